Source: an optimization exercise on an open RTL-to-GDS flow (aim: small area). Production flows keep margins and buffers that such runs may drop.
At most, simulation tests tie the RTL to the original design; equivalence was not proved.
Runs are listed by start time; runs that overlapped did not see each other's results, and the first one shown may already differ from the original design.
Some runs may be left out. An edit can pass the tests and still lose a function that they never use.
For runs 3, 10 and 11, only the layout was checked, not whether the RTL still works.
The clock cells of runs 6, 7, 9 and 10 come from the design's own scripts or RTL, not from TritonCTS.
The flow treats the clock pin as an ideal source. Dropping or thinning the clock tree relies on that and would not hold on a real chip.
Power is estimated from default activity; no workload was simulated.

**flow/run.sh**
```bash
#!/bin/bash
# synth_recipe.tcl (not shown) runs the flow's synth.tcl, then flattens the netlist and writes it again
# the make line also repeats each setting of config.mk as NAME=value (left out here)
make -C /OpenROAD-flow-scripts/flow DESIGN_CONFIG=/design/flow/config.mk WORK_HOME=/design/flow/orfs CLKGATE_MAP_FILE= SYNTH_SCRIPT=/design/flow/synth_recipe.tcl finish
```
**flow/config.mk**
```make
export PLATFORM = sky130hd
export DESIGN_NAME = BP
export DESIGN_NICKNAME = BP
export VERILOG_FILES = /design/flow/design.v
export SDC_FILE = /design/flow/constraint.sdc
export NUM_CORES = 4
export LEC_CHECK = 0
export CAP_MARGIN = 20
export CORE_MARGIN = 2
export CORE_UTILIZATION = 40
export SLEW_MARGIN = 20
```
**flow/constraint.sdc**
```tcl
create_clock -name core_clock -period 8.0 [get_ports {clk}]
set_input_delay 1.6000 -clock core_clock [delete_from_list [all_inputs] [get_ports {clk}]]
set_output_delay 1.6000 -clock core_clock [all_outputs]
set_load 0.01 [all_outputs]
```
**flow/design.v**
```verilog
module BP(
  clk,
  rst_n,
  in_valid,
  guy,
  in0,
  in1,
  in2,
  in3,
  in4,
  in5,
  in6,
  in7,
  out_valid,
  out
);
parameter IDLE=2'd0,LOAD=2'd1,OUT=2'd2;
reg [1:0]ns ,cs ;
input             clk, rst_n;
input             in_valid;
input       [2:0] guy;
input       [1:0] in0, in1, in2, in3, in4, in5, in6, in7;
output reg        out_valid;
output reg  [1:0] out;
reg [3:0]prev_pos;
reg [5:0]counter;
reg [5:0]cnta,cnt,cntc;
reg [5:0]cycle_gap[0:31];
reg [3:0]idx_gap[0:31];
reg [1:0]type_wall[0:31];
integer i;
reg [5:0]cnt2,cnt1;
reg [3:0]abs;
always@(*)
begin
  if(idx_gap[cnt1][3]) 
  begin
    abs=~(idx_gap[cnt1])+4'd1;
  end
  else begin
    abs=idx_gap[cnt1];
  end
end
always@(posedge clk or negedge rst_n)
begin
  if(!rst_n)
  begin
    cs <= IDLE ;
  end
  else begin
    cs <= ns ;
  end
end
always@(*)
begin
  case(cs)
  IDLE:begin
    if(in_valid)
    begin
      ns = LOAD ;
    end
    else begin
      ns = IDLE ;
    end
  end
  LOAD:begin
    if(in_valid)
    begin
      ns = LOAD;
    end
    else begin
      ns = OUT ; 
    end
  end
  OUT:begin
    if(counter < 6'd63)
    begin
      ns = OUT ;
    end
    else begin
      ns = IDLE ;
    end
  end
  default:ns = IDLE ;
  endcase
end
always@(posedge clk or negedge rst_n)begin 
  if(!rst_n)
  begin
    cnt<=6'd0;
  end
  else if(ns == IDLE)
  begin
      cnt<= 6'd0 ;
  end
  else if(ns == LOAD)
  begin
    if(in7!=2'b0)
    begin
      cnt<=cnt+6'd1;
    end
  end
end
always@(posedge clk or negedge rst_n)
begin
  if(!rst_n)
  begin
    for(i=0;i<32;i=i+1)
    begin
      idx_gap[i]<=0;
    end
  end
  else if( ns == IDLE)
  begin
    for(i=0;i<32;i=i+1)
    begin
      idx_gap[i]<=0;
    end
  end
  else if(ns == LOAD)
  begin
    if(in7 != 2'b00) begin
      if( in0 != 2'b11)begin
        idx_gap[cnt]<= $signed($signed(4'd7)-prev_pos);
      end
      else if(in1 != 2'b11) begin
        idx_gap[cnt]<= $signed($signed(4'd6)-prev_pos);
      end
      else if(in2 != 2'b11) begin
        idx_gap[cnt]<= $signed($signed(4'd5)-prev_pos);
      end
      else if(in3 != 2'b11) begin
        idx_gap[cnt]<= $signed($signed(4'd4)-prev_pos);
      end
      else if(in4 != 2'b11) begin
        idx_gap[cnt]<= $signed($signed(4'd3)-prev_pos);
      end
      else if(in5 != 2'b11) begin
        idx_gap[cnt]<= $signed($signed(4'd2)-prev_pos);
      end
      else if(in6 != 2'b11) begin
        idx_gap[cnt]<= $signed($signed(4'd1)-prev_pos);
      end
      else if(in7 != 2'b11) begin
       idx_gap[cnt]<= $signed($signed(4'd0)-prev_pos);
      end
    end
  end
end
always@(posedge clk or negedge rst_n)
begin
  if(!rst_n)
  begin
    prev_pos<=0;
  end
  else if(cs == IDLE  && in_valid)
  begin
    prev_pos<=7-guy;
  end
  else if(ns == LOAD)
  begin
    if(in7 != 2'b00) begin
      if( in0 != 2'b11)begin
        prev_pos<= $signed(4'd7);
      end
      else if(in1 != 2'b11) begin
        prev_pos<=$signed(4'd6);
      end
      else if(in2 != 2'b11) begin
        prev_pos<=$signed(4'd5);
      end
      else if(in3 != 2'b11) begin
        prev_pos<=$signed(4'd4);
      end
      else if(in4 != 2'b11) begin
        prev_pos<=$signed(4'd3);
      end
      else if(in5 != 2'b11) begin
        prev_pos<=$signed(4'd2);
      end
      else if(in6 != 2'b11) begin
        prev_pos<=$signed(4'd1);
      end
      else if(in7 != 2'b11) begin
        prev_pos<=$signed(4'd0);
      end
    end
  end
end
always@(posedge clk or negedge rst_n)begin
  if(!rst_n)
  begin
    for(i=0;i<32;i=i+1)
    begin
      type_wall[i]<=2'b00;
    end
  end
  else if (ns == IDLE )
  begin
    for(i=0;i<32;i=i+1)
    begin
      type_wall[i]<=2'b00;
    end
  end
  else if(ns == LOAD)
  begin
   if(in0 == 2'b01 || in1 == 2'b01 || in2 == 2'b01 ||in3 == 2'b01 || in4 == 2'b01 || in5 == 2'b01 ||in6 == 2'b01 || in7 == 2'b01 ) 
    begin
        type_wall[cnt]<=2'b01;
    end
    else if(in0 == 2'b10 || in1 == 2'b10 || in2 == 2'b10 ||in3 == 2'b10 || in4 == 2'b10 || in5 == 2'b10 ||in6 == 2'b10 || in7 == 2'b10) 
    begin
        type_wall[cnt]<=2'b10;
    end
  end
end
always@(posedge clk or negedge rst_n)
begin
  if(!rst_n) begin
    counter <= 6'd0;
  end
  else if( ns == IDLE )
  begin
    counter <=  6'd0;
  end
  else if( cs == OUT )
  begin
    counter <= counter + 6'd1;
  end
end
always@(posedge clk or negedge rst_n)
begin
  if(!rst_n) begin
    out_valid <= 1'b0;
  end
  else if( ns == IDLE) begin
    out_valid <= 1'b0;
  end
  else if( cs == OUT )
  begin
    out_valid<=1'b1;
  end
end
always@(posedge clk or negedge rst_n)
begin
  if(!rst_n)
  begin
    for(i=0;i<32;i=i+1)
    begin
      cycle_gap[i]<=0;
    end
  end
  else if(ns == IDLE)
  begin
    for(i=0;i<32;i=i+1)
    begin
      cycle_gap[i]<=0;
    end
  end
  else if( ns == LOAD)
  begin
    if(in7!=2'b00)
    begin
      cycle_gap[cnt]<=cntc-cnta;
    end
  end
end
always@(posedge clk or negedge rst_n)begin
  if(!rst_n)
  begin
    cntc<=6'd0;
  end
  else if(ns == IDLE)
  begin
      cntc<= 6'd0 ;
  end
  else if(ns == LOAD)
  begin
      cntc<=cntc+6'd1;
  end
end
always@(posedge clk or negedge rst_n)begin
  if(!rst_n)
  begin
    cnta <= 6'd0;
  end
  else if(ns ==IDLE)
  begin
    cnta<=6'd0;
  end
  else if( ns == LOAD)  
  begin
   if({in7}!=2'b0)
    begin
        cnta <= cntc;
    end
  end
end
always@(posedge clk or negedge rst_n)
begin
  if(!rst_n)
  begin
    cnt1<=6'd0;
    cnt2<=6'd0;
  end
  else if(ns == IDLE)
  begin
    cnt1<=6'd0;
    cnt2<=6'd0;
  end
  else if(cs == OUT)
  begin
    if(cycle_gap[cnt1]-1==cnt2)
    begin
      cnt1<=cnt1+6'd1;
      cnt2<=6'd0;
    end
    else begin
      cnt2<=cnt2+6'd1;
    end
  end
end
always@(posedge clk or negedge rst_n)
begin
  if(!rst_n) begin
    out <= 2'b0;
  end
  else if(ns == IDLE)
  begin
    out<=2'b0;
  end
  else if(cs == OUT)
  begin
    if(abs >  cnt2 )
    begin
     if(!idx_gap[cnt1][3])
      begin
        out<=2'b10;
      end
      else if(idx_gap[cnt1][3])
      begin
        out<=2'b01;
      end
    end
    else if(abs < cnt2 || abs == cnt2)
    begin
      if(cycle_gap[cnt1]-6'd1>cnt2  )
      begin
        out<=2'b00;
      end
      else if(cycle_gap[cnt1]-6'd1==cnt2)
      begin
        if(type_wall[cnt1]==2'b01)
        begin
          out<=2'b11;
        end
        else if(type_wall[cnt1]==2'b10)
        begin
          out<=2'b00;
        end
        else begin
          out<=2'b00;
        end
      end
    end
  end
end
endmodule
```
==> flow_metrics.py, run 1 <==
metrics = {
    "clocking": {
        "ctsHoldBuffers": 0,
        "cts-root-buf": "clkbuf_16",
        "cts.sinks": 426,
        "cts_setup_buffers": 0,
        "cts.htree.levels": 2,
        "clk_pin_slew_worst_paths_ns": 0.06,
        "cts.path.max_buffers": 3,
        "tritoncts": "built",
        "clk_latency_ns": 0.61,
        "numCtsBuffers": 47,
        "cts-resized-gates": 0,
    },
    "yosys": {
        "synthArstFlopShare_pct": 100,
        "yosys.cell_types.count": 72,
        "yosysWarnings": 4,
        "mappedNetlistNets": 1909,
        "synth_seq_cells": 426,
        "synth.area.top_cells": "dfrtp_1, mux2_2, o21ai_0, nand2_1, ha_1",
        "synthesis.area_sq_um": 21000,
        "syn_area_per_cell_sq_um": 11.4,
        "yosysTopAreaCell": "dfrtp_1",
        "synth_ff_type": "dfrtp_1",
        "synth_top_area_share_pct": 50.7,
        "synth-edff-count": 0,
        "ys_seq_area_share_pct": 50.7,
        "synth_cells": 1847,
    },
    "drt": {
        "via_count": 15893,
        "wire_per_inst_um": 28.0,
        "wirelength_um": 71900,
        "viasPerCell": 6.20,
        "drtIter0Drc": 1884,
        "detail-route-antenna-nets": 0,
        "drc_errors": 0,
        "drt_pass1_iterations": 6,
    },
    "worst_hold_path": {
        "hold_path.class": "flip-flop to flip-flop",
        "min_path_cells": 2,
    },
    "finish": {
        "areaGrowthSynthToFinish_pct": 13.2,
        "nNetsFinal": 1904,
        "final_common_cell": "dfrtp_1",
        "instances_no_fill": 2565,
        "layout_common_cells": "dfrtp_1, mux2_2, nand2_1, o21ai_0, nor2_1",
        "n_antenna_cell": 0,
        "design_area_sq_um": 23800,
        "drive_above_1_share_pct": 25.1,
        "final_core_util_pct": 45.6,
    },
    "pwr": {
        "irDropWorstVdd_mv": 0.170,
        "power_density_nw_per_um2": 376,
        "p_leak_nw": 10.6,
        "finalPower_mw": 8.96,
    },
    "timing": {
        "slew_viol_final": 0,
        "setup_viol": 0,
        "worst_pin_slew_ns": 1.13,
        "fin_skew_ns": 0.0190,
        "period_needed_ns": 6.08,
        "fin_setup_tns_ns": 0,
        "report.final.hold_viol_count": 0,
        "rsz0062_at_grt": "no",
        "fmax_mhz": 165,
        "finalCritPeriodShare_pct": 76.0,
        "max-slew-margin-rel_pct": 24.3,
    },
    "place": {
        "dp.cells": 2480,
        "dp_hpwl_um": 47900,
        "finalWeightedCongestion": 0.923,
        "portBuffers": 24,
        "postPlaceCellArea_sq_um": 22200,
    },
    "floorplanning": {
        "core_sq_um": 52200,
        "die_y_um": 233,
        "io_pins": 25,
        "die-area_sq_um": 54400,
        "num_rows": 84,
        "start_util_pct": 40.3,
        "die_x_um": 233,
    },
    "outcome": {
        "status": "complete, no violations",
    },
    "worst_setup_path": {
        "start_kind": "flip-flop",
        "endpoint_kind": "flip-flop",
        "cp.arrival_ns": 6.60,
        "cp_max_fo": 54,
        "crit_type": "flip-flop to flip-flop",
        "r2r_cells": 20,
        "critical_path_required_ns": 8.52,
    },
    "global_routing": {
        "grt_overflow_total": 0,
        "grt_pass1_wl_um": 107000,
        "grt_use_met2_pct": 40.4,
        "track_usage_pct": 26.7,
        "antenna_found_initial": 0,
        "grtUsageMet3_pct": 5.48,
        "grtUsageMet1_pct": 37.1,
        "grt_start_max_net_pins": 174,
        "grt_pass1_vias": 15658,
        "grt_busiest_layer": "met2",
    },
    "flow_run": {
        "drv_cap": 0,
    },
}
==> power by group <==
part / switching, mW / total, mW / leakage (nW) / internal (mW)
clock: 0.929 / 2.32 / 0.798 / 1.39
combinational: 1.97 / 3.33 / 4.08 / 1.36
sequential: 0.440 / 3.31 / 5.69 / 2.87
==> logic make-up (layout without fill, tap and decap cells) <==
kind of cell	count (synthesis)	count (layout)	synth area share [%]
buffers and inverters	183	213	3.60
and+or+nand+nor	427	427	10.8
AOI/OAI and AO/OA	418	418	14.0
xor gates and xnor gates	24	24	0.999
DFF	426	426	50.7
muxes	329	329	17.5
adders and majority gates	40	40	2.42
==> per-layer routing <==
metal | wire length (um) | vias up
met2 | 31700 | 736
met4 | 3280 | 0
met5 | 0 | -
met3 | 6010 | 171
li1 | - | 6803
met1 | 30900 | 8183
==> cells in the mapped netlist, drive strengths merged, types with 35 or more instances <==
cell type,instances
a21oi,42
nand2,149
mux2,305
o21ai,117
dfrtp,426
a22oi,50
clkbuf,103
inv,48
nor2,83
ha,39
a221oi,35
a22o,54
==> state kept, by name (all words and copies together), names as in the netlist <==
| register | cells |
|---|---|
| cycle_gap | 192 |
| idx_gap | 128 |
| type_wall | 64 |
| cnt2 | 6 |
| cnta | 6 |
| cntc | 6 |
| counter | 6 |
| cnt1 | 5 |
| cnt | 5 |
| prev_pos | 3 |
| cs | 2 |
| out | 2 |
| out_valid | 1 |
==> metrics by stage <==
stage / hold WS (ns) / setup slack, ns
after CTS: 0.484 / 2.05
after detailed placement: 0.472 / 2.09
after global routing: 0.501 / 1.59
after global placement: 0.463 / 2.33
after floorplan: 0.444 / 3.33
final: 0.479 / 1.92
==> worst paths after layout <==
check                      slack (ns)                        end             startpoint
setup / recovery                 1.92         out[0]$_DFFE_PN0P_    cnt1[2]$_DFFE_PN0P_
hold / removal                   0.48      out_valid$_DFFE_PN0P_  out_valid$_DFFE_PN0P_
setup reg to reg                 1.92         out[0]$_DFFE_PN0P_    cnt1[2]$_DFFE_PN0P_
hold reg to reg                  0.48      out_valid$_DFFE_PN0P_  out_valid$_DFFE_PN0P_
max in group asynchronous        5.43        cnt1[2]$_DFFE_PN0P_                  rst_n
min in group asynchronous        1.03  idx_gap[7][0]$_DFFE_PN0P_                  rst_n
==> cell type report <==
type | count | area, sq um
Timing Repair Buffer | 81 | 711
Tap cell | 688 | 861
Fill cell | 4721 | 28400
Clock buffer | 67 | 1330
Inverter | 48 | 180
Multi-Input combinational cell | 1238 | 9760
Sequential cell | 426 | 10700
Clock inverter | 17 | 304
==> critical path: stages (launching register included) <==
cell and delay (ns):
dfrtp_4 0.85, buf_4 0.47, nand2_1 0.15, nor2_1 0.18
ha_1 0.57, nor2_1 0.10, nor4b_2 0.19, o311ai_4 0.28
nand4_1 0.22, o32ai_1 0.56, ha_1 0.33, mux2_2 0.26
ha_1 0.30, nor2b_1 0.14, o21a_1 0.16, o21a_1 0.16
o2111a_1 0.26, a221oi_1 0.24, o31a_1 0.18, o21ai_0 0.10
o22ai_1 0.21
==> inputs of run 2 (changes only) <==
==> flow/design.v (replaced) <==
module BP(
  clk,
  rst_n,
  in_valid,
  guy,
  in0,
  in1,
  in2,
  in3,
  in4,
  in5,
  in6,
  in7,
  out_valid,
  out
);
input             clk, rst_n;
input             in_valid;
input       [2:0] guy;
input       [1:0] in0, in1, in2, in3, in4, in5, in6, in7;
output reg        out_valid;
output reg  [1:0] out;
localparam NS = 95;           
localparam C0 = 8'd99;        
reg  [7:0] c;
reg  [NS-1:0] s;
reg  [2:0] f [0:30];
reg  [4:0] k;
reg  [2:0] lane;
reg        skip;
wire idle  = ~|c;
wire start = idle & in_valid;
wire ob    = |in0;
wire ty    = ~&{in0[1], in1[1], in2[1], in3[1], in4[1], in5[1], in6[1], in7[1]};
wire g1 = ~&in1, g2 = ~&in2, g3 = ~&in3, g4 = ~&in4, g5 = ~&in5, g6 = ~&in6, g7 = ~&in7;
wire [2:0] q = {g4|g5|g6|g7, g2|g3|g6|g7, g1|g3|g5|g7};
wire push  = in_valid & ob;
wire fill  = ~in_valid & |k;
wire win   = c[7] & c[6] & |c[5:0];
wire [2:0] tgt = f[30];
wire ne    = lane != tgt;
wire gt    = tgt > lane;
wire m     = s[NS-1] & ~skip;
wire j     = m & s[NS-2];
wire pop   = win & m;
wire sh    = start | push | fill | pop;
wire [1:0] mv = ne ? (gt ? 2'b01 : 2'b10) : {j, j};
integer i;
always @(posedge clk or negedge rst_n) begin
  if (!rst_n) begin
    c <= 8'd0;
    out_valid <= 1'b0;
    out <= 2'b00;
  end else begin
    if (start) c <= C0;
    else if (!idle) c <= c + 8'd1;
    out_valid <= win;
    out <= win ? mv : 2'b00;
  end
end
always @(posedge clk) begin
  s <= {s[NS-2:1], s[0] | (in_valid & ob), ob & ty};
  skip <= pop;
  if (start) k <= 5'd1;
  else if (push | fill) k <= k + 5'd1;
  if (start | push) f[0] <= start ? guy : q;
  if (sh) for (i = 1; i < 31; i = i + 1) f[i] <= f[i-1];
  if (start) lane <= guy;
  else if (win & ne) lane <= gt ? lane + 3'd1 : lane - 3'd1;
end
endmodule
==> flow_metrics.py, run 2 <==
metrics = {
    "timing": {
        "slew_viol_final": 0,
        "worst_slack_ns": 4.48,
        "rsz0062_at_grt": "no",
        "fin_skew_ns": 0.00863,
        "report.final.hold_viol_count": 0,
        "fmax_mhz": 284,
        "fin_setup_tns_ns": 0,
        "setup_viol": 0,
        "worst_pin_slew_ns": 0.534,
        "period_needed_ns": 3.52,
        "finalCritPeriodShare_pct": 44.0,
        "max-slew-margin-rel_pct": 64.3,
    },
    "yosys": {
        "yosys.cell_types.count": 36,
        "yosysTopAreaCell": "edfxtp_1",
        "mappedNetlistNets": 344,
        "yosysWarnings": 2,
        "synth_common_cells": "dfxtp_1, edfxtp_1, nor2_1",
        "synth.area.top_cells": "edfxtp_1, dfxtp_1, dfrtp_1, ha_1, nor2_1",
        "ys_seq_area_share_pct": 88.1,
        "syn_area_per_cell_sq_um": 18.7,
        "synth_ff_type": "dfxtp_1",
        "yosysMostFrequentCell": "dfxtp_1",
        "synth_cells": 314,
        "synth_seq_cells": 208,
        "synthArstFlopShare_pct": 5.29,
        "synthesis.area_sq_um": 5880,
        "synth-edff-count": 96,
        "synth_top_area_share_pct": 49.0,
    },
    "floorplanning": {
        "num_rows": 44,
        "io_pins": 25,
        "die_y_um": 125,
        "die-area_sq_um": 15700,
        "start_util_pct": 40.8,
        "core_sq_um": 14400,
        "die_x_um": 125,
    },
    "place": {
        "postPlaceCellArea_sq_um": 6350,
        "finalWeightedCongestion": 0.705,
        "portBuffers": 24,
        "pre_cts_ws_ns": 3.71,
        "dp_hpwl_um": 4210,
    },
    "finish": {
        "n_antenna_cell": 0,
        "regMostFlops": "s",
        "final_common_cell": "dfxtp_1",
        "drive_above_1_share_pct": 10.7,
        "final_core_util_pct": 48.6,
        "nNetsFinal": 390,
        "top_regs": "s: 95 flops, f: 93 flops, c: 8 flops",
        "design_area_sq_um": 7010,
        "largest_register_ffs": 95,
        "nFillCells": 1226,
        "layout_common_cells": "dfxtp_1, edfxtp_1, clkdlybuf4s50_1, clkbuf_16, nor2_1",
        "areaGrowthSynthToFinish_pct": 19.3,
    },
    "outcome": {
        "status": "complete, no violations",
    },
    "worst_setup_path": {
        "cp.arrival_ns": 3.67,
        "slowest_stage": "clkdlybuf4s50_1",
        "crit_type": "input port to flip-flop",
        "critical_path_required_ns": 8.15,
        "endpoint_kind": "flip-flop",
        "cp_max_fo": 63,
        "slowest_delay_ns": 0.60,
        "start_kind": "input port",
        "cp_cell_sequence": "clkdlybuf4s50_1, nor4b_1, and2_1, or3_4, buf_16",
    },
    "pwr": {
        "power_density_nw_per_um2": 330,
        "finalPower_mw": 2.31,
        "p_leak_nw": 2.64,
        "irDropWorstVdd_mv": 0.163,
    },
    "clocking": {
        "cts-resized-gates": 0,
        "cts.sinks": 208,
        "numCtsBuffers": 21,
        "clk_pin_slew_worst_paths_ns": 0.06,
        "tritoncts": "built",
        "clk_latency_ns": 0.48,
        "ctsHoldBuffers": 0,
        "cts.path.max_buffers": 3,
        "cts.htree.levels": 1,
        "cts-root-buf": "clkbuf_16",
        "cts_setup_buffers": 0,
    },
    "global_routing": {
        "track_usage_pct": 9.79,
        "grt_pass1_wl_um": 12400,
        "grt_start_max_net_pins": 91,
        "grt_pass1_vias": 2484,
        "grt_overflow_total": 0,
        "antenna_found_initial": 0,
    },
    "drt": {
        "detail-route-antenna-nets": 0,
        "drtIter0Drc": 145,
        "wire_per_inst_um": 13.6,
        "viasPerCell": 4.42,
        "drt_pass1_iterations": 4,
        "drc_errors": 0,
        "wirelength_um": 7590,
        "via_count": 2467,
    },
    "flow_run": {
        "drv_cap": 0,
    },
    "worst_hold_path": {
        "hold_path.class": "flip-flop to flip-flop",
    },
}
-- run 2: changes by cell type in the layout (fill, tap and decap cells not counted), sizes merged, moves of 57 or more --
cell,change
buf,-57
dfrtp,-415
dfxtp,+101
edfxtp,+96
mux2,-305
nand2,-140
nor2,-69
o21ai,-113
-- run 2: kinds of logic (layout without fill, tap and decap cells) --
family | count (synthesis) | after routing | synth area share [%]
DFF | 208 | 208 | 88.1
and+or+nand+nor | 55 | 55 | 5.62
AOI/OAI and AO/OA | 18 | 18 | 1.74
buffers and inverters | 13 | 73 | 0.872
xor gates and xnor gates | 9 | 9 | 1.34
adders and majority gates | 8 | 8 | 1.83
muxes | 3 | 3 | 0.511
-- run 2: cell type report --
| type | count | area [sq um] | area share (%) |
|---|---|---|---|
| timing repair buffer | 25 | 268 | 3.82 |
| inverter | 11 | 41.3 | 0.589 |
| sequential | 208 | 5180 | 73.8 |
| clock buffer | 27 | 578 | 8.24 |
| tap | 184 | 230 | 3.28 |
| multi-input combinational | 93 | 654 | 9.33 |
| clock inverter | 10 | 62.6 | 0.892 |
-- run 2: worst paths after layout --
check | start | endpoint | slack, ns | cells past startpoint
setup / recovery | in_valid | f[18][0]$_DFFE_PP_ | 4.48 | 5
hold / removal | s[52]$_DFF_P_ | s[53]$_DFF_P_ | 0.32 | 0
setup reg to reg | c[0]$_DFFE_PN0P_ | f[18][0]$_DFFE_PP_ | 5.47 | 7
hold reg to reg | s[52]$_DFF_P_ | s[53]$_DFF_P_ | 0.32 | 0
max in group asynchronous | rst_n | c[2]$_DFFE_PN0P_ | 6.18 | 1
min in group asynchronous | rst_n | c[7]$_DFFE_PN0P_ | 1.47 | 1
-- run 2: metrics by stage --
step / cells / hold slack (ns)
6_report: 558 / 0.325
5_1_grt: 558 / 0.331
4_1_cts: 557 / 0.325
3_5_place_dp: 520 / 0.312
3_3_place_gp: 520 / 0.312
2_1_floorplan: 314 / 0.310
-- run 2: power breakdown --
part	switching, mW	internal (mW)	total (mW)
sequential	0.0452	1.28	1.33
clock	0.373	0.513	0.886
combinational	0.0586	0.0432	0.102
-- run 2: critical path, delay by kind of cell --
family                 cells  cell delay (ns)
and+or+nand+nor            3             1.10
buffers and inverters      2             0.94
-- run 2: routing by layer --
metal	wire [um]	share of wire (%)	GRT usage [%]	up-vias
li1	-	-	-	1210
met1	3920	52	14.7	1191
met4	175	2.3	3.99	0
met3	330	4.3	2.52	22
met5	0	0	0	-
met2	3160	42	13.6	44
==> inputs of run 3 (changes only) <==
--- a/flow/design.v
+++ b/flow/design.v
@@ -21,6 +21,6 @@
 output reg        out_valid;
 output reg  [1:0] out;
-localparam NS = 95;           
-localparam C0 = 8'd99;        
+localparam NS = 71;           
+localparam C0 = 8'd123;       
 reg  [7:0] c;
 reg  [NS-1:0] s;
@@ -36,7 +36,14 @@
 wire [2:0] q = {g4|g5|g6|g7, g2|g3|g6|g7, g1|g3|g5|g7};
 wire push  = in_valid & ob;
-wire fill  = ~in_valid & |k;
+wire fill  = ~in_valid & |k[2:0];
 wire win   = c[7] & c[6] & |c[5:0];
-wire [2:0] tgt = f[30];
+reg  [2:0] tgt;
+always @(*)
+  case (k[4:3])
+    2'd1: tgt = f[6];
+    2'd2: tgt = f[14];
+    2'd3: tgt = f[22];
+    default: tgt = f[30];
+  endcase
 wire ne    = lane != tgt;
 wire gt    = tgt > lane;
--- a/flow/config.mk
+++ b/flow/config.mk
@@ -8,4 +8,7 @@
 export CAP_MARGIN = 20
 export CORE_MARGIN = 2
-export CORE_UTILIZATION = 40
+export CORE_UTILIZATION = 60
+export CTS_BUF_LIST = sky130_fd_sc_hd__clkbuf_4 sky130_fd_sc_hd__clkbuf_8
+export CTS_CLUSTER_DIAMETER = 40
+export CTS_CLUSTER_SIZE = 20
 export SLEW_MARGIN = 20
==> flow_metrics.py, run 3 <==
metrics = {
    "drt": {
        "drt_pass1_iterations": 4,
        "wirelength_um": 7030,
        "drtIter0Drc": 144,
        "detail-route-antenna-nets": 0,
        "wire_per_inst_um": 15.3,
        "drc_errors": 0,
        "via_count": 2362,
        "viasPerCell": 5.13,
    },
    "yosys": {
        "yosysWarnings": 2,
        "yosys.cell_types.count": 41,
        "mappedNetlistNets": 326,
        "synth_top_area_share_pct": 52.4,
        "synthesis.area_sq_um": 5510,
        "synth_cells": 296,
        "yosysMostFrequentCell": "edfxtp_1",
        "yosysTopAreaCell": "edfxtp_1",
        "synth_ff_type": "edfxtp_1",
        "synth.area.top_cells": "edfxtp_1, dfxtp_1, dfrtp_1, ha_1, mux4_2",
        "synth_common_cells": "edfxtp_1, dfxtp_1, inv_1",
        "synth_seq_cells": 184,
        "synthArstFlopShare_pct": 5.98,
        "ys_seq_area_share_pct": 85.4,
        "synth-edff-count": 96,
        "syn_area_per_cell_sq_um": 18.6,
    },
    "timing": {
        "max-slew-margin-rel_pct": 59.1,
        "setup_viol": 0,
        "fmax_mhz": 279,
        "fin_skew_ns": 0.0129,
        "worst_slack_ns": 4.42,
        "fin_setup_tns_ns": 0,
        "report.final.hold_viol_count": 0,
        "period_needed_ns": 3.58,
        "worst_pin_slew_ns": 0.614,
        "finalCritPeriodShare_pct": 44.8,
        "fin_hold_ws_ns": 0.328,
        "slew_viol_final": 0,
        "rsz0062_at_grt": "no",
    },
    "finish": {
        "layout_common_cells": "edfxtp_1, dfxtp_1, clkdlybuf4s50_1, clkbuf_8, inv_1",
        "largest_register_ffs": 93,
        "areaGrowthSynthToFinish_pct": 14.5,
        "nFillCells": 566,
        "top_regs": "f: 93 flops, s: 71 flops, c: 8 flops",
        "regArea_sq_um": 4700,
        "design_area_sq_um": 6300,
        "n_antenna_cell": 0,
        "nNetsFinal": 369,
        "final_core_util_pct": 71.6,
        "drive_above_1_share_pct": 12.8,
        "multi_input_comb_area_sq_um": 762,
        "regMostFlops": "f",
        "final_common_cell": "edfxtp_1",
    },
    "worst_setup_path": {
        "start_kind": "input port",
        "slowest_stage": "clkdlybuf4s50_1",
        "crit_type": "input port to flip-flop",
        "cp_max_fo": 50,
        "cp.arrival_ns": 3.65,
        "rrSetupSlack_ns": 4.94,
        "endpoint_kind": "flip-flop",
        "critical_path_required_ns": 8.06,
        "slowest_delay_ns": 0.72,
        "cp_cell_sequence": "clkdlybuf4s50_1, nand4b_1, o311ai_4, buf_4",
    },
    "place": {
        "pre_cts_ws_ns": 3.95,
        "finalWeightedCongestion": 0.782,
        "portBuffers": 24,
        "postPlaceCellArea_sq_um": 5900,
        "dp_hpwl_um": 4290,
    },
    "clocking": {
        "cts-root-buf": "clkbuf_8",
        "cts_setup_buffers": 0,
        "clk_pin_slew_worst_paths_ns": 0.10,
        "cts.path.max_buffers": 2,
        "tritoncts": "built",
        "cts-resized-gates": 0,
        "numCtsBuffers": 17,
        "clk_latency_ns": 0.43,
        "ctsHoldBuffers": 0,
        "cts.sinks": 184,
        "cts.htree.levels": 4,
    },
    "floorplanning": {
        "num_rows": 34,
        "die_x_um": 99.8,
        "die-area_sq_um": 9960,
        "die_y_um": 99.8,
        "start_util_pct": 62.5,
        "core_sq_um": 8810,
        "io_pins": 25,
    },
    "global_routing": {
        "antenna_found_initial": 0,
        "grt_pass1_wl_um": 11800,
        "grt_overflow_total": 0,
        "track_usage_pct": 16.0,
        "grt_pass1_vias": 2400,
        "grt_start_max_net_pins": 51,
    },
    "flow_run": {
        "drv_cap": 0,
    },
    "outcome": {
        "status": "complete, no violations",
    },
    "pwr": {
        "irDropWorstVdd_mv": 0.163,
        "power_density_nw_per_um2": 355,
        "p_leak_nw": 2.43,
    },
    "worst_hold_path": {
        "hold_path.class": "flip-flop to flip-flop",
    },
}
-- run 3: worst paths after layout --
kind	to	from	depth (start not counted)
worst max-delay path	f[5][2]$_DFFE_PP_	in_valid	4
worst min-delay path	s[25]$_DFF_P_	s[24]$_DFF_P_	0
worst max register to register	lane[2]$_DFFE_PP_	k[4]$_SDFFE_PP0P_	9
worst min register to register	s[25]$_DFF_P_	s[24]$_DFF_P_	0
max in group asynchronous	out[0]$_DFF_PN0_	rst_n	1
min in group asynchronous	c[1]$_DFFE_PN0P_	rst_n	1
-- run 3: report_power, final --
group / internal (mW) / total (mW) / switching (mW) / leakage (nW)
registers: 1.34 / 1.44 / 0.0987 / 1.76
clock network: 0.241 / 0.587 / 0.346 / 0.203
logic: 0.101 / 0.213 / 0.112 / 0.464
total: 1.68 / 2.24 / 0.557 / 2.43
-- run 3: logic make-up after synthesis --
kind of cell,count (synthesis),synth area share (%)
flip-flops,184,85.4
AND/OR/NAND/NOR,53,5.98
buffers and inverters,16,1.11
multiplexers,7,1.98
XOR/XNOR,8,1.27
AO/OA/AOI/OAI,20,2.34
adder cells (fa/ha/maj),8,1.95
-- run 3: per-stage QoR --
step | power [mW] | std cells
global placement | 1.66 | 428
CTS | 2.27 | 460
detailed placement | 1.67 | 428
global route | 2.36 | 460
floorplan | 1.58 | 296
finish | 2.24 | 460
-- run 3: worst max-delay path: cells and delay by family --
family,cells,cell delay [ns]
buffers and inverters,2,1.28
and+or+nand+nor,1,0.55
AOI/OAI and AO/OA,1,0.20
-- run 3: metal layers --
layer	global-route usage, %	share of wire (%)	up-vias
met5	0	0	-
met4	6.43	1.3	0
met3	6.13	4.5	6
met2	21.8	43	51
met1	23.4	51	1137
li1	-	-	1168
-- run 3: final cells by class --
type / instances / share of cell area [%]
clock buffers: 18 / 3.83
inverters: 14 / 0.834
repair buffers: 26 / 4.05
well taps: 108 / 2.14
flip-flops and latches: 184 / 74.6
multi-input cells: 96 / 12.1
clock inverters: 14 / 2.50
==> inputs of run 4 (changes only) <==
--- a/flow/design.v
+++ b/flow/design.v
@@ -19,9 +19,8 @@
 input       [2:0] guy;
 input       [1:0] in0, in1, in2, in3, in4, in5, in6, in7;
-output reg        out_valid;
-output reg  [1:0] out;
-localparam NS = 71;           
-localparam C0 = 8'd123;       
-reg  [7:0] c;
+output            out_valid;
+output      [1:0] out;
+localparam NS = 71;
+reg  [6:0] c;
 reg  [NS-1:0] s;
 reg  [2:0] f [0:30];
@@ -29,4 +28,5 @@
 reg  [2:0] lane;
 reg        skip;
+reg  [2:0] tgt;
 wire idle  = ~|c;
 wire start = idle & in_valid;
@@ -37,6 +37,12 @@
 wire push  = in_valid & ob;
 wire fill  = ~in_valid & |k[2:0];
-wire win   = c[7] & c[6] & |c[5:0];
-reg  [2:0] tgt;
+wire win   = c[6] & |c[5:0];
+wire ne    = lane != tgt;
+wire gt    = tgt > lane;
+wire m     = s[NS-1] & ~skip;
+wire j     = m & s[NS-2];
+wire pop   = win & m;
+wire sh    = start | push | fill | pop;
+integer i;
 always @(*)
   case (k[4:3])
@@ -46,23 +52,10 @@
     default: tgt = f[30];
   endcase
-wire ne    = lane != tgt;
-wire gt    = tgt > lane;
-wire m     = s[NS-1] & ~skip;
-wire j     = m & s[NS-2];
-wire pop   = win & m;
-wire sh    = start | push | fill | pop;
-wire [1:0] mv = ne ? (gt ? 2'b01 : 2'b10) : {j, j};
-integer i;
+assign out_valid = win;
+assign out = ~win ? 2'b00 : ne ? (gt ? 2'b01 : 2'b10) : {j, j};
 always @(posedge clk or negedge rst_n) begin
-  if (!rst_n) begin
-    c <= 8'd0;
-    out_valid <= 1'b0;
-    out <= 2'b00;
-  end else begin
-    if (start) c <= C0;
-    else if (!idle) c <= c + 8'd1;
-    out_valid <= win;
-    out <= win ? mv : 2'b00;
-  end
+  if (!rst_n) c <= 7'd0;
+  else if (start) c <= 7'd58;
+  else if (!idle && !in_valid) c <= c + 7'd1;
 end
 always @(posedge clk) begin
==> flow/flow/run.sh (new file) <==
#!/bin/bash
# Standard ORFS layout (standard.sh), with two changes:
#  - CTS without dummy clock loads, using small clock buffers;
#  - port buffers of the smallest buffer cell.
set -euo pipefail
export CTS_ARGS="-sink_clustering_enable -repair_clock_nets -dont_use_dummy_load -buf_list sky130_fd_sc_hd__clkbuf_8 -sink_clustering_size 20"
export BUFFER_PORTS_ARGS="-buffer_cell sky130_fd_sc_hd__buf_1"
bash standard.sh > standard.log 2>&1
==> flow/standard.sh (new file) <==
#!/bin/bash
# synth_recipe.tcl (not shown) runs the flow's synth.tcl, then flattens the netlist and writes it again
# the make line also repeats each setting of config.mk as NAME=value (left out here)
make -C /OpenROAD-flow-scripts/flow DESIGN_CONFIG=/design/flow/config.mk WORK_HOME=/design/flow/orfs CLKGATE_MAP_FILE= SYNTH_SCRIPT=/design/flow/synth_recipe.tcl "${@:-finish}"
==> flow/config.mk (replaced) <==
export PLATFORM = sky130hd
export DESIGN_NAME = BP
export DESIGN_NICKNAME = BP
export VERILOG_FILES = /design/flow/design.v
export SDC_FILE = /design/flow/constraint.sdc
export NUM_CORES = 4
export LEC_CHECK = 0
export CAP_MARGIN = 20
export CORE_MARGIN = 2
export CORE_UTILIZATION = 70
export SLEW_MARGIN = 20
removed: flow/run.sh
==> flow_metrics.py, run 4 <==
metrics = {
    "outcome": {
        "status": "complete, no violations",
    },
    "yosys": {
        "mappedNetlistNets": 321,
        "synth_seq_cells": 180,
        "synth.area.top_cells": "edfxtp_1, dfxtp_1, dfrtp_1, ha_1, mux4_2",
        "yosysWarnings": 2,
        "synth_cells": 290,
        "syn_area_per_cell_sq_um": 18.5,
        "ys_seq_area_share_pct": 85.9,
        "yosysMostFrequentCell": "edfxtp_1",
        "synthesis.area_sq_um": 5360,
        "synthArstFlopShare_pct": 3.89,
        "synth_common_cells": "edfxtp_1, dfxtp_1, inv_1, nor2_1, nand2_1",
        "synth_top_area_share_pct": 53.8,
        "synth-edff-count": 96,
        "yosys.cell_types.count": 37,
        "yosysTopAreaCell": "edfxtp_1",
        "synth_ff_type": "edfxtp_1",
    },
    "floorplanning": {
        "die_y_um": 91.5,
        "num_rows": 31,
        "start_util_pct": 73.1,
        "core_sq_um": 7330,
        "die_x_um": 91.5,
        "io_pins": 25,
        "die-area_sq_um": 8370,
    },
    "global_routing": {
        "grt_pass1_wl_um": 11600,
        "grtUsageMet3_pct": 6.39,
        "grtUsageMet1_pct": 27.3,
        "grt_use_met2_pct": 27.9,
        "grt_pass1_vias": 2324,
        "grt_overflow_total": 0,
        "track_usage_pct": 19.3,
        "grt_start_max_net_pins": 91,
        "antenna_found_initial": 0,
        "grt_busiest_layer": "met2",
    },
    "drt": {
        "viasPerCell": 5.37,
        "drt_pass1_iterations": 5,
        "detail-route-antenna-nets": 0,
        "wirelength_um": 7280,
        "wire_per_inst_um": 17.0,
        "via_count": 2300,
        "drtIter0Drc": 151,
        "drc_errors": 0,
    },
    "place": {
        "dp_hpwl_um": 4290,
        "pre_cts_ws_ns": 4.20,
        "portBuffers": 24,
        "postPlaceCellArea_sq_um": 5560,
        "dp.cells": 410,
        "finalWeightedCongestion": 0.839,
    },
    "clocking": {
        "cts-resized-gates": 0,
        "clk_latency_ns": 0.44,
        "numCtsBuffers": 17,
        "cts.htree.levels": 4,
        "cts.sinks": 180,
        "cts_setup_buffers": 0,
        "tritoncts": "built",
        "cts-root-buf": "clkbuf_8",
        "cts.path.max_buffers": 2,
        "ctsHoldBuffers": 0,
        "clk_pin_slew_worst_paths_ns": 0.09,
    },
    "finish": {
        "largest_register_ffs": 93,
        "nNetsFinal": 362,
        "n_antenna_cell": 0,
        "final_core_util_pct": 79.5,
        "regMostFlops": "f",
        "drive_above_1_share_pct": 8.51,
        "top_regs": "f: 93 flops, s: 71 flops, c: 7 flops",
        "design_area_sq_um": 5830,
        "areaGrowthSynthToFinish_pct": 8.76,
        "instances_no_fill": 428,
        "final_common_cell": "edfxtp_1",
        "layout_common_cells": "edfxtp_1, dfxtp_1, buf_1, clkbuf_8",
    },
    "flow_run": {
        "drv_cap": 0,
    },
    "timing": {
        "rsz0062_at_grt": "no",
        "setup_viol": 0,
        "slew_viol_final": 0,
        "fmax_mhz": 244,
        "finalCritPeriodShare_pct": 51.2,
        "max-slew-margin-rel_pct": 53.5,
        "worst_slack_ns": 3.90,
        "worst_pin_slew_ns": 0.698,
        "period_needed_ns": 4.10,
        "fin_setup_tns_ns": 0,
        "report.final.hold_viol_count": 0,
        "fin_skew_ns": 0.0339,
        "fin_hold_ws_ns": 0.309,
    },
    "pwr": {
        "p_comb_share_pct": 16.2,
        "seq_power_share_pct": 62.9,
        "switching_share_pct": 25.5,
        "finalPower_mw": 2.10,
        "irDropWorstVdd_mv": 0.177,
        "p_int_mw": 1.56,
        "p_leak_nw": 2.08,
        "switchingPower_mw": 0.534,
        "p_clk_share_pct": 20.8,
        "power_density_nw_per_um2": 360,
    },
    "worst_setup_path": {
        "cp.arrival_ns": 2.50,
        "startpoint": "k[3]$_SDFFE_PP0P_",
        "endpoint_kind": "output port",
        "critical_path_required_ns": 6.40,
        "crit_type": "flip-flop to output port",
        "start_kind": "flip-flop",
        "cp_max_fo": 5,
        "timing.rr.start": "c[0]$_DFFE_PN0P_",
    },
    "worst_hold_path": {
        "min_from": "s[49]$_DFF_P_",
        "hold_path.class": "flip-flop to flip-flop",
    },
}
==> run 4: area by class of cell <==
class / instances / area, sq um
Fill cell: 367 / 1510
Timing Repair Buffer: 25 / 118
Sequential cell: 180 / 4600
Clock buffer: 17 / 234
Multi-Input combinational cell: 95 / 706
Inverter: 12 / 45.0
Tap cell: 99 / 124
==> run 4: final timing paths <==
| kind | endpoint | slack (ns) | depth (start not counted) |
|---|---|---|---|
| hold reg to reg | s[50]$_DFF_P_ | 0.31 | 0 |
| min in group asynchronous | c[2]$_DFFE_PN0P_ | 1.05 | 1 |
| hold / removal | s[50]$_DFF_P_ | 0.31 | 0 |
| max in group asynchronous | c[5]$_DFFE_PN0P_ | 6.67 | 1 |
| setup / recovery | out[1] | 3.90 | 8 |
| setup reg to reg | f[9][1]$_DFFE_PP_ | 4.86 | 8 |
==> run 4: logic make-up after synthesis <==
logic type | after synthesis | share of synthesized area (%)
AOI/OAI and AO/OA | 28 | 3.18
and+or+nand+nor | 46 | 4.81
buffers and inverters | 15 | 1.05
adders and majority gates | 9 | 2.24
muxes | 6 | 1.87
xor gates and xnor gates | 6 | 0.981
DFF | 180 | 85.9
==> run 4: metal layers <==
layer  routed length, um  share of wire [%]  vias to the layer above
met5                   0                  0                        -
met3                 400                5.5                        9
met2                3450                 47                       61
li1                    -                  -                     1128
met1                3320                 46                     1102
met4                 104                1.4                        0
==> run 4: power by group through the flow <==
stage / Clock (mW) / Sequential, mW / Combinational [mW]
2_1_floorplan: 0 / 1.30 / 0.259
3_3_place_gp: 0 / 1.33 / 0.310
3_5_place_dp: 0 / 1.33 / 0.330
4_1_cts: 0.449 / 1.32 / 0.333
5_1_grt: 0.490 / 1.34 / 0.390
6_report: 0.437 / 1.32 / 0.340
==> run 4: worst max-delay path: stages (launching register included) <==
cell      delay [ns]
dfxtp_1         0.44
mux4_2          0.52
inv_1           0.08
ha_1            0.23
nand2b_1        0.15
a21o_1          0.17
a21o_1          0.17
a21oi_1         0.15
buf_1           0.18
==> inputs of run 5 (changes only) <==
--- a/flow/flow/run.sh
+++ b/flow/flow/run.sh
@@ -1,5 +1,5 @@
 #!/bin/bash
 # Standard ORFS layout (standard.sh), with two changes:
-#  - CTS without dummy clock loads, using small clock buffers;
+#  - CTS without dummy clock loads, clkbuf_8 clock buffers;
 #  - port buffers of the smallest buffer cell.
 set -euo pipefail
==> flow_metrics.py, run 5 <==
metrics = {
    "outcome": {
        "status": "complete, no violations",
    },
    "timing": {
        "rsz0062_at_grt": "no",
        "worst_pin_slew_ns": 0.698,
        "fin_skew_ns": 0.0339,
        "fin_hold_ws_ns": 0.309,
        "fin_setup_tns_ns": 0,
        "finalCritPeriodShare_pct": 51.2,
        "period_needed_ns": 4.10,
        "slew_viol_final": 0,
        "fmax_mhz": 244,
        "max-slew-margin-rel_pct": 53.5,
        "setup_viol": 0,
        "report.final.hold_viol_count": 0,
    },
    "clocking": {
        "tritoncts": "built",
        "cts-root-buf": "clkbuf_8",
        "cts_setup_buffers": 0,
        "cts.path.max_buffers": 2,
        "ctsHoldBuffers": 0,
        "cts.htree.levels": 4,
        "cts-resized-gates": 0,
        "clk_latency_ns": 0.44,
        "numCtsBuffers": 17,
        "cts.sinks": 180,
        "clk_pin_slew_worst_paths_ns": 0.09,
    },
    "finish": {
        "top_regs": "f: 93 flops, s: 71 flops, c: 7 flops",
        "layout_common_cells": "edfxtp_1, dfxtp_1, buf_1, clkbuf_8",
        "largest_register_ffs": 93,
        "nNetsFinal": 362,
        "areaGrowthSynthToFinish_pct": 8.76,
        "final_common_cell": "edfxtp_1",
        "regMostFlops": "f",
        "n_antenna_cell": 0,
        "drive_above_1_share_pct": 8.51,
    },
    "pwr": {
        "p_leak_nw": 2.08,
        "p_clk_share_pct": 20.8,
        "switching_share_pct": 25.5,
        "irDropWorstVdd_mv": 0.177,
        "power_density_nw_per_um2": 360,
        "switchingPower_mw": 0.534,
        "p_comb_share_pct": 16.2,
        "seq_power_share_pct": 62.9,
        "p_int_mw": 1.56,
    },
    "place": {
        "finalWeightedCongestion": 0.839,
        "portBuffers": 24,
        "dp_hpwl_um": 4290,
    },
    "drt": {
        "detail-route-antenna-nets": 0,
        "via_count": 2300,
        "viasPerCell": 5.37,
        "wire_per_inst_um": 17.0,
        "drc_errors": 0,
        "drt_pass1_iterations": 5,
        "wirelength_um": 7280,
        "drtIter0Drc": 151,
    },
    "yosys": {
        "synth_top_area_share_pct": 53.8,
        "synth_compound_area_share_pct": 3.18,
        "synthXorXnorAreaFrac_pct": 0.981,
        "synthArstFlopShare_pct": 3.89,
        "synth_mux_area_share_pct": 1.87,
        "synth.area.top_cells": "edfxtp_1, dfxtp_1, dfrtp_1, ha_1, mux4_2",
        "synth_common_cells": "edfxtp_1, dfxtp_1, inv_1, nor2_1, nand2_1",
        "yosysWarnings": 2,
        "yosys.cell_types.count": 37,
        "mappedNetlistNets": 321,
        "synth_ff_type": "edfxtp_1",
        "ys_seq_area_share_pct": 85.9,
        "syn_area_per_cell_sq_um": 18.5,
        "synth_top_family_by_area": "simple AND/OR/NAND/NOR gates",
        "synthesis.area_sq_um": 5360,
        "synth_fa_ha_area_share_pct": 2.24,
        "yosysTopAreaCell": "edfxtp_1",
        "yosysMostFrequentCell": "edfxtp_1",
        "synth_seq_cells": 180,
        "synth-edff-count": 96,
        "synthSimpleGateAreaFrac_pct": 4.81,
        "synth_cells": 290,
    },
    "worst_setup_path": {
        "crit_type": "flip-flop to output port",
        "cp.buffers_inverters": 2,
        "crit_family": "multiplexers",
        "start_kind": "flip-flop",
        "endpoint_kind": "output port",
        "cp_max_fo": 5,
        "cp_cell_sequence": "mux4_2, inv_1, ha_1, nand2b_1, a21o_1, a21o_1, a21oi_1, buf_1",
        "critical_path_required_ns": 6.40,
        "slowest_delay_ns": 0.52,
        "cp.arrival_ns": 2.50,
        "cpMostUsedCell": "a21o_1",
        "slowest_stage": "mux4_2",
    },
    "floorplanning": {
        "die_x_um": 91.5,
        "die-area_sq_um": 8370,
        "core_sq_um": 7330,
        "io_pins": 25,
        "num_rows": 31,
        "start_util_pct": 73.1,
        "die_y_um": 91.5,
    },
    "worst_hold_path": {
        "hold_path.class": "flip-flop to flip-flop",
    },
    "flow_run": {
        "drv_cap": 0,
    },
    "global_routing": {
        "grt_pass1_vias": 2324,
        "grt_start_max_net_pins": 91,
        "track_usage_pct": 19.3,
        "grt_overflow_total": 0,
        "antenna_found_initial": 0,
        "grt_pass1_wl_um": 11600,
    },
}
[run 5: metal layers]
| metal | vias up | GRT usage [%] | part of all wire (%) |
|---|---|---|---|
| met3 | 9 | 6.39 | 5.5 |
| met1 | 1102 | 27.3 | 46 |
| met2 | 61 | 27.9 | 47 |
| met4 | 0 | 8.33 | 1.4 |
| met5 | - | 0 | 0 |
| li1 | 1128 | - | - |
[run 5: final cells by class]
| cell class | count | area [sq um] |
|---|---|---|
| Multi-Input combinational cell | 95 | 706 |
| Timing Repair Buffer | 25 | 118 |
| Clock buffer | 17 | 234 |
| Inverter | 12 | 45.0 |
| Sequential cell | 180 | 4600 |
| Fill cell | 367 | 1510 |
| Tap cell | 99 | 124 |
[run 5: final timing paths]
kind,start,to,slack [ns],cells past startpoint
min in group asynchronous,rst_n,c[2]$_DFFE_PN0P_,1.05,1
max in group asynchronous,rst_n,c[5]$_DFFE_PN0P_,6.67,1
min reg2reg,s[49]$_DFF_P_,s[50]$_DFF_P_,0.31,0
max reg2reg,c[0]$_DFFE_PN0P_,f[9][1]$_DFFE_PP_,4.86,8
min,s[49]$_DFF_P_,s[50]$_DFF_P_,0.31,0
max,k[3]$_SDFFE_PP0P_,out[1],3.90,8
[run 5: metrics by stage]
| stage | utilization [%] | area [sq um] | power, mW | instances | setup WS [ns] |
|---|---|---|---|---|---|
| CTS | 79.1 | 5800 | 2.10 | 427 | 3.88 |
| floorplan | - | 5360 | 1.56 | 290 | 3.48 |
| global route | 79.5 | 5830 | 2.22 | 428 | 3.74 |
| finish | 79.5 | 5830 | 2.10 | 428 | 3.90 |
| global placement | 75.9 | 5560 | 1.64 | 410 | 4.25 |
| detailed placement | 75.9 | 5560 | 1.66 | 410 | 4.20 |
[run 5: cells by family (layout without fill, tap and decap cells)]
group | after synthesis | after routing
xor gates and xnor gates | 6 | 6
DFF | 180 | 180
muxes | 6 | 6
adders and majority gates | 9 | 9
buffers and inverters | 15 | 54
AOI/OAI and AO/OA | 28 | 28
and+or+nand+nor | 46 | 46
[run 5: power groups by stage]
stage / clock network [mW] / logic (mW) / registers, mW
after floorplan: 0 / 0.259 / 1.30
after global placement: 0 / 0.310 / 1.33
after detailed placement: 0 / 0.330 / 1.33
after CTS: 0.449 / 0.333 / 1.32
after global routing: 0.490 / 0.390 / 1.34
final: 0.437 / 0.340 / 1.32
==> inputs of run 6 (changes only) <==
==> flow/flow/run.sh (replaced) <==
#!/bin/bash
# Standard ORFS layout (standard.sh), with two changes:
#  - after CTS, flow/clocktree.tcl rebuilds the clock tree: one root buffer
#    and one leaf buffer per cluster of about CT_SINKS flip-flops;
#  - port buffers of the smallest buffer cell.
set -euo pipefail
export CTS_ARGS="-sink_clustering_enable -repair_clock_nets -dont_use_dummy_load -buf_list sky130_fd_sc_hd__clkbuf_8"
export POST_CTS_TCL="$(pwd)/flow/clocktree.tcl"
export CT_LEAF=sky130_fd_sc_hd__clkbuf_8
export CT_ROOT=sky130_fd_sc_hd__clkbuf_4
export CT_SINKS=18
export BUFFER_PORTS_ARGS="-buffer_cell sky130_fd_sc_hd__buf_1"
bash standard.sh > standard.log 2>&1
==> flow/flow/clocktree.tcl (new file) <==
# Rebuild the clock tree after CTS: leaf buffers over k-means clusters of the
# flip-flops, all driven by one root buffer on the clock port.
set block [ord::get_db_block]
set db [ord::get_db]
set leaf_cell [expr {[info exists ::env(CT_LEAF)] ? $::env(CT_LEAF) : "sky130_fd_sc_hd__clkbuf_8"}]
set root_cell [expr {[info exists ::env(CT_ROOT)] ? $::env(CT_ROOT) : "sky130_fd_sc_hd__clkbuf_4"}]
set per_leaf  [expr {[info exists ::env(CT_SINKS)] ? $::env(CT_SINKS) : 20}]

set clknet [[$block findBTerm clk] getNet]

# remove the CTS buffers and their nets
foreach inst [$block getInsts] {
  set name [$inst getName]
  if {[string match "clkbuf_*" $name] || [string match "clkload*" $name]} {
    foreach it [$inst getITerms] {
      set n [$it getNet]
      if {$n eq "NULL" || $n eq ""} continue
      if {[$it isOutputSignal]} {
        foreach s [$n getITerms] { if {$s ne $it} { $s disconnect; $s connect $clknet } }
        $it disconnect
        if {[llength [$n getITerms]] == 0 && [llength [$n getBTerms]] == 0} { odb::dbNet_destroy $n }
      } else { $it disconnect }
    }
    odb::dbInst_destroy $inst
  }
}

# clock sinks
set sinks {}
foreach it [$clknet getITerms] {
  set inst [$it getInst]
  set bb [$inst getBBox]
  lappend sinks [list $it [expr {([$bb xMin]+[$bb xMax])/2.0}] [expr {([$bb yMin]+[$bb yMax])/2.0}]]
}
set n [llength $sinks]
set k [expr {int(ceil(double($n)/$per_leaf))}]
puts "clocktree: $n sinks, $k leaves of $leaf_cell"

# k-means, seeded from sinks sorted along x
set sorted [lsort -real -index 1 $sinks]
set cents {}
for {set i 0} {$i < $k} {incr i} {
  set s [lindex $sorted [expr {int(($i+0.5)*$n/$k)}]]
  lappend cents [list [lindex $s 1] [lindex $s 2]]
}
for {set iter 0} {$iter < 50} {incr iter} {
  set assign {}
  for {set i 0} {$i < $k} {incr i} { set sx($i) 0; set sy($i) 0; set cnt($i) 0 }
  foreach s $sinks {
    set best 0; set bd 1e18
    for {set i 0} {$i < $k} {incr i} {
      set c [lindex $cents $i]
      set d [expr {abs([lindex $s 1]-[lindex $c 0]) + abs([lindex $s 2]-[lindex $c 1])}]
      if {$d < $bd && $cnt($i) < $per_leaf} { set bd $d; set best $i }
    }
    incr cnt($best)
    set sx($best) [expr {$sx($best)+[lindex $s 1]}]
    set sy($best) [expr {$sy($best)+[lindex $s 2]}]
    lappend assign $best
  }
  set cents {}
  for {set i 0} {$i < $k} {incr i} {
    if {$cnt($i) > 0} { lappend cents [list [expr {$sx($i)/$cnt($i)}] [expr {$sy($i)/$cnt($i)}]] } else { lappend cents [list 0 0] }
  }
}

set rootnet [odb::dbNet_create $block "clknet_root"]
$rootnet setSigType CLOCK
set root [odb::dbInst_create $block [$db findMaster $root_cell] "clkbuf_root"]
set ax 0; set ay 0
for {set i 0} {$i < $k} {incr i} {
  set c [lindex $cents $i]
  set net($i) [odb::dbNet_create $block "clknet_leaf_$i"]
  $net($i) setSigType CLOCK
  set b [odb::dbInst_create $block [$db findMaster $leaf_cell] "clkbuf_leaf_$i"]
  $b setLocation [expr {int([lindex $c 0])}] [expr {int([lindex $c 1])}]
  $b setPlacementStatus PLACED
  [$b findITerm A] connect $rootnet
  [$b findITerm X] connect $net($i)
  set ax [expr {$ax + [lindex $c 0]}]; set ay [expr {$ay + [lindex $c 1]}]
}
foreach s $sinks a $assign {
  set it [lindex $s 0]
  $it disconnect
  $it connect $net($a)
}
$root setLocation [expr {int($ax/$k)}] [expr {int($ay/$k)}]
$root setPlacementStatus PLACED
[$root findITerm A] connect $clknet
[$root findITerm X] connect $rootnet

detailed_placement
check_placement -verbose
estimate_parasitics -placement
==> flow_metrics.py, run 6 <==
metrics = {
    "outcome": {
        "status": "complete, no violations",
    },
    "drt": {
        "viasPerCell": 5.41,
        "drtIter0Drc": 173,
        "detail-route-antenna-nets": 0,
        "via_count": 2285,
        "drc_errors": 0,
        "wire_per_inst_um": 16.6,
        "drt_pass1_iterations": 5,
        "wirelength_um": 7000,
    },
    "finish": {
        "regMostFlops": "f",
        "final_common_cell": "edfxtp_1",
        "top_regs": "f: 93 flops, s: 71 flops, c: 7 flops",
        "design_area_sq_um": 5740,
        "nNetsFinal": 356,
        "largest_register_ffs": 93,
        "layout_common_cells": "edfxtp_1, dfxtp_1, buf_1, inv_1, nor2_1",
        "areaGrowthSynthToFinish_pct": 7.10,
        "drive_above_1_share_pct": 6.81,
        "n_antenna_cell": 0,
        "instances_no_fill": 422,
    },
    "yosys": {
        "synth_top_area_share_pct": 53.8,
        "yosysWarnings": 2,
        "yosys.cell_types.count": 37,
        "synthArstFlopShare_pct": 3.89,
        "syn_area_per_cell_sq_um": 18.5,
        "synth_common_cells": "edfxtp_1, dfxtp_1, inv_1, nor2_1, nand2_1",
        "ys_seq_area_share_pct": 85.9,
        "synth_seq_cells": 180,
        "yosysTopAreaCell": "edfxtp_1",
        "yosysMostFrequentCell": "edfxtp_1",
        "mappedNetlistNets": 321,
        "synth-edff-count": 96,
        "synthesis.area_sq_um": 5360,
        "synth.area.top_cells": "edfxtp_1, dfxtp_1, dfrtp_1, ha_1, mux4_2",
        "synth_cells": 290,
        "synth_ff_type": "edfxtp_1",
    },
    "worst_setup_path": {
        "r2r_cells": 8,
        "cp.buffers_inverters": 2,
        "slowest_stage": "mux4_2",
        "cp_cell_sequence": "mux4_2, inv_1, ha_1, nand2b_1, a21o_1, a21o_1, a21oi_1, buf_1",
        "rrSetupSlack_ns": 4.86,
        "crit_type": "flip-flop to output port",
        "endpoint_kind": "output port",
        "crit_family": "multiplexers",
        "cp.arrival_ns": 2.61,
        "cp_max_fo": 5,
        "r2r_end": "f[18][2]$_DFFE_PP_",
        "cpMostUsedCell": "a21o_1",
        "critical_path_required_ns": 6.40,
        "start_kind": "flip-flop",
        "slowest_delay_ns": 0.53,
        "timing.rr.start": "c[0]$_DFFE_PN0P_",
    },
    "clocking": {
        "cts.sinks": 180,
        "clk_latency_ns": 0.49,
        "clk_pin_slew_worst_paths_ns": 0.11,
    },
    "timing": {
        "finalCritPeriodShare_pct": 52.6,
        "fin_skew_ns": 0.0178,
        "slew_viol_final": 0,
        "worst_pin_slew_ns": 0.676,
        "max-slew-margin-rel_pct": 55.0,
        "fin_setup_tns_ns": 0,
        "rsz0062_at_grt": "no",
        "report.final.hold_viol_count": 0,
        "period_needed_ns": 4.21,
        "setup_viol": 0,
        "fmax_mhz": 238,
    },
    "place": {
        "postPlaceCellArea_sq_um": 5560,
        "portBuffers": 24,
        "finalWeightedCongestion": 0.839,
        "dp.cells": 410,
        "dp_hpwl_um": 4290,
    },
    "pwr": {
        "irDropWorstVdd_mv": 0.185,
        "power_density_nw_per_um2": 350,
        "p_leak_nw": 2.03,
        "finalPower_mw": 2.01,
    },
    "global_routing": {
        "track_usage_pct": 17.6,
        "grt_pass1_vias": 2259,
        "grt_start_max_net_pins": 91,
        "grt_pass1_wl_um": 11300,
        "antenna_found_initial": 0,
        "grt_overflow_total": 0,
    },
    "floorplanning": {
        "start_util_pct": 73.1,
        "io_pins": 25,
        "core_sq_um": 7330,
        "num_rows": 31,
        "die_x_um": 91.5,
        "die_y_um": 91.5,
        "die-area_sq_um": 8370,
    },
    "flow_run": {
        "drv_cap": 0,
    },
    "worst_hold_path": {
        "min_from": "s[27]$_DFF_P_",
        "hold_path_end": "s[28]$_DFF_P_",
        "min_path_cells": 0,
        "hold_path.class": "flip-flop to flip-flop",
    },
}
[run 6: cell counts after synthesis]
No cell type changed its count.
[run 6: worst max path at each step]
stage | startpoint | end | slack, ns | cells after the start
after floorplan | in_valid | f[10][0]$_DFFE_PP_ | 3.48 | 3
after global placement | in_valid | f[11][1]$_DFFE_PP_ | 4.25 | 3
after detailed placement | in_valid | f[13][1]$_DFFE_PP_ | 4.20 | 3
after global routing | k[3]$_SDFFE_PP0P_ | out[1] | 3.63 | 8
final | k[3]$_SDFFE_PP0P_ | out[1] | 3.79 | 8
[run 6: logic make-up after synthesis]
kind of cell             synth area share, %
AO/OA/AOI/OAI                           3.18
XOR/XNOR                               0.981
adder cells (fa/ha/maj)                 2.24
buffers and inverters                   1.05
flip-flops                              85.9
multiplexers                            1.87
AND/OR/NAND/NOR                         4.81
[run 6: metal layers]
metal | global-route usage [%] | routed length [um] | vias to the layer above
met2 | 26.8 | 3180 | 59
met4 | 4.04 | 119 | 0
met1 | 27.7 | 3390 | 1102
met3 | 2.32 | 310 | 12
li1 | - | - | 1112
met5 | 0 | 0 | -
[run 6: cell type report]
class	count	area, sq um
fillers	379	1590
repair buffers	25	118
flip-flops and latches	180	4600
plain buffers	11	145
multi-input cells	95	706
well taps	99	124
inverters	12	45.0
[run 6: stage by stage]
stage	utilization [%]	hold slack, ns	setup slack [ns]
floorplan	-	0.310	3.48
global placement	75.9	0.312	4.25
detailed placement	75.9	0.312	4.20
global route	78.3	0.344	3.63
finish	78.3	0.335	3.79
[run 6: where the power goes]
group          leakage, nW  total, mW  switching, mW  internal [mW]
combinational        0.371      0.342          0.186          0.155
sequential            1.58       1.31         0.0962           1.22
clock               0.0765      0.351          0.233          0.117
total                 2.03       2.01          0.516           1.49
==> inputs of run 7 (changes only) <==
--- a/flow/config.mk
+++ b/flow/config.mk
@@ -8,4 +8,4 @@
 export CAP_MARGIN = 20
 export CORE_MARGIN = 2
-export CORE_UTILIZATION = 70
+export CORE_UTILIZATION = 80
 export SLEW_MARGIN = 20
==> flow_metrics.py, run 7 <==
metrics = {
    "worst_hold_path": {
        "hold_path_end": "s[28]$_DFF_P_",
        "min_path_cells": 0,
        "hold_path.class": "flip-flop to flip-flop",
        "min_from": "s[27]$_DFF_P_",
    },
    "finish": {
        "drive_above_1_share_pct": 6.81,
        "regMostFlops": "f",
        "multi_input_comb_area_sq_um": 706,
        "instances_no_fill": 400,
        "n_antenna_cell": 0,
        "final_common_cell": "edfxtp_1",
        "largest_register_ffs": 93,
        "layout_common_cells": "edfxtp_1, dfxtp_1, buf_1, inv_1, nor2_1",
        "areaGrowthSynthToFinish_pct": 6.59,
        "nNetsFinal": 356,
        "top_regs": "f: 93 flops, s: 71 flops, c: 7 flops",
        "regArea_sq_um": 4600,
        "nFillCells": 212,
    },
    "global_routing": {
        "antenna_found_initial": 0,
        "grt_pass1_vias": 2469,
        "track_usage_pct": 24.4,
        "grt_pass1_wl_um": 13100,
        "grt_start_max_net_pins": 91,
        "grt_overflow_total": 0,
    },
    "drt": {
        "wire_per_inst_um": 21.5,
        "drtIter0Drc": 267,
        "via_count": 2455,
        "viasPerCell": 6.14,
        "wirelength_um": 8590,
        "detail-route-antenna-nets": 0,
        "drt_pass1_iterations": 5,
        "drc_errors": 0,
    },
    "timing": {
        "fin_setup_tns_ns": 0,
        "max-slew-margin-rel_pct": 49.7,
        "worst_slack_ns": 3.62,
        "slew_viol_final": 0,
        "worst_pin_slew_ns": 0.754,
        "fin_skew_ns": 0.0185,
        "rsz0062_at_grt": "no",
        "finalCritPeriodShare_pct": 54.7,
        "report.final.hold_viol_count": 0,
        "period_needed_ns": 4.38,
        "setup_viol": 0,
        "fmax_mhz": 228,
    },
    "floorplanning": {
        "die_y_um": 85.8,
        "core_sq_um": 6420,
        "die-area_sq_um": 7370,
        "die_x_um": 85.8,
        "start_util_pct": 83.4,
        "num_rows": 29,
        "io_pins": 25,
    },
    "yosys": {
        "yosysMostFrequentCell": "edfxtp_1",
        "synth_common_cells": "edfxtp_1, dfxtp_1, inv_1, nor2_1, nand2_1",
        "yosysWarnings": 2,
        "synth_cells": 290,
        "synth-edff-count": 96,
        "synth.area.top_cells": "edfxtp_1, dfxtp_1, dfrtp_1, ha_1, mux4_2",
        "ys_seq_area_share_pct": 85.9,
        "synth_seq_cells": 180,
        "yosys.cell_types.count": 37,
        "synth_ff_type": "edfxtp_1",
        "syn_area_per_cell_sq_um": 18.5,
        "synth_top_area_share_pct": 53.8,
        "mappedNetlistNets": 321,
        "synthArstFlopShare_pct": 3.89,
        "synthesis.area_sq_um": 5360,
        "yosysTopAreaCell": "edfxtp_1",
    },
    "worst_setup_path": {
        "crit_type": "flip-flop to output port",
        "endpoint_kind": "output port",
        "rrSetupSlack_ns": 4.77,
        "slowest_delay_ns": 0.53,
        "r2r_cells": 8,
        "slowest_stage": "mux4_2",
        "cp_max_fo": 5,
        "start_kind": "flip-flop",
        "timing.rr.start": "c[0]$_DFFE_PN0P_",
        "cp.arrival_ns": 2.78,
        "cpMostUsedCell": "a21o_1",
        "r2r_end": "f[9][0]$_DFFE_PP_",
        "cp_cell_sequence": "mux4_2, inv_1, ha_1, nand2b_1, a21o_1, a21o_1, a21oi_1, buf_1",
        "critical_path_required_ns": 6.40,
    },
    "pwr": {
        "power_density_nw_per_um2": 362,
        "finalPower_mw": 2.06,
        "irDropWorstVdd_mv": 0.288,
        "p_leak_nw": 2.03,
    },
    "outcome": {
        "status": "complete, no violations",
    },
    "place": {
        "dp_hpwl_um": 4830,
        "dp.cells": 388,
        "finalWeightedCongestion": 0.778,
        "portBuffers": 24,
        "pre_cts_ws_ns": 4.15,
    },
    "flow_run": {
        "drv_cap": 0,
    },
    "clocking": {
        "cts.sinks": 180,
        "clk_pin_slew_worst_paths_ns": 0.10,
        "clk_latency_ns": 0.51,
    },
}
==> run 7: cell counts in the layout (fill, tap and decap cells not counted) <==
No cell type changed its count.
==> run 7: area by class of cell <==
cell class,count,share of cell area [%]
Sequential cell,180,80.6
Inverter,12,0.789
Tap cell,77,1.69
Buffer,11,2.54
Timing Repair Buffer,25,2.06
Multi-Input combinational cell,95,12.4
==> run 7: report_power, final <==
group          internal [mW]  switching [mW]
clock network          0.117           0.238
logic                  0.160           0.225
registers               1.22           0.107
==> run 7: how the worst max path moves through the flow <==
stage | to | start | cells after the start | slack [ns]
after floorplan | f[10][0]$_DFFE_PP_ | in_valid | 3 | 3.48
after global placement | f[12][0]$_DFFE_PP_ | in_valid | 3 | 4.27
after detailed placement | f[12][2]$_DFFE_PP_ | in_valid | 3 | 4.15
after global routing | out[1] | k[3]$_SDFFE_PP0P_ | 8 | 3.55
final | out[1] | k[3]$_SDFFE_PP0P_ | 8 | 3.62
==> run 7: cells by family after synthesis <==
family | count (synthesis) | share of synthesized area, %
muxes | 6 | 1.87
buffers and inverters | 15 | 1.05
and+or+nand+nor | 46 | 4.81
DFF | 180 | 85.9
xor gates and xnor gates | 6 | 0.981
AOI/OAI and AO/OA | 28 | 3.18
adders and majority gates | 9 | 2.24
==> run 7: critical path: cells and delay by family, from the launching register on <==
kind,cells,cell delay [ns]
compound gates,3,0.55
mux,1,0.53
flops,1,0.48
buf+inv,2,0.28
fa+ha+maj,1,0.26
simple gates,1,0.16
==> run 7: per-layer routing <==
layer  global-route usage, %  wire, um  vias to the layer above  part of all wire (%)
met1                    34.4      3560                     1176                    41
met5                       0         0                        -                     0
met3                    3.66       595                       23                   6.9
met2                    41.1      4210                      143                    49
li1                        -         -                     1113                     -
met4                    6.64       214                        0                   2.5
==> run 7: stage by stage <==
stage / hold slack (ns) / util (%) / cell area, sq um
floorplan: 0.310 / - / 5360
global placement: 0.311 / 86.2 / 5540
detailed placement: 0.313 / 86.2 / 5540
global route: 0.338 / 88.9 / 5710
finish: 0.329 / 88.9 / 5710
==> inputs of run 8 (changes only) <==
--- a/flow/config.mk
+++ b/flow/config.mk
@@ -8,4 +8,5 @@
 export CAP_MARGIN = 20
 export CORE_MARGIN = 2
-export CORE_UTILIZATION = 80
+export CORE_UTILIZATION = 88
+export PLACE_DENSITY = 0.9
 export SLEW_MARGIN = 20
==> flow_metrics.py, run 8 <==
metrics = {
    "place": {
        "finalWeightedCongestion": 0.781,
        "portBuffers": 24,
        "dp_hpwl_um": 8850,
    },
    "yosys": {
        "yosysWarnings": 2,
        "synth_cells": 290,
        "synthArstFlopShare_pct": 3.89,
        "yosysTopAreaCell": "edfxtp_1",
        "synth_top_area_share_pct": 53.8,
        "yosysMostFrequentCell": "edfxtp_1",
        "syn_area_per_cell_sq_um": 18.5,
        "synthesis.area_sq_um": 5360,
        "ys_seq_area_share_pct": 85.9,
        "synth.area.top_cells": "edfxtp_1, dfxtp_1, dfrtp_1, ha_1, mux4_2",
        "yosys.cell_types.count": 37,
        "synth-edff-count": 96,
        "mappedNetlistNets": 321,
        "synth_ff_type": "edfxtp_1",
        "synth_seq_cells": 180,
        "synth_common_cells": "edfxtp_1, dfxtp_1, inv_1, nor2_1, nand2_1",
    },
    "outcome": {
        "error": "[ERROR DPL-0033] detailed placement checks failed during check placement.",
        "lastStage": "3_5_place_dp",
        "status": "stopped before the end",
    },
    "floorplanning": {
        "num_rows": 28,
        "die_y_um": 82.0,
        "start_util_pct": 91.0,
        "die_x_um": 82.0,
        "io_pins": 25,
    },
}
## run 8: cells by family after synthesis
| logic type | count (synthesis) | share of synthesized area (%) |
|---|---|---|
| multiplexers | 6 | 1.87 |
| adder cells (fa/ha/maj) | 9 | 2.24 |
| AO/OA/AOI/OAI | 28 | 3.18 |
| buffers and inverters | 15 | 1.05 |
| XOR/XNOR | 6 | 0.981 |
| flip-flops | 180 | 85.9 |
| AND/OR/NAND/NOR | 46 | 4.81 |
## run 8: worst max path at each step
stage                   startpoint                  to  slack, ns  cells past startpoint
after global placement    in_valid  f[20][1]$_DFFE_PP_       4.29                      3
after floorplan           in_valid  f[10][0]$_DFFE_PP_       3.48                      3
## run 8: power by group through the flow
stage | registers, mW | logic (mW) | clock network [mW]
after global placement | 1.33 | 0.304 | 0
after floorplan | 1.30 | 0.259 | 0
## run 8: metrics by stage
stage	std cells	cell area [sq um]	worst slack, ns	power [mW]
2_1_floorplan	290	5360	3.48	1.56
3_3_place_gp	386	5530	4.29	1.63
==> inputs of run 9 (changes only) <==
==> flow/config.mk (replaced) <==
export PLATFORM = sky130hd
export DESIGN_NAME = BP
export DESIGN_NICKNAME = BP
export VERILOG_FILES = /design/flow/design.v
export SDC_FILE = /design/flow/constraint.sdc
export NUM_CORES = 4
export LEC_CHECK = 0
export CAP_MARGIN = 0
export CORE_MARGIN = 2
export CORE_UTILIZATION = 70
export SLEW_MARGIN = 0
==> flow_metrics.py, run 9 <==
metrics = {
    "outcome": {
        "status": "complete, no violations",
    },
    "global_routing": {
        "grt_overflow_total": 0,
        "grt_pass1_wl_um": 11300,
        "grt_start_max_net_pins": 91,
        "antenna_found_initial": 0,
        "track_usage_pct": 17.6,
        "grt_pass1_vias": 2259,
    },
    "place": {
        "finalWeightedCongestion": 0.839,
        "dp.cells": 410,
        "dp_hpwl_um": 4290,
        "portBuffers": 24,
    },
    "pwr": {
        "p_int_mw": 1.49,
        "seq_power_share_pct": 65.9,
        "power_density_nw_per_um2": 350,
        "switching_share_pct": 25.6,
        "p_clk_share_pct": 17.6,
        "irDropWorstVdd_mv": 0.182,
        "p_leak_nw": 2.02,
        "switchingPower_mw": 0.512,
        "finalPower_mw": 2.00,
        "p_comb_share_pct": 16.5,
    },
    "worst_setup_path": {
        "r2r_cells": 7,
        "critical_path_required_ns": 6.40,
        "cp_max_fo": 5,
        "crit_type": "flip-flop to output port",
        "start_kind": "flip-flop",
        "cp.arrival_ns": 2.58,
        "endpoint_kind": "output port",
    },
    "drt": {
        "drtIter0Drc": 166,
        "drc_errors": 0,
        "wirelength_um": 6940,
        "drt_pass1_iterations": 6,
        "via_count": 2260,
        "wire_per_inst_um": 16.5,
        "detail-route-antenna-nets": 0,
        "viasPerCell": 5.37,
    },
    "timing": {
        "max-slew-margin-rel_pct": 27.1,
        "fin_setup_tns_ns": 0,
        "worst_pin_slew_ns": 1.09,
        "report.final.hold_viol_count": 0,
        "finalCritPeriodShare_pct": 52.3,
        "fin_skew_ns": 0.0181,
        "fmax_mhz": 239,
        "period_needed_ns": 4.18,
        "rsz0062_at_grt": "no",
        "slew_viol_final": 0,
        "setup_viol": 0,
    },
    "finish": {
        "nNetsFinal": 355,
        "regMostFlops": "f",
        "areaGrowthSynthToFinish_pct": 6.59,
        "nFillCells": 383,
        "top_regs": "f: 93 flops, s: 71 flops, c: 7 flops",
        "instances_no_fill": 421,
        "n_antenna_cell": 0,
        "largest_register_ffs": 93,
        "drive_above_1_share_pct": 6.52,
        "layout_common_cells": "edfxtp_1, dfxtp_1, buf_1, inv_1, nor2_1",
        "final_common_cell": "edfxtp_1",
    },
    "clocking": {
        "clk_pin_slew_worst_paths_ns": 0.11,
        "clk_latency_ns": 0.49,
        "cts.sinks": 180,
    },
    "yosys": {
        "synthArstFlopShare_pct": 3.89,
        "synthesis.area_sq_um": 5360,
        "yosysMostFrequentCell": "edfxtp_1",
        "yosysWarnings": 2,
        "yosys.cell_types.count": 37,
        "yosysTopAreaCell": "edfxtp_1",
        "synth_seq_cells": 180,
        "synth_common_cells": "edfxtp_1, dfxtp_1, inv_1, nor2_1, nand2_1",
        "mappedNetlistNets": 321,
        "ys_seq_area_share_pct": 85.9,
        "synth-edff-count": 96,
        "syn_area_per_cell_sq_um": 18.5,
        "synth_ff_type": "edfxtp_1",
        "synth_top_area_share_pct": 53.8,
        "synth_cells": 290,
        "synth.area.top_cells": "edfxtp_1, dfxtp_1, dfrtp_1, ha_1, mux4_2",
    },
    "floorplanning": {
        "start_util_pct": 73.1,
        "die-area_sq_um": 8370,
        "die_y_um": 91.5,
        "core_sq_um": 7330,
        "io_pins": 25,
        "num_rows": 31,
        "die_x_um": 91.5,
    },
    "flow_run": {
        "drv_cap": 0,
    },
    "worst_hold_path": {
        "min_path_cells": 0,
        "hold_path.class": "flip-flop to flip-flop",
    },
}
==> run 9: power groups by stage <==
stage	Clock (mW)	Sequential, mW	Combinational, mW
finish	0.351	1.32	0.330
global placement	0	1.33	0.310
floorplan	0	1.30	0.259
global route	0.393	1.34	0.380
detailed placement	0	1.33	0.330
==> run 9: logic make-up (layout without fill, tap and decap cells) <==
| group | count (synthesis) | count (layout) | synth area share (%) |
|---|---|---|---|
| multiplexers | 6 | 6 | 1.87 |
| flip-flops | 180 | 180 | 85.9 |
| AO/OA/AOI/OAI | 28 | 28 | 3.18 |
| XOR/XNOR | 6 | 6 | 0.981 |
| adder cells (fa/ha/maj) | 9 | 9 | 2.24 |
| AND/OR/NAND/NOR | 46 | 46 | 4.81 |
| buffers and inverters | 15 | 47 | 1.05 |
==> run 9: path summary, 6_finish.rpt <==
check,from,end,slack (ns)
max in group asynchronous,rst_n,c[3]$_DFFE_PN0P_,6.74
worst min-delay path,s[27]$_DFF_P_,s[28]$_DFF_P_,0.33
worst max register to register,c[0]$_DFFE_PN0P_,f[1][1]$_DFFE_PP_,4.66
worst max-delay path,k[3]$_SDFFE_PP0P_,out[1],3.82
min in group asynchronous,rst_n,c[0]$_DFFE_PN0P_,0.98
worst min register to register,s[27]$_DFF_P_,s[28]$_DFF_P_,0.33
==> run 9: cell type report <==
type                            instances  area (sq um)  area share [%]
Sequential cell                       180          4600            80.6
Multi-Input combinational cell         95           706            12.4
Buffer                                 11           145            2.54
Tap cell                               99           124            2.17
Timing Repair Buffer                   24          90.1            1.58
Inverter                               12          45.0           0.789
==> run 9: critical path: stages, from the launching register on <==
cell	delay (ns)
dfxtp_1	0.46
mux4_2	0.52
inv_1	0.08
ha_1	0.23
nand2b_1	0.14
a21o_1	0.17
a21o_1	0.17
a21oi_1	0.14
buf_1	0.18
==> run 9: routing by layer <==
layer | track usage [%] | part of all wire, % | up-vias
met5 | 0 | 0 | -
met3 | 2.32 | 4.9 | 12
li1 | - | - | 1110
met2 | 26.8 | 45 | 55
met4 | 4.04 | 1.7 | 0
met1 | 27.7 | 49 | 1083
==> run 9: stage by stage <==
stage	hold slack, ns	area (sq um)	worst slack, ns	util [%]
final	0.331	5710	3.82	77.9
after global routing	0.344	5710	3.64	77.9
after detailed placement	0.312	5560	4.20	75.9
after global placement	0.312	5560	4.25	75.9
after floorplan	0.310	5360	3.48	-
==> inputs of run 10 (changes only) <==
--- a/flow/design.v
+++ b/flow/design.v
@@ -56,6 +56,6 @@
 always @(posedge clk or negedge rst_n) begin
   if (!rst_n) c <= 7'd0;
-  else if (start) c <= 7'd58;
-  else if (!idle && !in_valid) c <= c + 7'd1;
+  else if (in_valid) c <= 7'd58;
+  else c <= c + {6'd0, ~idle};
 end
 always @(posedge clk) begin
==> flow_metrics.py, run 10 <==
metrics = {
    "outcome": {
        "status": "complete, no violations",
    },
    "place": {
        "postPlaceCellArea_sq_um": 5580,
        "pre_cts_ws_ns": 3.96,
        "dp.cells": 405,
        "portBuffers": 24,
        "dp_hpwl_um": 4590,
        "finalWeightedCongestion": 0.748,
    },
    "finish": {
        "regMostFlops": "f",
        "multi_input_comb_area_sq_um": 741,
        "largest_register_ffs": 93,
        "layout_common_cells": "edfxtp_1, dfxtp_1, buf_1, nor2_1, clkbuf_8",
        "final_core_util_pct": 78.2,
        "drive_above_1_share_pct": 8.52,
        "regArea_sq_um": 4600,
        "nFillCells": 376,
        "design_area_sq_um": 5730,
        "instances_no_fill": 416,
        "top_regs": "f: 93 flops, s: 71 flops, c: 7 flops",
        "nNetsFinal": 350,
        "n_antenna_cell": 0,
        "areaGrowthSynthToFinish_pct": 6.49,
        "final_common_cell": "edfxtp_1",
    },
    "worst_setup_path": {
        "critical_path_required_ns": 6.40,
        "endpoint_kind": "output port",
        "cp_cell_sequence": "mux4_2, inv_1, ha_1, nand2b_1, a21o_1, a21o_1, a21oi_1, buf_1",
        "cp_max_fo": 5,
        "cp.arrival_ns": 2.68,
        "slowest_delay_ns": 0.54,
        "slowest_stage": "mux4_2",
        "crit_family": "multiplexers",
        "start_kind": "flip-flop",
        "crit_type": "flip-flop to output port",
        "cpMostUsedCell": "a21o_1",
        "cp.buffers_inverters": 2,
    },
    "timing": {
        "fin_skew_ns": 0.0162,
        "slew_viol_final": 0,
        "period_needed_ns": 4.28,
        "fin_setup_tns_ns": 0,
        "max-slew-margin-rel_pct": 25.6,
        "worst_slack_ns": 3.72,
        "worst_pin_slew_ns": 1.12,
        "report.final.hold_viol_count": 0,
        "finalCritPeriodShare_pct": 53.5,
        "setup_viol": 0,
        "fmax_mhz": 234,
        "rsz0062_at_grt": "no",
    },
    "global_routing": {
        "grt_pass1_vias": 2295,
        "grt_start_max_net_pins": 91,
        "antenna_found_initial": 0,
        "track_usage_pct": 17.9,
        "grt_overflow_total": 0,
        "grt_pass1_wl_um": 11500,
    },
    "drt": {
        "wire_per_inst_um": 17.3,
        "viasPerCell": 5.46,
        "via_count": 2271,
        "wirelength_um": 7220,
        "drtIter0Drc": 228,
        "detail-route-antenna-nets": 0,
        "drc_errors": 0,
        "drt_pass1_iterations": 4,
    },
    "floorplanning": {
        "core_sq_um": 7330,
        "die_y_um": 91.7,
        "num_rows": 31,
        "die_x_um": 91.7,
        "io_pins": 25,
        "start_util_pct": 73.4,
        "die-area_sq_um": 8400,
    },
    "yosys": {
        "yosys.cell_types.count": 39,
        "synth_seq_cells": 180,
        "synth-edff-count": 96,
        "synthArstFlopShare_pct": 3.89,
        "yosysMostFrequentCell": "edfxtp_1",
        "synth_common_cells": "edfxtp_1, dfxtp_1, nor2_1",
        "synth.area.top_cells": "edfxtp_1, dfxtp_1, dfrtp_1, ha_1, mux4_2",
        "syn_area_per_cell_sq_um": 18.9,
        "yosysWarnings": 2,
        "yosysTopAreaCell": "edfxtp_1",
        "synth_top_area_share_pct": 53.6,
        "ys_seq_area_share_pct": 85.5,
        "synthesis.area_sq_um": 5380,
        "synth_cells": 284,
        "synth_ff_type": "edfxtp_1",
        "mappedNetlistNets": 315,
    },
    "flow_run": {
        "drv_cap": 0,
    },
    "clocking": {
        "clk_latency_ns": 0.51,
        "clk_pin_slew_worst_paths_ns": 0.11,
        "cts.sinks": 180,
    },
    "pwr": {
        "irDropWorstVdd_mv": 0.220,
        "power_density_nw_per_um2": 352,
        "p_leak_nw": 2.09,
    },
    "worst_hold_path": {
        "hold_path.class": "flip-flop to flip-flop",
    },
}
[run 10: cell types whose count changed after synthesis, sizes merged, moves of 3 or more]
cell and delta:
o21ai -5, nor2 +3, inv -4, a31oi -5, nand3 +3, nand2 -4
[run 10: report_power, final]
part           internal, mW  switching, mW
logic                 0.111          0.133
clock network         0.117          0.233
registers              1.31          0.111
total                  1.54          0.478
[run 10: final cells by class]
class                   count  share of cell area (%)
inverters                   8                   0.524
plain buffers              11                    2.53
multi-input cells          94                    12.9
flip-flops and latches    180                    80.3
well taps                  99                    2.16
repair buffers             24                    1.57
[run 10: layer usage]
metal	track usage (%)	vias to the layer above	routed length, um
met2	29.1	59	3450
met4	4.17	0	130
met1	26.1	1117	3350
met5	0	-	0
li1	-	1083	-
met3	2.96	12	286
[run 10: worst paths after layout]
| kind | to | cells after the start | slack [ns] | from |
|---|---|---|---|---|
| hold reg to reg | s[43]$_DFF_P_ | 0 | 0.33 | s[42]$_DFF_P_ |
| max in group asynchronous | c[0]$_DFF_PN0_ | 1 | 6.77 | rst_n |
| hold / removal | s[43]$_DFF_P_ | 0 | 0.33 | s[42]$_DFF_P_ |
| min in group asynchronous | c[2]$_DFF_PN0_ | 1 | 0.96 | rst_n |
| setup / recovery | out[1] | 8 | 3.72 | k[3]$_SDFFE_PP0P_ |
| setup reg to reg | f[25][0]$_DFFE_PP_ | 5 | 5.12 | c[0]$_DFF_PN0_ |
[run 10: metrics by stage]
step           total power, mW  hold slack, ns
2_1_floorplan             1.57           0.310
3_3_place_gp              1.64           0.311
3_5_place_dp              1.68           0.312
5_1_grt                   2.11           0.338
6_report                  2.01           0.329
[run 10: kinds of logic (layout without fill, tap and decap cells)]
logic type | Yosys count | count (layout) | share of synthesized area [%]
mux | 4 | 4 | 1.44
flops | 180 | 180 | 85.5
fa+ha+maj | 9 | 9 | 2.23
simple gates | 54 | 54 | 6.02
buf+inv | 10 | 43 | 0.837
compound gates | 17 | 17 | 2.35
xor+xnor | 10 | 10 | 1.63
[run 10: worst reg2reg max path: cells and delay by family, from the launching register on]
family / cells / cell delay [ns]
flops: 1 / 0.41
fa+ha+maj: 1 / 0.13
simple gates: 3 / 1.84
buf+inv: 1 / 0.07
==> inputs of run 11 (changes only) <==
--- a/flow/design.v
+++ b/flow/design.v
@@ -36,5 +36,5 @@
 wire [2:0] q = {g4|g5|g6|g7, g2|g3|g6|g7, g1|g3|g5|g7};
 wire push  = in_valid & ob;
-wire fill  = ~in_valid & |k[2:0];
+wire fill  = ~in_valid & ~&k[2:0];
 wire win   = c[6] & |c[5:0];
 wire ne    = lane != tgt;
@@ -43,11 +43,11 @@
 wire j     = m & s[NS-2];
 wire pop   = win & m;
-wire sh    = start | push | fill | pop;
+wire sh    = push | fill | pop;
 integer i;
 always @(*)
   case (k[4:3])
-    2'd1: tgt = f[6];
-    2'd2: tgt = f[14];
-    2'd3: tgt = f[22];
+    2'd0: tgt = f[6];
+    2'd1: tgt = f[14];
+    2'd2: tgt = f[22];
     default: tgt = f[30];
   endcase
@@ -56,11 +56,11 @@
 always @(posedge clk or negedge rst_n) begin
   if (!rst_n) c <= 7'd0;
-  else if (in_valid) c <= 7'd58;
-  else c <= c + {6'd0, ~idle};
+  else if (start) c <= 7'd58;
+  else if (!idle && !in_valid) c <= c + 7'd1;
 end
 always @(posedge clk) begin
   s <= {s[NS-2:1], s[0] | (in_valid & ob), ob & ty};
   skip <= pop;
-  if (start) k <= 5'd1;
+  if (start) k <= 5'd0;
   else if (push | fill) k <= k + 5'd1;
   if (start | push) f[0] <= start ? guy : q;
==> flow_metrics.py, run 11 <==
metrics = {
    "outcome": {
        "error": "[ERROR DPL-0033] detailed placement checks failed during check placement.",
        "lastStage": "3_5_place_dp",
        "status": "stopped before the end",
    },
    "floorplanning": {
        "start_util_pct": 73.1,
        "die_y_um": 91.8,
        "io_pins": 25,
        "num_rows": 31,
        "die_x_um": 91.8,
    },
    "yosys": {
        "synth_top_area_share_pct": 53.5,
        "mappedNetlistNets": 324,
        "synth_ff_type": "edfxtp_1",
        "synth_seq_cells": 180,
        "synthArstFlopShare_pct": 3.89,
        "syn_area_per_cell_sq_um": 18.4,
        "yosysWarnings": 2,
        "synth_common_cells": "edfxtp_1, dfxtp_1, inv_1, nand2_1, nor2_1",
        "synthesis.area_sq_um": 5390,
        "ys_seq_area_share_pct": 85.3,
        "synth_cells": 293,
        "yosys.cell_types.count": 37,
        "synth.area.top_cells": "edfxtp_1, dfxtp_1, dfrtp_1, ha_1, mux4_2",
        "yosysTopAreaCell": "edfxtp_1",
        "yosysMostFrequentCell": "edfxtp_1",
        "synth-edff-count": 96,
    },
    "place": {
        "finalWeightedCongestion": 0.842,
        "portBuffers": 24,
        "dp_hpwl_um": 4530,
    },
}
[run 11: cell families after synthesis]
kind of cell,count (synthesis),share of synthesized area (%)
AOI/OAI and AO/OA,30,3.39
xor gates and xnor gates,5,0.812
adders and majority gates,9,2.23
buffers and inverters,15,1.09
DFF,180,85.3
muxes,6,1.86
and+or+nand+nor,48,5.29
[run 11: power groups by stage]
stage | Combinational (mW) | Clock [mW] | Sequential [mW]
floorplan | 0.233 | 0 | 1.23
global placement | 0.276 | 0 | 1.26
[run 11: through the flow]
step                    cells  area [sq um]  power (mW)  setup WS [ns]  hold WS (ns)
after global placement    412          5600        1.53           4.28         0.312
after floorplan           293          5390        1.46           3.40         0.310
[run 11: how the worst max path moves through the flow]
| stage | end | slack [ns] |
|---|---|---|
| after global placement | out[1] | 4.28 |
| after floorplan | f[10][0]$_DFFE_PP_ | 3.40 |

[static timing again, ports no longer ideal]
In the flow no input, the clock included, has a driving cell. The finished layouts below were timed again as built, in two steps. Step 1 (the two cells are an assumption about what drives the block):
set clk [get_ports {clk}]
set_driving_cell -lib_cell sky130_fd_sc_hd__clkbuf_16 $clk
set_driving_cell -lib_cell sky130_fd_sc_hd__buf_2 [delete_from_list [all_inputs] $clk]
Step 2 also shifts input and output timing later by t, the mid clock arrival at the registers, as if the neighbouring blocks saw the same clock. Three values: ideal, step 1, step 2; two values: the first two.
run | shift t [ns] | setup WS [ns] | worst hold slack (ns) | worst data-port slew with drivers (ns) | cell pins on the clock port's net
run 1 | 0.659 | 1.922 / 1.922 / 1.922 | 0.479 / 0.479 / 0.479 | 0.05 | 1
run 2 | 0.516 | 4.479 / 4.492 / 3.977 | 0.325 / 0.325 / 0.325 | 0.04 | 1
run 3 | 0.457 | 4.415 / 4.419 / 3.963 | 0.328 / 0.328 / 0.328 | 0.03 | 1
run 4 | 0.455 | 3.901 / 3.870 / 4.325 | 0.309 / 0.309 / 0.309 | 0.03 | 1
run 5 | 0.455 | 3.901 / 3.870 / 4.325 | 0.309 / 0.309 / 0.309 | 0.03 | 1
run 6 | 0.512 | 3.790 / 3.762 / 4.274 | 0.335 / 0.335 / 0.335 | 0.03 | 1
run 7 | 0.530 | 3.623 / 3.598 / 4.127 | 0.329 / 0.329 / 0.329 | 0.04 | 1
run 9 | 0.511 | 3.816 / 3.788 / 4.226 | 0.331 / 0.331 / 0.331 | 0.03 | 1
run 10 | 0.528 | 3.720 / 3.693 / 3.988 | 0.329 / 0.329 / 0.329 | 0.04 | 1
After both steps every run listed still meets setup and hold. For run 2, which loses most, drivers alone change the setup slack by +0.013 ns; drivers and shift together by -0.502 ns.
